Source: an optimization exercise on an open RTL-to-GDS flow (aim: a short achievable clock period and few clock cycles). Production flows keep margins and buffers that such runs may drop.
In this exercise RTL edits were held to simulation tests only and were not proved equivalent to the original.
The runs stand in the order in which they began. Some may have run side by side, so a run need not build on the results above it, and the first need not be the original design.
Not every run is shown, and edits may drop behaviour that the tests do not exercise.
Power figures rest on the tool's default switching activity, not on a simulated workload.

[design/flow/run.sh]
#!/bin/bash
# synth_recipe.tcl (not shown) runs the flow's synth.tcl, then flattens the netlist and writes it again
# the make line also repeats each setting of config.mk as NAME=value (left out here)
make -C /OpenROAD-flow-scripts/flow DESIGN_CONFIG=/design/flow/config.mk WORK_HOME=/design/flow/orfs CLKGATE_MAP_FILE= SYNTH_SCRIPT=/design/flow/synth_recipe.tcl finish
[design/flow/config.mk]
export PLATFORM = sky130hd
export DESIGN_NAME = Full
export DESIGN_NICKNAME = Full
export VERILOG_FILES = /design/flow/design.v
export SDC_FILE = /design/flow/constraint.sdc
export NUM_CORES = 4
export LEC_CHECK = 0
export CAP_MARGIN = 20
export CORE_MARGIN = 2
export CORE_UTILIZATION = 40
export SLEW_MARGIN = 20
[design/flow/constraint.sdc]
create_clock -name core_clock -period 7.5 [get_ports {clk}]
set_input_delay 1.5000 -clock core_clock [delete_from_list [all_inputs] [get_ports {clk}]]
set_output_delay 1.5000 -clock core_clock [all_outputs]
set_load 0.01 [all_outputs]
[design/flow/design.v]
`timescale 1ns / 1ps
module ff_dce(q, clk, d, reset, en);
	output reg q;
	input clk, reset, en, d;
	always @(posedge clk)
		if(reset) q <= 0;
		else if(en) q <= d;
endmodule
`timescale 1ns / 1ps
module register16(dout, clk, din, reset, load);
	input clk, reset, load;
	input [15:0] din;
	output reg [15:0] dout;
	always @(posedge clk)
		if(reset) dout <= 16'd0;
		else if(load) dout <= din;
endmodule
`timescale 1ns / 1ps
module ALU(aluOut, aluControl, IR, Ra, Rb);
	output [15:0] aluOut;
	input [1:0] aluControl;
	input [5:0] IR;
	input [15:0] Ra, Rb;
	wire [15:0] B;
	assign B = IR[5] ? {{11{IR[4]}},IR[4:0]} : Rb;
	assign aluOut = aluControl[1] ? (aluControl[0] ? ~Ra : (Ra & B))
							: (aluControl[0] ? (Ra + B) : Ra);
endmodule
`timescale 1ns / 1ps
module EAB(input[10:0] IR, input[1:0] selEAB2, input selEAB1, input [15:0] PC, input [15:0] Ra, output[15:0] eabOut);
	wire[15:0] w2, w1, w0;
	wire[15:0] e1, e0;
	assign w2 = IR[10]?{5'b11111, IR[10:0]}:{5'b00000, IR[10:0]};
	assign w1 = IR[8]?{7'b1111111, IR[8:0]}:{7'b0000000, IR[8:0]};
	assign w0 = IR[5]?{10'b1111111111, IR[5:0]}:{10'b0000000000, IR[5:0]};
	assign e1 = selEAB2[1]?(selEAB2[0]?w2:w1):(selEAB2[0]?w0:16'd0);
	assign e0 = selEAB1?Ra:PC;
	assign eabOut = e1 + e0;
endmodule
`timescale 1ns / 1ps
module FF_DC2(q, clk, clr, en, d);
	input clk, clr, en;
	input[15:0] d;
	output reg[15:0] q;
	always @(posedge clk)
	if (clr) q <= 0;
	else if (en)  q <= d;
endmodule
module IR_block(output[15:0] IR, input[15:0] Buss, input clk, input ldIR, input reset);
	FF_DC2 ff(IR, clk, reset, ldIR, Buss);
endmodule
`timescale 1ns / 1ps
module MARMUX(output[15:0] MARMuxOut, input[7:0] IR, input[15:0] eabOut, input selMAR);
	assign MARMuxOut = selMAR?{8'b00000000, IR}:eabOut;
endmodule
`timescale 1ns / 1ps
module NZP(N, Z, P, clk, flagWE, reset, Buss);
	output N, Z, P;
	input clk, flagWE, reset;
	input [15:0] Buss;
	wire Nval, Zval, Pval;
	ff_dce REGN(N, clk, Nval, reset, flagWE);
	ff_dce REGZ(Z, clk, Zval, reset, flagWE);
	ff_dce REGP(P, clk, Pval, reset, flagWE);
	assign Nval = Buss[15];
	assign Zval = &(~Buss);
	assign Pval = ~Zval & ~Buss[15];
endmodule
`timescale 1ns / 1ps
module FF_DC(q, clk, clr, en, d);
	input clk, clr, en;
	input[15:0] d;
	output reg[15:0] q;
	always @(posedge clk)
	if (clr) q <= 0;
	else if (en)  q <= d;
endmodule
module PC(output[15:0] PC, input[15:0] Buss, input[15:0] eabOut, input[1:0] selPC, input clk, input reset, input ldPC);
	 wire[15:0] w;
	 assign w = selPC[1]?Buss:(selPC[0]?eabOut:(PC + 1));
	 FF_DC ff(PC, clk, reset, ldPC, w);
endmodule
`timescale 1ns / 1ps
module RegFile(Ra, Rb, clk, regWE, reset, 
			Buss, DR, SR1, SR2);
	output [15:0] Ra, Rb;
	input [15:0] Buss;
	input clk, regWE, reset;
	input [2:0] DR, SR1, SR2;
	wire [15:0] regs [7:0];
	wire [7:0] write;
	assign write = {8{regWE}} & (8'd1 << DR); 
	register16 REG0(regs[0], clk, Buss, reset, write[0]);
	register16 REG1(regs[1], clk, Buss, reset, write[1]);
	register16 REG2(regs[2], clk, Buss, reset, write[2]);
	register16 REG3(regs[3], clk, Buss, reset, write[3]);
	register16 REG4(regs[4], clk, Buss, reset, write[4]);
	register16 REG5(regs[5], clk, Buss, reset, write[5]);
	register16 REG6(regs[6], clk, Buss, reset, write[6]);
	register16 REG7(regs[7], clk, Buss, reset, write[7]);
	assign Ra = regs[SR1];
	assign Rb = regs[SR2];
endmodule
`timescale 1ns / 1ps
module Memory(output[15:0] mdrOut, input[15:0] Buss, input clk, input reset,
	input ldMAR, input ldMDR, input selMDR, input memWE,
	input[15:0] mem_rdata, output[15:0] mem_addr, output[15:0] mem_wdata);
	wire[15:0] mdrIn;
	assign mdrIn = selMDR ? mem_rdata : Buss;
	register16 MAR(mem_addr, clk, Buss, reset, ldMAR);
	register16 MDR(mdrOut, clk, mdrIn, reset, ldMDR);
	assign mem_wdata = mdrOut;
endmodule
`timescale 1ns / 1ps
module Datapath(
    input selMAR, input[1:0] selPC, input ldPC, input clk, input reset,
	 input enaMARM, input enaPC, input[2:0] DR, input[2:0] SR1, input[2:0] SR2,
	 input regWE, input selEAB1, input[1:0] selEAB2, input ldIR, input[1:0] aluControl,
	 input enaALU, input flagWE, input enaMDR, input ldMAR, input ldMDR, input memWE,
	 input selMDR, output N, output Z, output P, output[15:0] IR,
	 input[15:0] mem_rdata, output[15:0] mem_addr, output[15:0] mem_wdata);
	wire[15:0] MARMuxOut, Buss, PC_out, Ra, Rb, aluOut, mdrOut, eabOut;
	MARMUX marmux_obj(MARMuxOut, IR[7:0], eabOut, selMAR);
	PC pc_obj(PC_out, Buss, eabOut, selPC, clk, reset, ldPC);
	RegFile reg_obj(Ra, Rb, clk, regWE, reset, Buss, DR, SR1, SR2);
	EAB eab_obj(IR[10:0], selEAB2, selEAB1, PC_out, Ra, eabOut);
	IR_block ir_obj(IR, Buss, clk, ldIR, reset);
	NZP nzp_obj(N, Z, P, clk, flagWE, reset, Buss);
	ALU alu_obj(aluOut, aluControl, IR[5:0], Ra, Rb);
	Memory mem_obj(mdrOut, Buss, clk, reset, ldMAR, ldMDR, selMDR, memWE,
		mem_rdata, mem_addr, mem_wdata);
	assign Buss = enaMARM ? MARMuxOut :
	              enaPC   ? PC_out :
	              enaMDR  ? mdrOut :
	              enaALU  ? aluOut : 16'd0;
endmodule
`timescale 1ns / 1ps
module LC3_Control(
	output reg[1:0] aluControl, output reg[2:0] SR1, output[2:0] SR2, output reg[2:0] DR,
	output reg[1:0] selPC, output reg selEAB1, output reg[1:0] selEAB2,
	output enaALU, output regWE, output flagWE, output enaMARM, output selMAR,
	output enaPC, output ldPC, output ldIR, output ldMAR, output ldMDR,
	output selMDR, output memWE, output enaMDR,
	input clk, input reset, input[15:0] IR, input N, input Z, input P,
	input mem_ready, output mem_req, output mem_we);
	parameter IDLE   = 5'd1;
	parameter FETCH0 = 5'd2;
	parameter FETCH1 = 5'd3;
	parameter FETCH2 = 5'd4;
	parameter DECODE = 5'd5;
	parameter AND0   = 5'd6;
	parameter ADD0   = 5'd7;
	parameter NOT0   = 5'd8;
	parameter JSR0   = 5'd9;
	parameter BR0    = 5'd12;
	parameter LD0    = 5'd13;
	parameter ST0    = 5'd14;
	parameter ST1    = 5'd15;
	parameter ST2    = 5'd16;
	parameter RET0   = 5'd17;
	parameter LD1    = 5'd18;
	parameter LD2    = 5'd19;
	reg [4:0] state;
	wire TB;	 
	assign TB = (IR[11] & N) | (IR[10] & Z) | (IR[9] & P);
	always @(posedge clk)
		if(reset) state <= IDLE;
		else case (state)
			IDLE:   state <= FETCH0;
			FETCH0: state <= FETCH1;
			FETCH1: if(mem_ready) state <= FETCH2;
			FETCH2: state <= DECODE;
			DECODE: case (IR[15:12])
				4'b0001: state <= ADD0;
				4'b0101: state <= AND0;
				4'b1001: state <= NOT0;
				4'b0000: state <= BR0;
				4'b0100: state <= JSR0;
				4'b0010: state <= LD0;
				4'b0011: state <= ST0;
				4'b1100: state <= RET0;
				default: state <= FETCH0;
			endcase
			LD0:    state <= LD1;
			LD1:    if(mem_ready) state <= LD2;
			ST0:    state <= ST1;
			ST1:    state <= ST2;
			ST2:    if(mem_ready) state <= FETCH0;
			default: state <= FETCH0;
		endcase
	always @* begin
		aluControl = 2'b00;
		SR1 = IR[8:6];
		DR = IR[11:9];
		selPC = 2'b00;
		selEAB1 = 1'b0;
		selEAB2 = 2'b10;
		case (state)
			AND0: aluControl = 2'b10;
			ADD0: aluControl = 2'b01;
			NOT0: aluControl = 2'b11;
			ST1:  SR1 = IR[11:9];
			JSR0: begin DR = 3'd7; selPC = 2'b01; selEAB2 = 2'b11; end
			BR0:  selPC = 2'b01;
			RET0: begin selPC = 2'b01; selEAB1 = 1'b1; selEAB2 = 2'b00; end
			default: ;
		endcase
	end
	assign SR2 = IR[2:0];
	assign enaALU  = (state == AND0) || (state == ADD0) || (state == NOT0) || (state == ST1);
	assign regWE   = (state == AND0) || (state == ADD0) || (state == NOT0) ||
	                 (state == JSR0) || (state == LD2);
	assign flagWE  = (state == AND0) || (state == ADD0) || (state == NOT0) || (state == LD2);
	assign enaMARM = (state == LD0) || (state == ST0);
	assign selMAR  = 1'b0;
	assign enaPC   = (state == JSR0) || (state == FETCH0);
	assign ldPC    = (state == FETCH0) || (state == JSR0) || (state == RET0) || (state == BR0 && TB);
	assign ldIR    = (state == FETCH2);
	assign ldMAR   = (state == FETCH0) || (state == LD0) || (state == ST0);
	assign ldMDR   = ((state == FETCH1) || (state == LD1)) ? mem_ready : (state == ST1);
	assign selMDR  = (state == FETCH1) || (state == LD1);
	assign memWE   = (state == ST2);
	assign enaMDR  = (state == FETCH2) || (state == LD2);
	assign mem_req = (state == FETCH1) || (state == LD1) || (state == ST2);
	assign mem_we  = memWE;
endmodule
`timescale 1ns / 1ps
module Full(input clk, input reset,
	output mem_req, output mem_we, output[15:0] mem_addr, output[15:0] mem_wdata,
	input[15:0] mem_rdata, input mem_ready);
	wire[1:0] selPC, selEAB2, aluControl;
	wire[2:0] DR, SR1, SR2;
	wire[15:0] IR;
	wire selMAR, ldPC, enaMARM, enaPC, regWE, selEAB1, ldIR, enaALU, flagWE, enaMDR, ldMAR, ldMDR, memWE, selMDR;
	wire N, Z, P;
	Datapath data_obj(
     selMAR, selPC,  ldPC,  clk,  reset,
	  enaMARM,  enaPC,DR,  SR1,  SR2,
	  regWE,  selEAB1, selEAB2,  ldIR, aluControl,
	  enaALU,  flagWE,  enaMDR, ldMAR,  ldMDR,  memWE,
	  selMDR,  N,  Z,  P, IR,
	  mem_rdata, mem_addr, mem_wdata);
	LC3_Control control_obj(
		aluControl, SR1, SR2, DR, selPC, selEAB1, selEAB2,
		enaALU, regWE, flagWE, enaMARM, selMAR, enaPC, ldPC,
		ldIR, ldMAR, ldMDR, selMDR, memWE, enaMDR, clk, reset,
		IR, N, Z, P, mem_ready, mem_req, mem_we
	);
endmodule
==> flow_summary.yaml, run 1 <==
global_routing:
  grt_max_degree: 89
  met1_usage_pct: 50.5
  track_usage_pct: 36.9
  use_met2_pct: 55.4
  grt_pass1_vias: 14300
  grt_first_pass_wirelength_um: 99400
  antenna_found_initial: 0
  gr-usage-met3_pct: 5.92
  overflow: 0
  top_usage_layer: "met2"
cts:
  cts_resized: 0
  cts_tree: "built"
  clock_latency_ns: 0.56
  clockRootBuffer: "clkbuf_16"
  htree_levels: 1
  holdBufCountCts: 0
  clk_path_buf_depth: 3
  clkSinkCount: 205
  numCtsBuffers: 24
  clk_pin_slew_ns: 0.05
  postCtsSetupBuffers: 0
run_status:
  status: "complete, no violations"
setup_path:
  crit_fanout: 30
  cp_data_arrival_time_ns: 7.06
  worstSetupPathType: "register to register"
  start_kind: "register"
  critPathCaptureType: "register"
  worstPathRequired_ns: 7.95
placed_design:
  place.gp.congestion: 1.05
  place_area_um2: 15000
  pre_cts_ws_ns: 1.01
  dp_hpwl_um: 50700
  dp_cells: 2283
  io_buffer_count: 52
die:
  num_rows: 68
  core_um2: 34600
  chipWidth_um: 192
  num_io_pins: 53
  start_util_pct: 40.6
  dieArea_um2: 36700
  die_height_um: 192
layout:
  final_area_um2: 15800
  utilization_pct: 45.8
  fin_nets: 1909
  stdcell_count: 2326
  diodes: 0
  syn_to_final_growth_pct: 12.6
  layout-drive-gt1-share_pct: 9.35
synth:
  synth_area_per_cell_um2: 7.53
  synth-seq-cells: 205
  ys_seq_area_share_pct: 29.2
  ys_types: 99
  yosysWarningCount: 6
  synth-main-ff-cell: "dfxtp_1"
  synthCells: 1869
  netlist_area_um2: 14100
  synth_edf_count: 0
  syn_nets: 1924
  synthArstFlopShare_pct: 0
timing:
  slew_violations: 0
  finalSetupViolations: 0
  timing.final.crit_share_pct: 88.2
  max_freq_ghz: 0.151
  hold_viol: 0
  setup_tns_ns: 0
  tightestPinTransition_ns: 1.18
  slew-limit-headroom_pct: 21.3
  rsz0062_at_grt: "no"
  postLayoutSetupSlackWorst_ns: 0.884
  period_needed_ns: 6.62
  fin_skew_ns: 0.0177
detailed_routing:
  drc: 0
  dr.pass1.iters: 6
  ant_nets: 0
  totalWireLength_um: 68400
  wl_per_cell_um: 29.4
  post_drt_via_cell_ratio: 6.68
  vias: 15500
  drtIter0Drc: 1682
power_and_ir_drop:
  powerDensity_nw_per_um2: 164
  p_leak_uw: 0.00558
  peakVddDrop_mv: 0.156
job:
  maxCapViolations: 0
min_path:
  hp-class: "register to register"
-- state kept, by name (all words and copies together) (netlist names), named ones only --
signal                      count
control_obj.state               5
data_obj.ir_obj.ff.q           16
data_obj.mem_obj.MAR.dout      16
data_obj.mem_obj.MDR.dout      16
data_obj.nzp_obj.REGN.q         1
data_obj.nzp_obj.REGP.q         1
data_obj.nzp_obj.REGZ.q         1
data_obj.pc_obj.ff.q           16
data_obj.reg_obj.REG0.dout     16
data_obj.reg_obj.REG1.dout     16
data_obj.reg_obj.REG2.dout     16
data_obj.reg_obj.REG3.dout     16
data_obj.reg_obj.REG4.dout     16
data_obj.reg_obj.REG5.dout     16
data_obj.reg_obj.REG6.dout     16
data_obj.reg_obj.REG7.dout     16
-- layer usage --
layer	wire [µm]	share of wire, %	vias up
met1	29600	43	7480
met2	29000	42	875
met4	4280	6.3	0
met5	0	0	-
met3	5540	8.1	213
li1	-	-	6959
-- metrics by stage --
stage / hold WS, ns / power (µW)
detailed placement: 0.449 / 1420
global route: 0.498 / 2670
CTS: 0.457 / 2610
floorplan: 0.431 / 1300
global placement: 0.445 / 1420
finish: 0.454 / 2600
-- layout by cell type (no fill, tap or decap), types with 7 or more instances in the layout --
cell,synthesis,routed
nor2b_1,16,16
o211ai_1,11,11
a221oi_1,35,35
clkdlybuf4s50_1,0,51
nand2_1,227,227
nand3b_1,9,9
nor3_1,29,23
a31oi_1,13,12
and2_1,25,25
a311oi_1,8,8
or3_1,9,9
nand3_1,37,37
o21ai_0,130,129
o31ai_1,20,20
a22oi_1,22,22
a21boi_0,9,8
xnor2_1,15,15
a21o_1,17,17
xor2_1,9,9
o22ai_1,23,22
nand2b_1,21,21
o21a_1,21,21
a22o_1,7,7
and3_1,23,23
nor2_1,209,206
o221ai_1,8,8
clkbuf_16,0,24
mux2i_1,26,26
a211oi_1,116,116
mux2_2,25,25
or2_2,7,7
nand4_1,9,9
dfxtp_1,205,204
inv_1,29,29
ha_1,34,34
a21oi_1,157,156
buf_4,0,58
-- logic make-up after synthesis --
group	Yosys count	share of synthesized area [%]
AOI/OAI and AO/OA	692	33.3
adders and majority gates	37	3.38
and+or+nand+nor	672	22.6
muxes	57	4.81
buffers and inverters	182	5.28
DFF	205	29.2
xor gates and xnor gates	24	1.49
-- where the power goes --
part	switching (µW)	leakage, µW	total, µW	internal [µW]
clock	485	0.000390	1190	707
combinational	188	0.00354	281	92.7
sequential	20.1	0.00165	1120	1100
-- path summary, 6_finish.rpt --
check	from	to	slack [ns]	cells past startpoint
worst max-delay path	control_obj.state[0]$_SDFFE_PP1P_	data_obj.nzp_obj.REGP.q$_SDFFE_PP0P_	0.88	17
worst min-delay path	data_obj.nzp_obj.REGN.q$_SDFFE_PP0P_	data_obj.nzp_obj.REGN.q$_SDFFE_PP0P_	0.45	2
worst max register to register	control_obj.state[0]$_SDFFE_PP1P_	data_obj.nzp_obj.REGP.q$_SDFFE_PP0P_	0.88	17
worst min register to register	data_obj.nzp_obj.REGN.q$_SDFFE_PP0P_	data_obj.nzp_obj.REGN.q$_SDFFE_PP0P_	0.45	2
-- final cells by class --
cell class | count | area (µm²)
Clock buffer | 35 | 692
Tap cell | 455 | 569
Fill cell | 3539 | 18800
Sequential cell | 205 | 4110
Timing Repair Buffer | 110 | 957
Clock inverter | 8 | 104
Multi-Input combinational cell | 1482 | 9300
Inverter | 31 | 116
-- critical path: stages, from the launching register on --
cell	delay (ns)
dfxtp_1	0.60
and4b_4	0.69
a211oi_1	0.15
a41o_1	0.40
a2111o_1	0.55
o32ai_1	0.71
o21ai_0	0.33
fa_1	0.53
a21o_1	0.20
a221oi_1	0.31
xnor2_1	0.19
a221oi_1	0.31
o21ai_0	0.18
o31ai_1	0.29
nand2_1	0.19
or4b_1	0.55
nor3_2	0.20
o21ai_1	0.09
-- Yosys cell counts, drive strengths merged, types with 9 or more instances --
cell type    n  area (µm²)
or3          9        56.3
nand3b       9        67.6
dfxtp      205        4100
clkbuf     116         435
and3        23         144
a31oi       13        81.3
a22oi       22         165
nand2      229         878
and2        26         165
xor2         9        78.8
xnor2       15         131
mux2        25         282
a21boi      11        82.6
a221oi      35         307
o22ai       24         156
inv         30         113
nand4        9        56.3
mux2i       26         260
nor3        30         155
o21ai      136         703
buf         35         191
nor2       210         791
a211oi     116         871
a21o        17         128
nor2b       16         100
o211ai      12        95.1
o31ai       20         150
ha          34         425
nand3       38         195
a21oi      158         795
nand2b      21         131
o21a        21         158
Testbench counts, summed over its fixed seeds: cycles 148,711.
==> run 2: changes to the inputs <==
==> design/flow/design.v (replaced) <==
`timescale 1ns / 1ps
module Full(input clk, input reset,
	output mem_req, output mem_we, output[15:0] mem_addr, output[15:0] mem_wdata,
	input[15:0] mem_rdata, input mem_ready);
	reg [15:0] R [0:7];
	reg        N, Z, P;
	reg [15:0] IR;        
	reg [15:0] FA;        
	reg [15:0] TGT;       
	reg        xALU, xJSR, xLD, xST, xRET, xBRn, xBRz, xBRp;
	wire useT = xJSR | xLD | xST | (xBRn & N) | (xBRz & Z) | (xBRp & P);
	assign mem_addr  = useT ? TGT : xRET ? R[7] : FA;
	assign mem_we    = xST;
	assign mem_req   = 1'b1;
	assign mem_wdata = R[IR[11:9]];
	wire fetch = ~(xLD | xST);
	wire [15:0] ra = R[IR[8:6]];
	wire [15:0] rb = IR[5] ? {{11{IR[4]}}, IR[4:0]} : R[IR[2:0]];
	wire [15:0] alu = (IR[15:12] == 4'b0001) ? ra + rb :
	                  (IR[15:12] == 4'b0101) ? (ra & rb) : ~ra;
	wire [15:0] res = xLD ? mem_rdata : alu;
	wire        wr  = xALU | xLD;
	wire [15:0] ins  = mem_rdata;
	wire [3:0]  op   = ins[15:12];
	wire [15:0] nfa  = mem_addr + 16'd1;
	wire [15:0] off  = (op == 4'b0100) ? {{5{ins[10]}}, ins[10:0]} : {{7{ins[8]}}, ins[8:0]};
	wire [15:0] ntgt = nfa + off;
	integer i;
	always @(posedge clk) begin
		if (reset) begin
			for (i = 0; i < 8; i = i + 1) R[i] <= 16'd0;
			N <= 1'b0; Z <= 1'b0; P <= 1'b0;
			IR <= 16'd0; FA <= 16'd0; TGT <= 16'd0;
			xALU <= 1'b0; xJSR <= 1'b0; xLD <= 1'b0; xST <= 1'b0; xRET <= 1'b0;
			xBRn <= 1'b0; xBRz <= 1'b0; xBRp <= 1'b0;
		end else if (mem_ready) begin
			if (wr) begin
				R[IR[11:9]] <= res;
				N <= res[15];
				Z <= (res == 16'd0);
				P <= ~res[15] & (res != 16'd0);
			end
			if (xJSR) R[7] <= FA;
			if (fetch) begin
				IR   <= ins;
				FA   <= nfa;
				TGT  <= ntgt;
				xALU <= (op == 4'b0001) | (op == 4'b0101) | (op == 4'b1001);
				xJSR <= (op == 4'b0100);
				xLD  <= (op == 4'b0010);
				xST  <= (op == 4'b0011);
				xRET <= (op == 4'b1100);
				xBRn <= (op == 4'b0000) & ins[11];
				xBRz <= (op == 4'b0000) & ins[10];
				xBRp <= (op == 4'b0000) & ins[9];
			end else begin
				xALU <= 1'b0; xJSR <= 1'b0; xLD <= 1'b0; xST <= 1'b0; xRET <= 1'b0;
				xBRn <= 1'b0; xBRz <= 1'b0; xBRp <= 1'b0;
			end
		end
	end
endmodule
==> flow_summary.yaml, run 2 <==
min_path:
  hp-class: "register to register"
cts:
  clk_pin_slew_ns: 0.08
  cts_tree: "built"
  cts_resized: 0
  clock_latency_ns: 0.45
  holdBufCountCts: 0
  htree_levels: 4
  clockRootBuffer: "clkbuf_16"
  clk_path_buf_depth: 2
  clkSinkCount: 196
  numCtsBuffers: 17
  postCtsSetupBuffers: 0
layout:
  layout-drive-gt1-share_pct: 16.4
  fin_nets: 1261
  stdcell_count: 1625
  utilization_pct: 44.8
  layout_common_cells: "209 x nor2_1, 128 x edfxtp_1, 112 x nand2_1"
  regMostFlops: "R"
  syn_to_final_growth_pct: 11.4
  largest_reg_flops: 128
  layout_commonest_cell: "nor2_1"
global_routing:
  use_met2_pct: 38.8
  grt_max_degree: 57
  antenna_found_initial: 0
  met1_usage_pct: 32.5
  track_usage_pct: 24.1
  overflow: 0
  gr-usage-met3_pct: 3.11
  grt_pass1_vias: 9889
  grt_first_pass_wirelength_um: 59600
  top_usage_layer: "met2"
synth:
  synth_area_per_cell_um2: 10.4
  ys_types: 76
  synth_area_leaders: "edfxtp_1 30%, mux4_2 17%, dfxtp_1 11%"
  synthCells: 1207
  yosysMostFrequentCell: "nor2_1"
  netlist_area_um2: 12600
  synth-main-ff-cell: "edfxtp_1"
  synth_edf_count: 128
  yosysTopAreaCellShare_pct: 30.5
  synthArstFlopShare_pct: 0
  synth_top_area_cell: "edfxtp_1"
  synth-seq-cells: 196
  syn_nets: 1259
  ys_seq_area_share_pct: 41.3
  yosysWarningCount: 1
  synthTopCellsByCount: "210 x nor2_1, 128 x edfxtp_1, 112 x nand2_1"
timing:
  setup_tns_ns: 0
  timing.final.crit_share_pct: 70.8
  hold_viol: 0
  tightestPinTransition_ns: 1.17
  max_freq_ghz: 0.188
  slew_violations: 0
  finalSetupViolations: 0
  period_needed_ns: 5.31
  rsz0062_at_grt: "no"
  fin_skew_ns: 0.0131
  slew-limit-headroom_pct: 22.3
power_and_ir_drop:
  powerDensity_nw_per_um2: 209
  peakVddDrop_mv: 0.137
  p_leak_uw: 0.00515
setup_path:
  slowest_delay_ns: 0.86
  critPathCaptureType: "register"
  path_delay_family: "compound AO/OA/AOI/OAI gates"
  crit_chain: "buf_4, mux4_2, mux2i_1, o21bai_1, xor2_1, ha_1, or2_2, nor2_1, o21ai_0, o2111a_1, or3_1, a31oi_1, and3_1, o2111a_1, nand4_1, o31ai_1"
  cp_data_arrival_time_ns: 5.67
  worstSetupPathType: "register to register"
  start_kind: "register"
  worstPathRequired_ns: 7.86
  crit_top_cell: "o2111a_1"
  slowest_stage: "a31oi_1"
  crit_fanout: 32
  critical_path_buf_inv_count: 1
placed_design:
  dp_cells: 1592
  io_buffer_count: 51
  place.gp.congestion: 0.931
  dp_hpwl_um: 26900
die:
  num_io_pins: 53
  num_rows: 65
  chipWidth_um: 182
  start_util_pct: 40.3
  core_um2: 31300
  dieArea_um2: 33000
  die_height_um: 182
detailed_routing:
  ant_nets: 0
  wl_per_cell_um: 24.1
  post_drt_via_cell_ratio: 6.12
  drc: 0
  totalWireLength_um: 39200
  drtIter0Drc: 1044
  vias: 9938
  dr.pass1.iters: 5
job:
  maxCapViolations: 0
run_status:
  status: "complete, no violations"
[run 2: changes by cell type in the layout (fill, tap and decap cells not counted), sizes merged, moves of 89 or more]
| cell | delta |
|---|---|
| edfxtp | +128 |
| nand2 | -117 |
| dfxtp | -137 |
| mux4 | +89 |
| a21oi | -95 |
| a211oi | -95 |
[run 2: report_power, final]
part | switching, µW | internal (µW)
logic | 410 | 293
clock network | 460 | 511
registers | 54.4 | 1200
total | 925 | 2000
[run 2: area by class of cell]
class,count,area [µm²]
diodes,1,2.50
flip-flops and latches,196,5210
repair buffers,67,623
inverters,29,109
well taps,402,503
fillers,2928,17300
multi-input cells,898,6980
clock inverters,14,189
clock buffers,18,429
[run 2: path summary, 6_finish.rpt]
check / cells past startpoint / to / slack [ns] / start
max: 16 / Z$_SDFFE_PP0P_ / 2.19 / register
min: 2 / TGT[7]$_SDFFE_PP0P_ / 0.46 / TGT[7]$_SDFFE_PP0P_
min reg2reg: 2 / TGT[7]$_SDFFE_PP0P_ / 0.46 / TGT[7]$_SDFFE_PP0P_
max reg2reg: 16 / Z$_SDFFE_PP0P_ / 2.19 / register
[run 2: stage by stage]
stage / power [µW] / hold slack (ns) / area, µm² / worst slack (ns)
after floorplan: 1740 / 0.429 / 12600 / 3.00
after global placement: 1970 / 0.443 / 13400 / 2.16
after detailed placement: 1970 / 0.447 / 13400 / 2.19
after CTS: 2930 / 0.459 / 14000 / 2.13
after global routing: 3050 / 0.482 / 14000 / 1.84
final: 2930 / 0.456 / 14000 / 2.19
[run 2: metal layers]
metal  part of all wire, %  vias up
li1                      -     4520
met1                    42     4923
met2                    48      423
met3                   6.4       72
met4                   3.9        0
met5                     0        -
[run 2: cell families (layout without fill, tap and decap cells)]
kind of cell	after synthesis	count (layout)	synth area share [%]
muxes	152	152	21.8
xor gates and xnor gates	32	32	2.33
other	1	2	0.0297
adders and majority gates	33	33	3.33
AOI/OAI and AO/OA	218	218	11.1
buffers and inverters	113	128	3.57
and+or+nand+nor	462	462	16.5
DFF	196	196	41.3
[run 2: tightest hold or removal path, delay by kind of cell, from the launching register on]
kind / cells / cell delay (ns)
AND/OR/NAND/NOR: 1 / 0.05
flip-flops: 1 / 0.31
AO/OA/AOI/OAI: 1 / 0.05
Testbench counts for the RTL of run 2, summed over its fixed seeds: cycles 32,881.
==> run 3: changes to the inputs <==
--- a/design/flow/config.mk
+++ b/design/flow/config.mk
@@ -9,3 +9,5 @@
 export CORE_MARGIN = 2
 export CORE_UTILIZATION = 40
+export SETUP_SLACK_MARGIN = 5
 export SLEW_MARGIN = 20
+export TNS_END_PERCENT = 100
==> flow_summary.yaml, run 3 <==
run_status:
  status: "complete, no violations"
setup_path:
  cp.depth: 20
  slowest_delay_ns: 0.51
  worstSetupPathType: "register to register"
  cp_data_arrival_time_ns: 4.46
  critical_path_buf_inv_count: 6
  crit_fanout: 14
  path_delay_family: "simple AND/OR/NAND/NOR gates"
  slowest_stage: "or4_4"
  start_kind: "register"
  reg2reg_slack_ns: 3.39
  regToRegStartpoint: "xST$_SDFFE_PP0P_"
  crit-reg2reg-capture: "TGT[11]$_SDFFE_PP0P_"
  reg2regPathDepth: 20
  critPathCaptureType: "register"
  crit_chain: "nor3_1, buf_6, a21oi_4, or4_4, or3_4, buf_6, buf_6, nor2_4, xnor2_2, ha_4, and2_4, o21ai_4, o311ai_4, buf_4, nand2_2, a21oi_2, buf_4, buf_4, xnor2_1, a211oi_1"
  worstPathRequired_ns: 7.85
synth:
  ys_seq_area_share_pct: 41.3
  synth_area_leaders: "edfxtp_1 30%, mux4_2 17%, dfxtp_1 11%"
  synthCells: 1207
  synthArstFlopShare_pct: 0
  yosysWarningCount: 1
  synth_xor_area_share_pct: 2.33
  synth_top_family_by_area: "multiplexers"
  muxShareOfSynthArea_pct: 21.8
  yosys.area_share.simple_pct: 16.5
  synth_top_area_cell: "edfxtp_1"
  synth_edf_count: 128
  syn_nets: 1259
  synth-main-ff-cell: "edfxtp_1"
  ys_types: 76
  netlist_area_um2: 12600
  synthTopCellsByCount: "210 x nor2_1, 128 x edfxtp_1, 112 x nand2_1"
  synth-seq-cells: 196
  synth_area_per_cell_um2: 10.4
  synth_fa_ha_area_share_pct: 3.33
  yosysTopAreaCellShare_pct: 30.5
  yosysMostFrequentCell: "nor2_1"
  synth-compound-area-share_pct: 11.1
detailed_routing:
  vias: 11600
  ant_nets: 0
  totalWireLength_um: 48000
  post_drt_via_cell_ratio: 6.20
  drc: 0
  dr.pass1.iters: 5
  wl_per_cell_um: 25.6
  drtIter0Drc: 1245
cts:
  clockRootBuffer: "clkbuf_16"
  clk_path_buf_depth: 2
  clkSinkCount: 196
  htree_levels: 4
  clock_latency_ns: 0.44
  numCtsBuffers: 17
  holdBufCountCts: 0
  clk_pin_slew_ns: 0.08
  cts_tree: "built"
die:
  core_um2: 31300
  dieArea_um2: 33000
  start_util_pct: 40.3
  num_rows: 65
  num_io_pins: 53
  die_height_um: 182
  chipWidth_um: 182
min_path:
  hp-class: "register to register"
  min_path_cells: 2
  min_from: "IR[3]$_SDFFE_PP0P_"
  whs_endpoint: "IR[3]$_SDFFE_PP0P_"
layout:
  seqCellArea_um2: 5230
  syn_to_final_growth_pct: 48.3
  regMostFlops: "R"
  layout-drive-gt1-share_pct: 48.6
  layout_common_cells: "172 x nor2_1, 146 x buf_4, 128 x edfxtp_1"
  fin_nets: 1510
  layout_commonest_cell: "nor2_1"
  largest_reg_flops: 128
  nFillCells: 2386
  multi_input_area_um2: 9060
timing:
  rsz0062_at_grt: "yes"
  setup_tns_ns: 0
  timing.final.crit_share_pct: 54.8
  fin_skew_ns: 0.0132
  hold_viol: 0
  slew_violations: 0
  period_needed_ns: 4.11
  slew-limit-headroom_pct: 49.1
  finalSetupViolations: 0
  max_freq_ghz: 0.243
  holdWs_ns: 0.462
  tightestPinTransition_ns: 0.762
global_routing:
  antenna_found_initial: 1
  overflow: 0
  gr-usage-met3_pct: 4.79
  grt_max_degree: 41
  grt_first_pass_wirelength_um: 68500
  top_usage_layer: "met2"
  track_usage_pct: 28.0
  use_met2_pct: 47.4
  met1_usage_pct: 36.0
  grt_pass1_vias: 11200
placed_design:
  dp_hpwl_um: 26400
  io_buffer_count: 51
  place.gp.congestion: 0.935
job:
  maxCapViolations: 0
power_and_ir_drop:
  powerDensity_nw_per_um2: 180
  peakVddDrop_mv: 0.172
  p_leak_uw: 0.00719
run 3: cell counts after synthesis:
No cell type changed its count.
run 3: per-stage QoR:
stage	setup slack, ns	total power, µW	area [µm²]	std cells	utilization, %
6_report	3.39	3380	18700	1874	59.7
5_1_grt	3.28	3490	18700	1873	59.7
4_1_cts	3.40	3210	17300	1785	55.4
3_5_place_dp	2.47	2040	14200	1596	45.3
3_3_place_gp	2.57	2040	14200	1596	45.3
2_1_floorplan	3.67	1840	13700	1207	-
run 3: worst max path at each step:
stage / slack [ns] / from / endpoint
floorplan: 3.67 / register / R[7][15]$_DFFE_PP_
global placement: 2.57 / register / Z$_SDFFE_PP0P_
detailed placement: 2.47 / register / Z$_SDFFE_PP0P_
CTS: 3.40 / register / mem_wdata[13]
global route: 3.28 / register / R[5][15]$_SDFFCE_PN0P_
finish: 3.39 / xST$_SDFFE_PP0P_ / TGT[11]$_SDFFE_PP0P_
run 3: cell type report:
class                      count  area share (%)
antenna                        1          0.0134
clock inverter                13           0.736
tap                          402            2.69
inverter                      29           0.676
timing repair buffer         303            17.2
clock buffer                  19            2.31
multi-input combinational    911            48.4
sequential                   196            28.0
run 3: what timing repair did:
action	4_1_cts	5_1_grt
endpoints found under the setup margin	357	296
cloned	19	2
resized for setup	308	181
setup buffers	138	86
pin swaps	108	79
run 3: tightest hold or removal path, stage by stage (launching register included):
cell and delay [ns]:
dfxtp_1 0.32, nand2_1 0.05, a21oi_1 0.05
run 3: routing by layer:
metal  routed length [µm]  part of all wire, %
met1                18400                   38
met3                 3830                  8.0
met4                 2030                  4.2
met2                23700                   49
met5                    0                    0
run 3: logic make-up after synthesis:
| kind of cell | count (synthesis) |
|---|---|
| and+or+nand+nor | 462 |
| AOI/OAI and AO/OA | 218 |
| DFF | 196 |
| muxes | 152 |
| buffers and inverters | 113 |
| adders and majority gates | 33 |
| xor gates and xnor gates | 32 |
| other | 1 |
run 3: power breakdown:
part | internal [µW] | switching (µW) | total (µW)
logic | 593 | 608 | 1200
clock network | 471 | 455 | 926
registers | 1200 | 50.7 | 1250
==> run 4: changes to the inputs <==
==> design/flow/design.v (replaced) <==
`timescale 1ns / 1ps
module Full(input clk, input reset,
	output mem_req, output mem_we, output[15:0] mem_addr, output[15:0] mem_wdata,
	input[15:0] mem_rdata, input mem_ready);
	function [15:0] add16(input [15:0] a, input [15:0] b);
		reg [15:0] g, p, g1, p1, g2, p2, g3, p3, g4;
		integer k;
		begin
			g = a & b; p = a ^ b;
			for (k = 0; k < 16; k = k + 1) begin
				g1[k] = (k >= 1) ? g[k] | (p[k] & g[k-1]) : g[k];
				p1[k] = (k >= 1) ? p[k] & p[k-1] : p[k];
			end
			for (k = 0; k < 16; k = k + 1) begin
				g2[k] = (k >= 2) ? g1[k] | (p1[k] & g1[k-2]) : g1[k];
				p2[k] = (k >= 2) ? p1[k] & p1[k-2] : p1[k];
			end
			for (k = 0; k < 16; k = k + 1) begin
				g3[k] = (k >= 4) ? g2[k] | (p2[k] & g2[k-4]) : g2[k];
				p3[k] = (k >= 4) ? p2[k] & p2[k-4] : p2[k];
			end
			for (k = 0; k < 16; k = k + 1)
				g4[k] = (k >= 8) ? g3[k] | (p3[k] & g3[k-8]) : g3[k];
			add16 = p ^ {g4[14:0], 1'b0};
		end
	endfunction
	reg [15:0] R [0:7];
	reg        N, Z, P;
	reg [15:0] M;         
	reg [15:0] FA;        
	reg [15:0] A, B, S;   
	reg [2:0]  D;         
	reg        xADD, xAND, xNOT, xJSR, xLD, xST;
	reg        we;
	assign mem_addr  = M;
	assign mem_we    = we;
	assign mem_req   = 1'b1;
	assign mem_wdata = S;
	wire [15:0] sum  = add16(A, B);
	wire [15:0] band = A & B;
	wire [15:0] zv   = ~((A ^ B) ^ {A[14:0] | B[14:0], 1'b0});
	wire        xALU = xADD | xAND | xNOT;
	wire [15:0] res  = xLD ? mem_rdata : xADD ? sum : xAND ? band : ~A;
	wire        resZ = xLD ? (mem_rdata == 16'd0) : xADD ? (&zv) : xAND ? (band == 16'd0) : (&A);
	wire        wr   = xALU | xLD;
	wire        nN   = wr ? res[15] : N;
	wire        nZ   = wr ? resZ : Z;
	wire        nP   = wr ? ~res[15] & ~resZ : P;
	wire [15:0] R7n  = xJSR ? FA : R[7];
	function [15:0] rd(input [2:0] s);
		rd = (wr && D == s) ? res : (xJSR && s == 3'd7) ? FA : R[s];
	endfunction
	wire        fetch = ~(xLD | xST);
	wire [15:0] ins  = mem_rdata;
	wire [3:0]  op   = ins[15:12];
	wire [15:0] inc  = M + 16'd1;
	wire [15:0] off  = ins[14] ? {{5{ins[10]}}, ins[10:0]} : {{7{ins[8]}}, ins[8:0]};
	wire [15:0] tgt  = add16(inc, off);
	wire        iBR  = (op == 4'b0000);
	wire        iJSR = (op == 4'b0100);
	wire        iLD  = (op == 4'b0010);
	wire        iST  = (op == 4'b0011);
	wire        iRET = (op == 4'b1100);
	wire        take = iJSR | iLD | iST |
	                   (iBR & ((ins[11] & nN) | (ins[10] & nZ) | (ins[9] & nP)));
	wire [15:0] nM   = take ? tgt : iRET ? R7n : inc;
	integer i;
	always @(posedge clk) begin
		if (reset) begin
			for (i = 0; i < 8; i = i + 1) R[i] <= 16'd0;
			N <= 1'b0; Z <= 1'b0; P <= 1'b0;
			M <= 16'd0; FA <= 16'd0; A <= 16'd0; B <= 16'd0; S <= 16'd0; D <= 3'd0;
			xADD <= 1'b0; xAND <= 1'b0; xNOT <= 1'b0; xJSR <= 1'b0; xLD <= 1'b0; xST <= 1'b0;
			we <= 1'b0;
		end else if (mem_ready) begin
			if (wr) R[D] <= res;
			if (xJSR) R[7] <= FA;
			N <= nN; Z <= nZ; P <= nP;
			if (fetch) begin
				M    <= nM;
				FA   <= inc;
				A    <= rd(ins[8:6]);
				B    <= ins[5] ? {{11{ins[4]}}, ins[4:0]} : rd(ins[2:0]);
				S    <= rd(ins[11:9]);
				D    <= ins[11:9];
				xADD <= (op == 4'b0001);
				xAND <= (op == 4'b0101);
				xNOT <= (op == 4'b1001);
				xJSR <= iJSR;
				xLD  <= iLD;
				xST  <= iST;
				we   <= iST;
			end else begin
				M    <= FA;
				xADD <= 1'b0; xAND <= 1'b0; xNOT <= 1'b0; xJSR <= 1'b0; xLD <= 1'b0; xST <= 1'b0;
				we   <= 1'b0;
			end
		end
	end
endmodule
==> flow_summary.yaml, run 4 <==
global_routing:
  gr-usage-met3_pct: 5.60
  met1_usage_pct: 40.3
  top_usage_layer: "met2"
  grt_max_degree: 51
  track_usage_pct: 30.0
  use_met2_pct: 47.0
  grt_pass1_vias: 13600
  grt_first_pass_wirelength_um: 88200
  overflow: 0
  antenna_found_initial: 0
detailed_routing:
  drc: 0
  drtIter0Drc: 1861
  wl_per_cell_um: 26.9
  post_drt_via_cell_ratio: 6.30
  vias: 14600
  ant_nets: 0
  totalWireLength_um: 62000
  dr.pass1.iters: 6
die:
  dieArea_um2: 39600
  num_io_pins: 53
  die_height_um: 199
  chipWidth_um: 199
  start_util_pct: 40.5
  num_rows: 71
  core_um2: 37600
setup_path:
  regToRegStartpoint: "A[14]$_SDFFE_PP0P_"
  crit-reg2reg-capture: "M[2]$_SDFFE_PP0P_"
  reg2reg_slack_ns: 4.22
  crit_fanout: 6
  worstPathRequired_ns: 7.94
  worstSetupStartpoint: "mem_rdata[0]"
  reg2regPathDepth: 13
  critical_path_buf_inv_count: 6
  path_delay_family: "buffers and inverters"
  slowest_stage: "or3_1"
  crit_top_cell: "buf_4"
  critPathCaptureType: "register"
  cp_data_arrival_time_ns: 3.84
  start_kind: "input pin"
  worstSetupPathType: "input pin to register"
  crit_chain: "buf_12, buf_16, buf_4, buf_8, nor4_4, nand3_1, or3_1, o221ai_2, buf_4, nor2_1, mux2i_4, buf_4, a21o_4, nand3_1, a22o_1"
  slowest_delay_ns: 0.37
placed_design:
  dp_hpwl_um: 35500
  pre_cts_ws_ns: 2.74
  place_area_um2: 16600
  place.gp.congestion: 0.963
  io_buffer_count: 51
timing:
  hold_viol: 0
  slew-limit-headroom_pct: 40.6
  tightestPinTransition_ns: 0.888
  finalSetupViolations: 0
  slew_violations: 0
  holdWs_ns: 0.476
  rsz0062_at_grt: "yes"
  fin_skew_ns: 0.0129
  timing.final.crit_share_pct: 45.3
  postLayoutSetupSlackWorst_ns: 4.10
  setup_tns_ns: 0
  max_freq_ghz: 0.294
  period_needed_ns: 3.40
synth:
  yosysWarningCount: 1
  synth-main-ff-cell: "edfxtp_1"
  synth_edf_count: 128
  syn_nets: 1651
  synth-seq-cells: 220
  ys_seq_area_share_pct: 37.3
  synthArstFlopShare_pct: 0
  yosysTopAreaCellShare_pct: 25.2
  netlist_area_um2: 15200
  synthTopCellsByCount: "246 x nor2_1, 144 x nand2_1, 128 x edfxtp_1"
  synth_area_per_cell_um2: 9.62
  synthCells: 1583
  yosysMostFrequentCell: "nor2_1"
  synth_top_area_cell: "edfxtp_1"
  synth_area_leaders: "edfxtp_1 25%, mux4_2 14%, dfxtp_1 12%"
  ys_types: 79
layout:
  syn_to_final_growth_pct: 44.6
  largest_reg_flops: 128
  layout_common_cells: "168 x nor2_1, 128 x edfxtp_1, 125 x nand2_1"
  utilization_pct: 58.6
  fin_nets: 1846
  diodes: 0
  final_area_um2: 22000
  regMostFlops: "R"
  layout_commonest_cell: "nor2_1"
  layout-drive-gt1-share_pct: 44.8
min_path:
  min_from: "B[4]$_SDFFE_PP0P_"
  hp-class: "register to register"
  whs_endpoint: "B[4]$_SDFFE_PP0P_"
  min_path_cells: 2
cts:
  htree_levels: 1
  clock_latency_ns: 0.56
  clk_pin_slew_ns: 0.07
  clockRootBuffer: "clkbuf_16"
  clk_path_buf_depth: 3
  clkSinkCount: 220
  cts_tree: "built"
  numCtsBuffers: 26
job:
  maxCapViolations: 0
power_and_ir_drop:
  p_leak_uw: 0.00843
  powerDensity_nw_per_um2: 174
  peakVddDrop_mv: 0.201
run_status:
  status: "complete, no violations"
## run 4: worst min-delay path: stages (launching register included)
cell and delay, ns:
dfxtp_2 0.35, nand2_1 0.06, nand2_1 0.04
## run 4: area by class of cell
cell class,instances,area (µm²)
well taps,511,639
fillers,2944,15600
repair inverters,1,8.76
clock inverters,18,244
clock buffers,30,676
multi-input cells,1185,10900
flip-flops and latches,220,5800
repair buffers,288,3550
inverters,56,244
## run 4: where the power goes
part / switching (µW) / internal, µW
Combinational: 545 / 483
Sequential: 76.4 / 1340
Clock: 542 / 848
## run 4: worst max path at each step
stage                                    end  slack, ns  cells after the start
after detailed placement  R[7][12]$_DFFE_PP_       2.74                      6
after CTS                 M[14]$_SDFFE_PP0P_       4.14                     13
final                      M[2]$_SDFFE_PP0P_       4.10                     15
after global placement    R[7][12]$_DFFE_PP_       2.86                      6
after global routing      M[11]$_SDFFE_PP0P_       3.99                     15
after floorplan           M[14]$_SDFFE_PP0P_       3.82                     11
## run 4: timing repair
item,in CTS,in global routing
pin swaps,124,109
cloned,28,2
endpoints found under the hold margin,0,0
setup buffers,101,81
endpoints found under the setup margin,381,329
hold buffers,0,0
resized for setup,547,271
## run 4: metal layers
metal	share of wire, %	vias to the layer above	routed length (µm)
li1	-	6240	-
met1	38	7091	23400
met2	45	983	28100
met3	11	240	6720
met4	6.1	0	3810
met5	0	-	0
## run 4: kinds of logic (layout without fill, tap and decap cells)
group,count (synthesis),after routing,synth area share [%]
AOI/OAI and AO/OA,355,356,14.9
buffers and inverters,184,393,4.91
xor gates and xnor gates,59,59,3.39
DFF,220,220,37.3
muxes,181,181,19.9
other,1,1,0.0246
adders and majority gates,49,49,4.13
and+or+nand+nor,534,539,15.4
## run 4: stage by stage
step | total power, µW | cells
2_1_floorplan | 1910 | 1583
3_3_place_gp | 2110 | 2049
3_5_place_dp | 2110 | 2049
4_1_cts | 3690 | 2226
5_1_grt | 3940 | 2309
6_report | 3830 | 2309
Testbench counts for the RTL of run 4, summed over its fixed seeds: cycles 32,881.
==> run 5: changes to the inputs <==
--- a/design/flow/design.v
+++ b/design/flow/design.v
@@ -33,4 +33,9 @@
 	reg        xADD, xAND, xNOT, xJSR, xLD, xST;
 	reg        we;
+	reg [15:0] cIR  [0:15];
+	reg [15:0] cTGT [0:15];
+	reg [11:0] cTag [0:15];
+	reg [15:0] cV;
+	reg        fill;      
 	assign mem_addr  = M;
 	assign mem_we    = we;
@@ -65,4 +70,18 @@
 	                   (iBR & ((ins[11] & nN) | (ins[10] & nZ) | (ins[9] & nP)));
 	wire [15:0] nM   = take ? tgt : iRET ? R7n : inc;
+	wire [3:0]  ci   = FA[3:0];
+	wire        hit  = cV[ci] & (cTag[ci] == FA[15:4]) & ~(xST & (M == FA));
+	wire [15:0] cins = cIR[ci];
+	wire [3:0]  cop  = cins[15:12];
+	wire [15:0] cinc = FA + 16'd1;
+	wire        cBR  = (cop == 4'b0000);
+	wire        cJSR = (cop == 4'b0100);
+	wire        cLD  = (cop == 4'b0010);
+	wire        cST  = (cop == 4'b0011);
+	wire        cRET = (cop == 4'b1100);
+	wire        ctake = cJSR | cLD | cST |
+	                    (cBR & ((cins[11] & nN) | (cins[10] & nZ) | (cins[9] & nP)));
+	wire [15:0] cnM  = ctake ? cTGT[ci] : cRET ? R7n : cinc;
+	wire [3:0]  si   = M[3:0];    
 	integer i;
 	always @(posedge clk) begin
@@ -73,4 +92,5 @@
 			xADD <= 1'b0; xAND <= 1'b0; xNOT <= 1'b0; xJSR <= 1'b0; xLD <= 1'b0; xST <= 1'b0;
 			we <= 1'b0;
+			cV <= 16'd0; fill <= 1'b0;
 		end else if (mem_ready) begin
 			if (wr) R[D] <= res;
@@ -91,9 +111,33 @@
 				xST  <= iST;
 				we   <= iST;
+				fill <= 1'b0;
+				if (fill) begin
+					cIR[M[3:0]]  <= ins;
+					cTGT[M[3:0]] <= tgt;
+					cTag[M[3:0]] <= M[15:4];
+					cV[M[3:0]]   <= 1'b1;
+				end
+			end else if (hit) begin
+				M    <= cnM;
+				FA   <= cinc;
+				A    <= rd(cins[8:6]);
+				B    <= cins[5] ? {{11{cins[4]}}, cins[4:0]} : rd(cins[2:0]);
+				S    <= rd(cins[11:9]);
+				D    <= cins[11:9];
+				xADD <= (cop == 4'b0001);
+				xAND <= (cop == 4'b0101);
+				xNOT <= (cop == 4'b1001);
+				xJSR <= cJSR;
+				xLD  <= cLD;
+				xST  <= cST;
+				we   <= cST;
+				fill <= 1'b0;
 			end else begin
 				M    <= FA;
 				xADD <= 1'b0; xAND <= 1'b0; xNOT <= 1'b0; xJSR <= 1'b0; xLD <= 1'b0; xST <= 1'b0;
 				we   <= 1'b0;
+				fill <= 1'b1;
 			end
+			if (xST && cTag[si] == M[15:4]) cV[si] <= 1'b0;
 		end
 	end
==> flow_summary.yaml, run 5 <==
setup_path:
  critPathCaptureType: "register"
  start_kind: "register"
  worstPathRequired_ns: 8.14
  slowest_stage: "mux4_2"
  crit_fanout: 6
  crit_chain: "buf_8, buf_12, buf_8, buf_16, mux4_2, a22o_1, a221oi_4, buf_12, buf_8, buf_4, nand4_4, o21ai_1, mux2i_1, o22a_1, a311oi_2"
  worstSetupPathType: "register to register"
  crit_top_cell: "buf_8"
  cp_data_arrival_time_ns: 4.41
  slowest_delay_ns: 0.49
timing:
  rsz0062_at_grt: "yes"
  tightestPinTransition_ns: 1.41
  setup_tns_ns: 0
  max_freq_ghz: 0.265
  slew-limit-headroom_pct: 6.18
  holdWs_ns: 0.491
  timing.final.crit_share_pct: 50.2
  period_needed_ns: 3.77
  finalSetupViolations: 0
  hold_viol: 0
  slew_violations: 0
  fin_skew_ns: 0.0561
layout:
  syn_to_final_growth_pct: 39.8
  fin_nets: 4362
  layout-drive-gt1-share_pct: 44.8
  layout_common_cells: "832 x edfxtp_1, 387 x mux4_2, 321 x buf_4"
  layout_commonest_cell: "edfxtp_1"
  nFillCells: 9129
  stdcell_count: 6015
die:
  num_io_pins: 53
  die_height_um: 358
  core_um2: 124000
  num_rows: 129
  chipWidth_um: 358
  start_util_pct: 40.4
  dieArea_um2: 128000
placed_design:
  io_buffer_count: 51
  place.gp.congestion: 1.00
  dp_hpwl_um: 109000
  dp_cells: 5163
global_routing:
  antenna_found_initial: 10
  overflow: 0
  grt_first_pass_wirelength_um: 295000
  track_usage_pct: 32.7
  grt_pass1_vias: 38200
  grt_max_degree: 64
detailed_routing:
  drc: 0
  ant_nets: 0
  dr.pass1.iters: 12
  vias: 41200
  post_drt_via_cell_ratio: 6.84
  totalWireLength_um: 226000
  drtIter0Drc: 7509
  wl_per_cell_um: 37.6
synth:
  synthTopCellsByCount: "832 x edfxtp_1, 387 x mux4_2, 320 x nor2_1"
  ys_seq_area_share_pct: 54.4
  synth_area_per_cell_um2: 13.8
  synthCells: 3642
  ys_types: 94
  yosysTopAreaCellShare_pct: 49.8
  synthArstFlopShare_pct: 0
  synth-seq-cells: 949
  synth-main-ff-cell: "edfxtp_1"
  synth_edf_count: 832
  yosysMostFrequentCell: "edfxtp_1"
  netlist_area_um2: 50200
  synth_top_area_cell: "edfxtp_1"
  yosysWarningCount: 1
  synth_area_leaders: "edfxtp_1 50%, mux4_2 17%, dfxtp_1 4.7%"
  syn_nets: 3716
power_and_ir_drop:
  p_leak_uw: 0.0244
  peakVddDrop_mv: 0.207
  powerDensity_nw_per_um2: 217
cts:
  numCtsBuffers: 99
  clkSinkCount: 949
  htree_levels: 3
  clk_path_buf_depth: 3
  holdBufCountCts: 0
  clock_latency_ns: 0.77
  clk_pin_slew_ns: 0.07
  cts_tree: "built"
  clockRootBuffer: "clkbuf_16"
min_path:
  hp-class: "register to register"
job:
  maxCapViolations: 0
run_status:
  status: "complete, no violations"
[run 5: changes by cell type in the layout (fill, tap and decap cells not counted), moves of 74 or more]
cell       previous run  this run
edfxtp_1            128       832
mux4_2               95       387
buf_4               123       321
buf_12               38       175
nand2_1             125       247
mux2i_1              54       167
clkbuf_16            27       131
nor2_1              168       250
buf_6                81       155
[run 5: repair_timing]
item	in CTS	in global routing
setup endpoints to repair	1334	1222
resized for setup	1014	311
buffers inserted	405	124
gates cloned	97	34
pin swaps	149	142
[run 5: kinds of logic (layout without fill, tap and decap cells)]
family / Yosys count / count (layout) / synth area share [%]
other: 1 / 10 / 0.00747
adder cells (fa/ha/maj): 55 / 55 / 1.40
AND/OR/NAND/NOR: 873 / 884 / 7.82
AO/OA/AOI/OAI: 634 / 635 / 8.43
multiplexers: 632 / 632 / 22.4
flip-flops: 949 / 949 / 54.4
XOR/XNOR: 126 / 126 / 2.23
buffers and inverters: 372 / 1087 / 3.32
[run 5: routing by layer]
metal / track usage [%] / wire (µm) / vias to the layer above
met1: 40.5 / 74100 / 20500
met5: 0.667 / 158 / -
met4: 23.5 / 23700 / 6
li1: - / - / 15800
met2: 47.9 / 93400 / 3666
met3: 11.2 / 34800 / 1264
[run 5: power by group]
| group | switching [µW] | total (µW) | internal, µW |
|---|---|---|---|
| combinational | 2180 | 3990 | 1810 |
| sequential | 155 | 6100 | 5940 |
| clock | 2250 | 5120 | 2870 |
| total | 4590 | 15200 | 10600 |
[run 5: area by class of cell]
cell class	instances	area [µm²]	share of cell area, %
flip-flops and latches	949	27500	39.2
well taps	1637	2050	2.92
repair buffers	845	12200	17.4
multi-input cells	2333	24800	35.4
inverters	60	278	0.396
clock inverters	59	661	0.941
clock buffers	123	2650	3.77
diodes	9	22.5	0.0321
[run 5: per-stage QoR]
stage                     setup slack, ns  power [µW]  instance area [µm²]  util, %
after global placement               2.03        8740                53800     43.3
after floorplan                      3.65        7990                52200        -
after CTS                            3.95       14700                67000     54.0
final                                3.73       15200                70200     56.5
after global routing                 3.69       15500                70200     56.5
after detailed placement             1.87        8750                53900     43.4
[run 5: worst paths after layout]
| kind | startpoint | slack [ns] | cells past startpoint | end |
|---|---|---|---|---|
| min reg2reg | S[4]$_SDFFE_PP0P_ | 0.49 | 1 | S[4]$_SDFFE_PP0P_ |
| max | register | 3.73 | 15 | M[1]$_SDFFE_PP0P_ |
| max reg2reg | register | 3.73 | 15 | M[1]$_SDFFE_PP0P_ |
| min | S[4]$_SDFFE_PP0P_ | 0.49 | 1 | S[4]$_SDFFE_PP0P_ |
[run 5: critical path: cells and delay by family (launching register included)]
kind | cells | cell delay [ns]
DFF | 1 | 0.45
AOI/OAI and AO/OA | 5 | 1.41
and+or+nand+nor | 1 | 0.18
buffers and inverters | 7 | 0.91
muxes | 2 | 0.67
Testbench counts for the RTL of run 5, summed over its fixed seeds: cycles 29,404.
==> run 6: changes to the inputs <==
==> design/flow/design.v (replaced) <==
`timescale 1ns / 1ps
module Full(input clk, input reset,
	output mem_req, output mem_we, output[15:0] mem_addr, output[15:0] mem_wdata,
	input[15:0] mem_rdata, input mem_ready);
	function [15:0] pfx16(input [15:0] g, input [15:0] p);
		reg [15:0] g1, p1, g2, p2, g3, p3, g4;
		integer k;
		begin
			for (k = 0; k < 16; k = k + 1) begin
				g1[k] = (k >= 1) ? g[k] | (p[k] & g[k-1]) : g[k];
				p1[k] = (k >= 1) ? p[k] & p[k-1] : p[k];
			end
			for (k = 0; k < 16; k = k + 1) begin
				g2[k] = (k >= 2) ? g1[k] | (p1[k] & g1[k-2]) : g1[k];
				p2[k] = (k >= 2) ? p1[k] & p1[k-2] : p1[k];
			end
			for (k = 0; k < 16; k = k + 1) begin
				g3[k] = (k >= 4) ? g2[k] | (p2[k] & g2[k-4]) : g2[k];
				p3[k] = (k >= 4) ? p2[k] & p2[k-4] : p2[k];
			end
			for (k = 0; k < 16; k = k + 1)
				g4[k] = (k >= 8) ? g3[k] | (p3[k] & g3[k-8]) : g3[k];
			pfx16 = p ^ {g4[14:0], 1'b0};
		end
	endfunction
	function [15:0] inc16(input [15:0] x);
		integer k;
		begin
			inc16[0] = ~x[0];
			for (k = 1; k < 16; k = k + 1)
				inc16[k] = x[k] ^ (&(x | ~((16'd1 << k) - 16'd1)));
		end
	endfunction
	reg [15:0] R [0:7];
	reg        N, Z, P;
	reg [15:0] M;         
	reg [15:0] FA;        
	reg [15:0] A, B, Bn, S;   
	reg [2:0]  D;         
	reg        xADD, xAND, xNOT, xJSR, xLD, xST;
	reg        we;
	assign mem_addr  = M;
	assign mem_we    = we;
	assign mem_req   = 1'b1;
	assign mem_wdata = S;
	wire [15:0] band = A & ~Bn;
	wire [15:0] sum  = pfx16(band, A ^ B);
	wire [15:0] zv   = ~((A ^ B) ^ {A[14:0] | ~Bn[14:0], 1'b0});
	wire        xALU = xADD | xAND | xNOT;
	wire [15:0] res  = xLD ? mem_rdata : xADD ? sum : xAND ? band : ~A;
	wire        resZ = xLD ? (mem_rdata == 16'd0) : xADD ? (&zv) : xAND ? (band == 16'd0) : (&A);
	wire        wr   = xALU | xLD;
	wire        nN   = wr ? res[15] : N;
	wire        nZ   = wr ? resZ : Z;
	wire        nP   = wr ? ~res[15] & ~resZ : P;
	wire [15:0] R7n  = xJSR ? FA : R[7];
	function [15:0] rd(input [2:0] s);
		rd = (wr && D == s) ? res : (xJSR && s == 3'd7) ? FA : R[s];
	endfunction
	wire        fetch = ~(xLD | xST);
	wire [15:0] ins  = mem_rdata;
	wire [3:0]  op   = ins[15:12];
	wire [15:0] inc  = inc16(M);
	wire [15:0] off  = ins[14] ? {{5{ins[10]}}, ins[10:0]} : {{7{ins[8]}}, ins[8:0]};
	wire [15:0] tgt  = pfx16(inc & off, inc ^ off);
	wire        iBR  = (op == 4'b0000);
	wire        iJSR = (op == 4'b0100);
	wire        iLD  = (op == 4'b0010);
	wire        iST  = (op == 4'b0011);
	wire        iRET = (op == 4'b1100);
	wire        take = iJSR | iLD | iST |
	                   (iBR & ((ins[11] & nN) | (ins[10] & nZ) | (ins[9] & nP)));
	wire [15:0] nM   = take ? tgt : iRET ? R7n : inc;
	integer i;
	always @(posedge clk) begin
		if (reset) begin
			for (i = 0; i < 8; i = i + 1) R[i] <= 16'd0;
			N <= 1'b0; Z <= 1'b0; P <= 1'b0;
			M <= 16'd0; FA <= 16'd0; A <= 16'd0; B <= 16'd0; Bn <= 16'hffff; S <= 16'd0; D <= 3'd0;
			xADD <= 1'b0; xAND <= 1'b0; xNOT <= 1'b0; xJSR <= 1'b0; xLD <= 1'b0; xST <= 1'b0;
			we <= 1'b0;
		end else if (mem_ready) begin
			if (wr) R[D] <= res;
			if (xJSR) R[7] <= FA;
			N <= nN; Z <= nZ; P <= nP;
			if (fetch) begin
				M    <= nM;
				FA   <= inc;
				A    <= rd(ins[8:6]);
				B    <= ins[5] ? {{11{ins[4]}}, ins[4:0]} : rd(ins[2:0]);
				Bn   <= ~(ins[5] ? {{11{ins[4]}}, ins[4:0]} : rd(ins[2:0]));
				S    <= rd(ins[11:9]);
				D    <= ins[11:9];
				xADD <= (op == 4'b0001);
				xAND <= (op == 4'b0101);
				xNOT <= (op == 4'b1001);
				xJSR <= iJSR;
				xLD  <= iLD;
				xST  <= iST;
				we   <= iST;
			end else begin
				M    <= FA;
				xADD <= 1'b0; xAND <= 1'b0; xNOT <= 1'b0; xJSR <= 1'b0; xLD <= 1'b0; xST <= 1'b0;
				we   <= 1'b0;
			end
		end
	end
endmodule
==> flow_summary.yaml, run 6 <==
run_status:
  status: "complete, no violations"
cts:
  clk_pin_slew_ns: 0.07
  clk_path_buf_depth: 3
  cts_tree: "built"
  clockRootBuffer: "clkbuf_16"
  clock_latency_ns: 0.59
  htree_levels: 1
  numCtsBuffers: 28
  clkSinkCount: 236
detailed_routing:
  ant_nets: 0
  wl_per_cell_um: 28.8
  drtIter0Drc: 2186
  totalWireLength_um: 69100
  vias: 15900
  post_drt_via_cell_ratio: 6.61
  dr.pass1.iters: 8
  drc: 0
synth:
  synth_edf_count: 128
  synthArstFlopShare_pct: 0
  synth-seq-cells: 236
  ys_types: 79
  syn_nets: 1673
  ys_seq_area_share_pct: 38.1
  synth_area_leaders: "edfxtp_1 24%, dfxtp_1 14%, mux4_2 14%"
  yosysWarningCount: 1
  netlist_area_um2: 15800
  synth_top_area_cell: "edfxtp_1"
  synth_area_per_cell_um2: 9.65
  yosysTopAreaCellShare_pct: 24.4
  synthCells: 1633
  synthTopCellsByCount: "245 x nor2_1, 132 x nand2_1, 128 x edfxtp_1"
  synth-main-ff-cell: "edfxtp_1"
  yosysMostFrequentCell: "nor2_1"
setup_path:
  regToRegStartpoint: "xADD$_SDFFE_PP0P_"
  worstSetupStartpoint: "mem_rdata[1]"
  crit_chain: "buf_12, buf_12, fa_2, a21o_1, a21o_1, a21oi_2, buf_4, buf_6, buf_6, buf_6, buf_6, o21bai_1, xor2_1, mux2i_1, a211oi_1"
  path_delay_family: "compound AO/OA/AOI/OAI gates"
  worstSetupPathType: "input pin to register"
  worstPathRequired_ns: 7.99
  start_kind: "input pin"
  cp_data_arrival_time_ns: 3.72
  critical_path_buf_inv_count: 7
  slowest_delay_ns: 0.40
  critPathCaptureType: "register"
  slowest_stage: "fa_2"
  crit_fanout: 4
  crit_top_cell: "buf_6"
die:
  core_um2: 38700
  start_util_pct: 40.7
  chipWidth_um: 202
  dieArea_um2: 41000
  num_rows: 72
  die_height_um: 202
  num_io_pins: 53
timing:
  setup_tns_ns: 0
  period_needed_ns: 3.24
  timing.final.crit_share_pct: 43.2
  fin_skew_ns: 0.0180
  rsz0062_at_grt: "yes"
  tightestPinTransition_ns: 0.888
  max_freq_ghz: 0.309
  finalSetupViolations: 0
  hold_viol: 0
  slew-limit-headroom_pct: 40.4
  holdWs_ns: 0.487
  slew_violations: 0
job:
  maxCapViolations: 0
power_and_ir_drop:
  p_leak_uw: 0.00900
  powerDensity_nw_per_um2: 171
  peakVddDrop_mv: 0.157
  total_power_uw: 4070
global_routing:
  grt_first_pass_wirelength_um: 97400
  antenna_found_initial: 0
  grt_max_degree: 58
  grt_pass1_vias: 15000
  overflow: 0
  track_usage_pct: 31.6
placed_design:
  io_buffer_count: 51
  dp_hpwl_um: 36400
  place.gp.congestion: 0.938
layout:
  layout-drive-gt1-share_pct: 45.8
  layout_common_cells: "190 x nor2_1, 128 x edfxtp_1, 121 x buf_4"
  largest_reg_flops: 128
  syn_to_final_growth_pct: 50.7
  diodes: 0
  fin_nets: 1902
  layout_commonest_cell: "nor2_1"
  nFillCells: 2919
  regMostFlops: "R"
min_path:
  min_from: "Bn[15]$_SDFFE_PP1P_"
  hp-class: "register to register"
## run 6: cell count changes in the layout (fill, tap and decap cells not counted), sizes merged, moves of 110 or more
cell	before	now
mux2i	205	95
mux4	387	96
clkbuf	157	37
buf	787	302
nand2	280	139
edfxtp	832	128
## run 6: through the flow
step                      util, %  setup WS (ns)  std cells  cell area, µm²
final                        61.3           4.26       2402           23700
after global routing         61.3           4.15       2402           23700
after CTS                    57.0           4.28       2337           22100
after detailed placement     44.2           2.83       2093           17100
after global placement       44.2           2.92       2093           17100
after floorplan                 -           3.99       1633           16900
## run 6: final cells by class
type / instances / area [µm²] / area share, %
clock buffers: 32 / 737 / 3.10
clock inverters: 20 / 173 / 0.727
inverters: 20 / 90.1 / 0.379
multi-input cells: 1250 / 11700 / 49.3
flip-flops and latches: 236 / 6150 / 25.9
well taps: 518 / 648 / 2.73
repair buffers: 325 / 4230 / 17.8
repair inverters: 1 / 5.00 / 0.0211
## run 6: power by group
group	switching, µW	internal, µW
registers	114	1430
clock network	600	802
logic	580	542
total	1290	2770
## run 6: cell families after synthesis
kind of cell | Yosys count | share of synthesized area (%)
other | 1 | 0.0238
XOR/XNOR | 73 | 4.15
AO/OA/AOI/OAI | 380 | 15.2
flip-flops | 236 | 38.1
buffers and inverters | 157 | 3.92
multiplexers | 206 | 20.8
adder cells (fa/ha/maj) | 21 | 1.72
AND/OR/NAND/NOR | 559 | 16.0
## run 6: path summary, 6_finish.rpt
path                              end  slack, ns  cells past startpoint
setup reg to reg    M[3]$_SDFFE_PP0P_       4.39                     13
hold reg to reg   Bn[15]$_SDFFE_PP1P_       0.49                      1
setup / recovery    M[6]$_SDFFE_PP0P_       4.26                     15
hold / removal    Bn[15]$_SDFFE_PP1P_       0.49                      1
## run 6: metal layers
| metal | share of wire (%) | up-vias | track usage, % | wire length (µm) |
|---|---|---|---|---|
| met2 | 45 | 1198 | 49.8 | 31100 |
| li1 | - | 6574 | - | - |
| met4 | 7.9 | 0 | 18.4 | 5440 |
| met3 | 11 | 358 | 6.16 | 7910 |
| met1 | 36 | 7758 | 40.7 | 24700 |
| met5 | 0 | - | 0 | 0 |
## run 6: timing repair
action	4_1_cts	5_1_grt
pin swaps	108	115
hold buffers	0	0
gates resized for setup	645	268
buffers inserted	155	63
setup endpoints to repair	397	366
cloned	37	2
Testbench counts for the RTL of run 6, summed over its fixed seeds: cycles 32,881.
==> run 7: changes to the inputs <==
--- a/design/flow/design.v
+++ b/design/flow/design.v
@@ -3,4 +3,8 @@
 	output mem_req, output mem_we, output[15:0] mem_addr, output[15:0] mem_wdata,
 	input[15:0] mem_rdata, input mem_ready);
+	localparam CW = 2;             
+	localparam CN = 1 << CW;
+	localparam BW = 3;             
+	localparam BN = 1 << BW;
 	function [15:0] pfx16(input [15:0] g, input [15:0] p);
 		reg [15:0] g1, p1, g2, p2, g3, p3, g4;
@@ -40,4 +44,18 @@
 	reg        xADD, xAND, xNOT, xJSR, xLD, xST;
 	reg        we;
+	reg [15:0]      cIR  [0:CN-1];
+	reg [15:0]      cTGT [0:CN-1];
+	reg [15-CW:0]   cTag [0:CN-1];
+	reg [CN-1:0]    cV;
+	reg             fill;      
+	reg [15:0]      bT   [0:BN-1];
+	reg [15-BW:0]   bTag [0:BN-1];
+	reg [2:0]       bNZP [0:BN-1];
+	reg [BN-1:0]    bPr;       
+	reg [BN-1:0]    bV;
+	reg             fB, fPr;
+	reg [2:0]       fNZP;
+	reg [BW-1:0]    fIdx;
+	reg [15:0]      fAlt;      
 	assign mem_addr  = M;
 	assign mem_we    = we;
@@ -69,7 +87,29 @@
 	wire        iST  = (op == 4'b0011);
 	wire        iRET = (op == 4'b1100);
+	wire        iALU = (op == 4'b0001) | (op == 4'b0101) | (op == 4'b1001);
 	wire        take = iJSR | iLD | iST |
 	                   (iBR & ((ins[11] & nN) | (ins[10] & nZ) | (ins[9] & nP)));
-	wire [15:0] nM   = take ? tgt : iRET ? R7n : inc;
+	wire        fCond = (fNZP[2] & nN) | (fNZP[1] & nZ) | (fNZP[0] & nP);
+	wire        mis  = fB & (fCond != fPr);
+	wire [15:0] i15  = inc16({1'b0, M[15:1]});
+	wire [15:0] inc2 = {i15[14:0], M[0]};
+	wire [BW-1:0] bi = inc[BW-1:0];
+	wire        bhit = bV[bi] & (bTag[bi] == inc[15:BW]);
+	wire        fold = iALU & bhit;
+	wire [15:0] fM   = bPr[bi] ? bT[bi] : inc2;
+	wire [15:0] nM   = take ? tgt : iRET ? R7n : fold ? fM : inc;
+	wire [CW-1:0] ci = FA[CW-1:0];
+	wire        hit  = cV[ci] & (cTag[ci] == FA[15:CW]) & ~(xST & (M == FA));
+	wire [15:0] cins = cIR[ci];
+	wire [3:0]  cop  = cins[15:12];
+	wire [15:0] cinc = inc16(FA);
+	wire        cBR  = (cop == 4'b0000);
+	wire        cJSR = (cop == 4'b0100);
+	wire        cLD  = (cop == 4'b0010);
+	wire        cST  = (cop == 4'b0011);
+	wire        cRET = (cop == 4'b1100);
+	wire        ctake = cJSR | cLD | cST |
+	                    (cBR & ((cins[11] & nN) | (cins[10] & nZ) | (cins[9] & nP)));
+	wire [15:0] cnM  = ctake ? cTGT[ci] : cRET ? R7n : cinc;
 	integer i;
 	always @(posedge clk) begin
@@ -80,9 +120,30 @@
 			xADD <= 1'b0; xAND <= 1'b0; xNOT <= 1'b0; xJSR <= 1'b0; xLD <= 1'b0; xST <= 1'b0;
 			we <= 1'b0;
+			cV <= {CN{1'b0}}; fill <= 1'b0;
+			bV <= {BN{1'b0}}; fB <= 1'b0; fPr <= 1'b0; fNZP <= 3'd0; fIdx <= {BW{1'b0}}; fAlt <= 16'd0;
 		end else if (mem_ready) begin
 			if (wr) R[D] <= res;
 			if (xJSR) R[7] <= FA;
 			N <= nN; Z <= nZ; P <= nP;
-			if (fetch) begin
+			if (fB) bPr[fIdx] <= fCond;
+			fB <= 1'b0;
+			if (mis) begin
+				M    <= fAlt;
+				xADD <= 1'b0; xAND <= 1'b0; xNOT <= 1'b0; xJSR <= 1'b0; xLD <= 1'b0; xST <= 1'b0;
+				we   <= 1'b0;
+				fill <= 1'b0;
+			end else if (fetch) begin
+				fB   <= fold;
+				fPr  <= bPr[bi];
+				fNZP <= bNZP[bi];
+				fIdx <= bi;
+				fAlt <= bPr[bi] ? inc2 : bT[bi];
+				if (iBR) begin
+					bT[M[BW-1:0]]   <= tgt;
+					bTag[M[BW-1:0]] <= M[15:BW];
+					bNZP[M[BW-1:0]] <= ins[11:9];
+					bPr[M[BW-1:0]]  <= take;
+					bV[M[BW-1:0]]   <= 1'b1;
+				end
 				M    <= nM;
 				FA   <= inc;
@@ -99,9 +160,35 @@
 				xST  <= iST;
 				we   <= iST;
+				fill <= 1'b0;
+				if (fill) begin
+					cIR[M[CW-1:0]]  <= ins;
+					cTGT[M[CW-1:0]] <= tgt;
+					cTag[M[CW-1:0]] <= M[15:CW];
+					cV[M[CW-1:0]]   <= 1'b1;
+				end
+			end else if (hit) begin
+				M    <= cnM;
+				FA   <= cinc;
+				A    <= rd(cins[8:6]);
+				B    <= cins[5] ? {{11{cins[4]}}, cins[4:0]} : rd(cins[2:0]);
+				Bn   <= ~(cins[5] ? {{11{cins[4]}}, cins[4:0]} : rd(cins[2:0]));
+				S    <= rd(cins[11:9]);
+				D    <= cins[11:9];
+				xADD <= (cop == 4'b0001);
+				xAND <= (cop == 4'b0101);
+				xNOT <= (cop == 4'b1001);
+				xJSR <= cJSR;
+				xLD  <= cLD;
+				xST  <= cST;
+				we   <= cST;
+				fill <= 1'b0;
 			end else begin
 				M    <= FA;
 				xADD <= 1'b0; xAND <= 1'b0; xNOT <= 1'b0; xJSR <= 1'b0; xLD <= 1'b0; xST <= 1'b0;
 				we   <= 1'b0;
+				fill <= 1'b1;
 			end
+			if (xST && cTag[M[CW-1:0]] == M[15:CW]) cV[M[CW-1:0]] <= 1'b0;
+			if (xST && bTag[M[BW-1:0]] == M[15:BW]) bV[M[BW-1:0]] <= 1'b0;
 		end
 	end
==> flow_summary.yaml, run 7 <==
detailed_routing:
  wl_per_cell_um: 34.3
  vias: 36900
  dr.pass1.iters: 8
  drtIter0Drc: 5900
  drc: 0
  totalWireLength_um: 186000
  post_drt_via_cell_ratio: 6.82
  ant_nets: 0
die:
  start_util_pct: 40.2
  core_um2: 107000
  num_io_pins: 53
  dieArea_um2: 110000
  die_height_um: 332
  num_rows: 120
  chipWidth_um: 332
synth:
  synth-main-ff-cell: "edfxtp_1"
  synth_edf_count: 576
  synth-seq-cells: 723
  yosysMostFrequentCell: "edfxtp_1"
  ys_seq_area_share_pct: 47.2
  synthCells: 3558
  ys_types: 96
  synthArstFlopShare_pct: 0
  netlist_area_um2: 42900
  synth_area_per_cell_um2: 12.1
  synth_top_area_cell: "edfxtp_1"
  synthTopCellsByCount: "576 x edfxtp_1, 338 x nor2_1, 326 x mux4_2"
  yosysWarningCount: 1
  yosysTopAreaCellShare_pct: 40.3
  synth_area_leaders: "edfxtp_1 40%, mux4_2 17%, dfxtp_1 6.9%"
  syn_nets: 3617
setup_path:
  slowest_delay_ns: 0.42
  reg2regPathDepth: 18
  worstPathRequired_ns: 7.88
  crit_fanout: 6
  start_kind: "input pin"
  crit_chain: "buf_6, buf_6, buf_6, or4_4, nor3_2, a41oi_1, o21ai_1, nor2_2, a21oi_2, a2111o_1, o21ai_4, buf_12, nor3_4, buf_6, and4b_4, buf_12"
  crit_path_end: "cTGT[3][5]$_DFFE_PP_"
  cp_data_arrival_time_ns: 4.64
  crit_top_cell: "buf_6"
  critPathCaptureType: "register"
  reg2reg_slack_ns: 3.31
  slowest_stage: "or4_4"
  regToRegStartpoint: "M[0]$_SDFFE_PP0P_"
  worstSetupStartpoint: "mem_rdata[12]"
  worstSetupPathType: "input pin to register"
  crit-reg2reg-capture: "M[0]$_SDFFE_PP0P_"
global_routing:
  overflow: 0
  use_met2_pct: 46.8
  top_usage_layer: "met2"
  grt_pass1_vias: 34700
  gr-usage-met3_pct: 10.3
  track_usage_pct: 31.9
  met1_usage_pct: 39.1
  antenna_found_initial: 5
  grt_max_degree: 60
  grt_first_pass_wirelength_um: 254000
power_and_ir_drop:
  intPower_uw: 7990
  peakVddDrop_mv: 0.221
  swShare_pct: 30.7
  pwr-share-seq_pct: 40.1
  powerDensity_nw_per_um2: 202
  p_leak_uw: 0.0204
  power_frac_clock_pct: 34.7
  power.switching_uw: 3540
  combinationalPowerShare_pct: 25.2
timing:
  slew_violations: 0
  holdWs_ns: 0.460
  hold_viol: 0
  rsz0062_at_grt: "yes"
  slew-limit-headroom_pct: 19.3
  setup_tns_ns: 0
  timing.final.crit_share_pct: 56.7
  fin_skew_ns: 0.0679
  max_freq_ghz: 0.235
  finalSetupViolations: 0
  tightestPinTransition_ns: 1.21
  period_needed_ns: 4.25
placed_design:
  place_area_um2: 45200
  dp_cells: 4802
  place.gp.congestion: 0.926
  io_buffer_count: 51
  dp_hpwl_um: 95900
cts:
  clk_path_buf_depth: 3
  clk_pin_slew_ns: 0.06
  holdBufCountCts: 0
  htree_levels: 3
  clockRootBuffer: "clkbuf_16"
  clock_latency_ns: 0.70
  cts_tree: "built"
  numCtsBuffers: 78
  clkSinkCount: 723
layout:
  syn_to_final_growth_pct: 33.0
  layout-drive-gt1-share_pct: 38.3
  fin_nets: 3997
  stdcell_count: 5410
  utilization_pct: 53.4
  layout_commonest_cell: "edfxtp_1"
  final_area_um2: 57100
  layout_common_cells: "576 x edfxtp_1, 324 x mux4_2, 295 x nor2_1"
min_path:
  min_path_cells: 2
  hp-class: "register to register"
job:
  maxCapViolations: 0
run_status:
  status: "complete, no violations"
-- run 7: cell count changes after synthesis, moves of 37 or more --
cell / previous run / this run
a21oi_1: 97 / 189
buf_2: 8 / 58
clkbuf_1: 106 / 218
dfxtp_1: 108 / 147
edfxtp_1: 128 / 576
mux2i_1: 95 / 217
mux4_2: 96 / 326
nand2_1: 132 / 282
nand4_1: 12 / 49
nor2_1: 245 / 338
o211ai_1: 13 / 88
o21ai_0: 119 / 188
xnor2_1: 35 / 103
-- run 7: layer usage --
| layer | up-vias | wire [µm] |
|---|---|---|
| met4 | 6 | 17900 |
| met2 | 3110 | 78800 |
| met5 | - | 40 |
| met1 | 18200 | 63100 |
| li1 | 14600 | - |
| met3 | 984 | 25700 |
-- run 7: worst min path at each step --
stage	slack, ns	end	startpoint
CTS	0.46	S[8]$_SDFFE_PP0P_	S[8]$_SDFFE_PP0P_
global route	0.47	S[8]$_SDFFE_PP0P_	S[8]$_SDFFE_PP0P_
finish	0.46	S[8]$_SDFFE_PP0P_	S[8]$_SDFFE_PP0P_
global placement	0.43	Bn[15]$_SDFFE_PP1P_	Bn[15]$_SDFFE_PP1P_
detailed placement	0.45	fAlt[12]$_SDFFE_PP0P_	fAlt[12]$_SDFFE_PP0P_
floorplan	0.43	Bn[15]$_SDFFE_PP1P_	Bn[15]$_SDFFE_PP1P_
-- run 7: critical path: cells and delay by family --
| family | cells | cell delay [ns] |
|---|---|---|
| compound gates | 5 | 1.00 |
| buf+inv | 6 | 0.83 |
| simple gates | 5 | 1.28 |
-- run 7: cells by family after synthesis --
group | count (synthesis) | synth area share (%)
simple gates | 955 | 10.4
compound gates | 729 | 11.0
flops | 723 | 47.2
mux | 578 | 23.1
buf+inv | 360 | 3.60
xor+xnor | 172 | 3.61
fa+ha+maj | 40 | 1.18
other cells | 1 | 0.00874
-- run 7: area by class of cell --
cell class	instances	area, µm²
fillers	8547	49700
multi-input cells	2491	23800
flip-flops and latches	723	20400
repair buffers	618	8350
clock buffers	109	2130
well taps	1403	1760
clock inverters	37	474
inverters	26	114
diodes	3	7.51
-- run 7: power by group through the flow --
stage | clock, µW | sequential (µW) | combinational (µW)
after detailed placement | 0 | 4710 | 2020
after CTS | 4000 | 4610 | 2530
final | 4010 | 4620 | 2900
after floorplan | 0 | 4630 | 1450
after global routing | 4170 | 4630 | 2980
after global placement | 0 | 4700 | 2000
-- run 7: per-stage QoR --
step                      worst slack, ns  power (µW)
after detailed placement             1.20        6720
after global placement               1.34        6710
final                                3.25       11500
after CTS                            3.32       11100
after floorplan                      2.32        6080
after global routing                 3.20       11800
-- run 7: timing repair --
item / 4_1_cts / 5_1_grt
setup endpoints to repair: 1064 / 992
pin swaps: 118 / 118
hold endpoints to repair: 0 / 0
setup buffers: 265 / 111
cloned: 68 / 15
resized for setup: 728 / 301
Testbench counts for the RTL of run 7, summed over its fixed seeds: cycles 28,005.
==> run 8: changes to the inputs <==
==> design/flow/design.v: back to that of run 6 <==
--- a/design/flow/config.mk
+++ b/design/flow/config.mk
@@ -9,5 +9,5 @@
 export CORE_MARGIN = 2
 export CORE_UTILIZATION = 40
-export SETUP_SLACK_MARGIN = 5
+export SETUP_SLACK_MARGIN = 4.6
 export SLEW_MARGIN = 20
 export TNS_END_PERCENT = 100
==> flow_summary.yaml, run 8 <==
layout:
  layout-drive-gt1-share_pct: 29.9
  diodes: 0
  utilization_pct: 52.4
  largest_reg_flops: 128
  regMostFlops: "R"
  layout_commonest_cell: "nor2_1"
  syn_to_final_growth_pct: 28.8
  fin_nets: 1753
  layout_common_cells: "238 x nor2_1, 128 x edfxtp_1, 115 x nand2_1"
setup_path:
  path_delay_family: "simple AND/OR/NAND/NOR gates"
  critical_path_buf_inv_count: 3
  crit_chain: "buf_4, nor4_4, nand4_1, o32ai_2, a21oi_1, o31ai_2, or3b_1, mux2i_2, a21oi_4, buf_12, buf_16, and3_4, o31ai_1"
  reg2regPathDepth: 13
  slowest_delay_ns: 0.40
  regToRegStartpoint: "B[2]$_SDFFE_PP0P_"
  crit-reg2reg-capture: "M[9]$_SDFFE_PP0P_"
  critPathCaptureType: "register"
  reg2reg_slack_ns: 4.30
  worstSetupPathType: "input pin to register"
  cp_data_arrival_time_ns: 3.72
  worstPathRequired_ns: 7.98
  cp.depth: 13
  start_kind: "input pin"
  crit_fanout: 10
  slowest_stage: "or3b_1"
power_and_ir_drop:
  powerDensity_nw_per_um2: 191
  peakVddDrop_mv: 0.166
  intPower_uw: 2690
  power_frac_clock_pct: 37.6
  power.switching_uw: 1190
  pwr-share-seq_pct: 39.7
  swShare_pct: 30.6
  combinationalPowerShare_pct: 22.7
  p_leak_uw: 0.00794
synth:
  synth-seq-cells: 236
  yosysWarningCount: 1
  ys_seq_area_share_pct: 38.1
  synth_area_per_cell_um2: 9.65
  ys_types: 79
  syn_nets: 1673
  synthCells: 1633
  netlist_area_um2: 15800
  synthArstFlopShare_pct: 0
  yosysMostFrequentCell: "nor2_1"
  synth_area_leaders: "edfxtp_1 24%, dfxtp_1 14%, mux4_2 14%"
  yosysTopAreaCellShare_pct: 24.4
  synth-main-ff-cell: "edfxtp_1"
  synth_edf_count: 128
  synth_top_area_cell: "edfxtp_1"
  synthTopCellsByCount: "245 x nor2_1, 132 x nand2_1, 128 x edfxtp_1"
detailed_routing:
  dr.pass1.iters: 6
  ant_nets: 0
  wl_per_cell_um: 26.1
  totalWireLength_um: 58800
  post_drt_via_cell_ratio: 6.28
  drc: 0
  drtIter0Drc: 1812
  vias: 14200
min_path:
  whs_endpoint: "Bn[6]$_SDFFE_PP1P_"
  hp-class: "register to register"
  min_path_cells: 2
  min_from: "Bn[6]$_SDFFE_PP1P_"
run_status:
  status: "complete, no violations"
timing:
  slew_violations: 0
  timing.final.crit_share_pct: 43.2
  period_needed_ns: 3.24
  slew-limit-headroom_pct: 25.3
  rsz0062_at_grt: "yes"
  max_freq_ghz: 0.309
  setup_tns_ns: 0
  fin_skew_ns: 0.0325
  tightestPinTransition_ns: 1.12
  holdWs_ns: 0.480
  hold_viol: 0
  finalSetupViolations: 0
die:
  chipWidth_um: 202
  num_io_pins: 53
  num_rows: 72
  dieArea_um2: 41000
  core_um2: 38700
  start_util_pct: 40.7
  die_height_um: 202
global_routing:
  grt_max_degree: 63
  overflow: 0
  track_usage_pct: 27.7
  grt_pass1_vias: 13200
  grt_first_pass_wirelength_um: 85900
  antenna_found_initial: 2
cts:
  clk_pin_slew_ns: 0.06
  htree_levels: 1
  clkSinkCount: 236
  clk_path_buf_depth: 3
  clock_latency_ns: 0.60
  numCtsBuffers: 28
  clockRootBuffer: "clkbuf_16"
  cts_tree: "built"
job:
  maxCapViolations: 0
placed_design:
  place.gp.congestion: 0.936
  io_buffer_count: 51
  dp_hpwl_um: 37200
[run 8: cell count changes after synthesis, sizes merged, moves of 70 or more]
cell and delta:
mux2i -122, o211ai -75, o21ai -70, clkbuf -114, nand2 -152, a21oi -91
edfxtp -448, nor2 -94, mux4 -230, buf -83, xnor2 -70
[run 8: timing repair]
action,in CTS,in global routing
setup endpoints to repair,395,197
pin swaps,42,46
setup buffers,52,31
hold buffers,0,0
hold endpoints to repair,0,0
gates resized for setup,268,129
cloned,16,4
[run 8: cells by family (layout without fill, tap and decap cells)]
family | after synthesis | in the layout | share of synthesized area, %
and+or+nand+nor | 559 | 559 | 16.0
AOI/OAI and AO/OA | 380 | 381 | 15.2
DFF | 236 | 236 | 38.1
muxes | 206 | 206 | 20.8
buffers and inverters | 157 | 257 | 3.92
xor gates and xnor gates | 73 | 73 | 4.15
adders and majority gates | 21 | 21 | 1.72
other | 1 | 1 | 0.0238
[run 8: through the flow]
stage	total power, µW	instances	area [µm²]	setup slack, ns
floorplan	2010	1633	16400	3.99
global placement	2220	2096	16900	2.91
detailed placement	2230	2098	16900	2.81
CTS	3790	2217	19400	4.32
global route	3990	2252	20300	4.18
finish	3870	2252	20300	4.26
[run 8: layout make-up]
class	instances	area [µm²]
Tap cell	518	648
Sequential cell	236	6070
Clock buffer	30	708
Fill cell	3429	18400
Multi-Input combinational cell	1241	10300
Clock inverter	21	258
Inverter	20	82.6
Timing Repair inverter	1	5.00
Timing Repair Buffer	185	2230
[run 8: power groups by stage]
| stage | combinational [µW] | clock, µW | sequential (µW) |
|---|---|---|---|
| floorplan | 505 | 0 | 1500 |
| global placement | 673 | 0 | 1550 |
| detailed placement | 679 | 0 | 1550 |
| CTS | 791 | 1470 | 1530 |
| global route | 927 | 1520 | 1540 |
| finish | 880 | 1460 | 1540 |
[run 8: worst reg2reg max path, cell delays in order (launching register included)]
cell	delay, ns
dfxtp_1	0.44
xor2_1	0.29
xnor2_1	0.17
a2111oi_2	0.47
nand4_1	0.27
o31ai_2	0.29
or3b_1	0.18
mux2i_2	0.09
a21oi_4	0.22
buf_6	0.15
buf_16	0.13
buf_4	0.13
nor3_4	0.03
o31ai_1	0.25
[run 8: how the worst max path moves through the flow]
| stage | from | end | slack (ns) |
|---|---|---|---|
| final | mem_rdata[9] | M[9]$_SDFFE_PP0P_ | 4.26 |
| after global routing | mem_rdata[0] | M[14]$_SDFFE_PP0P_ | 4.18 |
| after CTS | M[0]$_SDFFE_PP0P_ | M[14]$_SDFFE_PP0P_ | 4.32 |
| after detailed placement | mem_ready | R[7][14]$_DFFE_PP_ | 2.81 |
| after global placement | mem_ready | R[3][2]$_SDFFCE_PN0P_ | 2.91 |
| after floorplan | mem_rdata[0] | M[14]$_SDFFE_PP0P_ | 3.99 |
[run 8: per-layer routing]
layer,vias up,part of all wire [%],routed length (µm),track usage [%]
met3,148,9.2,5400,4.45
met4,2,4.8,2810,10.3
met2,757,44,26100,42.8
li1,6224,-,-,-
met1,7022,42,24400,39.3
met5,-,0.020,12,0
Testbench counts for the RTL of run 8, summed over its fixed seeds: cycles 32,881.
==> run 9: changes to the inputs <==
--- a/design/flow/design.v
+++ b/design/flow/design.v
@@ -72,4 +72,5 @@
 	                   (iBR & ((ins[11] & nN) | (ins[10] & nZ) | (ins[9] & nP)));
 	wire [15:0] nM   = take ? tgt : iRET ? R7n : inc;
+	wire        rhaz = iRET & wr & (D == 3'd7);    
 	integer i;
 	always @(posedge clk) begin
@@ -84,5 +85,8 @@
 			if (xJSR) R[7] <= FA;
 			N <= nN; Z <= nZ; P <= nP;
-			if (fetch) begin
+			if (fetch & rhaz) begin
+				xADD <= 1'b0; xAND <= 1'b0; xNOT <= 1'b0; xJSR <= 1'b0; xLD <= 1'b0; xST <= 1'b0;
+				we   <= 1'b0;
+			end else if (fetch) begin
 				M    <= nM;
 				FA   <= inc;
--- a/design/flow/config.mk
+++ b/design/flow/config.mk
@@ -9,5 +9,5 @@
 export CORE_MARGIN = 2
 export CORE_UTILIZATION = 40
-export SETUP_SLACK_MARGIN = 4.6
+export SETUP_SLACK_MARGIN = 5
 export SLEW_MARGIN = 20
 export TNS_END_PERCENT = 100
==> flow_summary.yaml, run 9 <==
setup_path:
  reg2reg_slack_ns: 4.40
  critPathCaptureType: "register"
  worstPathRequired_ns: 7.96
  start_kind: "input pin"
  reg2regPathDepth: 11
  crit_chain: "buf_12, buf_16, nor4_4, nand4_1, a2bb2oi_2, o41ai_4, a21oi_2, nand2_1, a21oi_2, o22ai_4, o21a_4, mux2i_1, o21ai_1"
  worstSetupPathType: "input pin to register"
  slowest_stage: "o22ai_4"
  path_delay_family: "compound AO/OA/AOI/OAI gates"
  regToRegStartpoint: "A[9]$_SDFFE_PP0P_"
  cp_data_arrival_time_ns: 3.75
  critical_path_buf_inv_count: 2
  slowest_delay_ns: 0.34
  crit_fanout: 8
  crit-reg2reg-capture: "M[9]$_SDFFE_PP0P_"
  crit_top_cell: "a21oi_2"
placed_design:
  io_buffer_count: 51
  dp_hpwl_um: 35700
  dp_cells: 2074
  place.gp.congestion: 0.915
cts:
  clock_latency_ns: 0.61
  clk_path_buf_depth: 3
  cts_tree: "built"
  clkSinkCount: 236
  holdBufCountCts: 0
  clockRootBuffer: "clkbuf_16"
  htree_levels: 1
  numCtsBuffers: 29
  clk_pin_slew_ns: 0.07
synth:
  synth_xor_area_share_pct: 4.68
  yosysTopAreaCellShare_pct: 24.5
  yosysWarningCount: 1
  yosys.area_share.simple_pct: 16.6
  netlist_area_um2: 15700
  synth_area_leaders: "edfxtp_1 25%, dfxtp_1 14%, mux4_2 14%"
  synth_top_area_cell: "edfxtp_1"
  synth_edf_count: 128
  synth_top_family_by_area: "multiplexers"
  synth_area_per_cell_um2: 9.73
  yosysMostFrequentCell: "nor2_1"
  ys_types: 82
  synth-main-ff-cell: "edfxtp_1"
  synth-compound-area-share_pct: 14.1
  synthCells: 1611
  muxShareOfSynthArea_pct: 20.5
  synthArstFlopShare_pct: 0
  synthTopCellsByCount: "256 x nor2_1, 134 x nand2_1, 128 x edfxtp_1"
  ys_seq_area_share_pct: 38.3
  syn_nets: 1651
  synth-seq-cells: 236
  synth_fa_ha_area_share_pct: 1.72
run_status:
  status: "complete, no violations"
layout:
  layout-drive-gt1-share_pct: 44.3
  fin_nets: 1884
  stdcell_count: 2386
  layout_common_cells: "221 x nor2_1, 136 x buf_4, 128 x edfxtp_1"
  syn_to_final_growth_pct: 46.0
  regMostFlops: "R"
  layout_commonest_cell: "nor2_1"
  largest_reg_flops: 128
  nFillCells: 3000
global_routing:
  grt_max_degree: 39
  track_usage_pct: 30.4
  antenna_found_initial: 3
  grt_pass1_vias: 14300
  top_usage_layer: "met2"
  met1_usage_pct: 39.6
  gr-usage-met3_pct: 7.14
  use_met2_pct: 46.8
  grt_first_pass_wirelength_um: 92800
  overflow: 0
min_path:
  min_from: "Bn[13]$_SDFFE_PP1P_"
  whs_endpoint: "Bn[13]$_SDFFE_PP1P_"
  hp-class: "register to register"
  min_path_cells: 2
timing:
  hold_viol: 0
  slew_violations: 0
  fin_skew_ns: 0.0327
  slew-limit-headroom_pct: 48.8
  setup_tns_ns: 0
  rsz0062_at_grt: "yes"
  holdWs_ns: 0.482
  finalSetupViolations: 0
  period_needed_ns: 3.28
  tightestPinTransition_ns: 0.768
  max_freq_ghz: 0.305
  timing.final.crit_share_pct: 43.7
die:
  core_um2: 38600
  num_io_pins: 53
  die_height_um: 202
  num_rows: 72
  dieArea_um2: 40800
  start_util_pct: 40.6
  chipWidth_um: 202
power_and_ir_drop:
  power.switching_uw: 1310
  pwr-share-seq_pct: 36.9
  peakVddDrop_mv: 0.136
  p_leak_uw: 0.00890
  intPower_uw: 2860
  swShare_pct: 31.4
  combinationalPowerShare_pct: 26.4
  powerDensity_nw_per_um2: 182
  power_frac_clock_pct: 36.6
detailed_routing:
  drc: 0
  totalWireLength_um: 68500
  dr.pass1.iters: 6
  ant_nets: 0
  vias: 15300
  post_drt_via_cell_ratio: 6.42
  wl_per_cell_um: 28.7
  drtIter0Drc: 2297
job:
  maxCapViolations: 0
[run 9: how the worst max path moves through the flow]
stage / from / end / slack (ns) / depth (start not counted)
2_1_floorplan: mem_rdata[11] / M[7]$_SDFFE_PP0P_ / 4.08 / 13
6_report: mem_rdata[9] / M[11]$_SDFFE_PP0P_ / 4.22 / 13
3_3_place_gp: mem_rdata[13] / Bn[12]$_SDFFE_PP1P_ / 2.20 / 10
3_5_place_dp: mem_rdata[13] / Bn[12]$_SDFFE_PP1P_ / 2.13 / 10
5_1_grt: mem_rdata[9] / M[7]$_SDFFE_PP0P_ / 4.23 / 13
4_1_cts: mem_rdata[2] / M[9]$_SDFFE_PP0P_ / 4.35 / 13
[run 9: timing repair]
item	4_1_cts	5_1_grt
gates resized for setup	552	225
buffers inserted	122	91
setup endpoints to repair	397	305
pin swaps	83	85
cloned	28	16
[run 9: through the flow]
step | cell area [µm²] | worst slack, ns | power [µW] | utilization (%)
CTS | 21000 | 4.35 | 3980 | 54.4
finish | 22900 | 4.22 | 4160 | 59.2
global route | 22900 | 4.23 | 4260 | 59.2
detailed placement | 17000 | 2.13 | 2270 | 44.1
floorplan | 16800 | 4.08 | 2070 | -
global placement | 17000 | 2.20 | 2260 | 44.1
[run 9: kinds of logic after synthesis]
| family | after synthesis |
|---|---|
| AOI/OAI and AO/OA | 347 |
| xor gates and xnor gates | 77 |
| adders and majority gates | 21 |
| buffers and inverters | 160 |
| DFF | 236 |
| muxes | 198 |
| other | 1 |
| and+or+nand+nor | 571 |
[run 9: power groups by stage]
stage	Combinational [µW]	Sequential, µW	Clock [µW]
finish	1100	1540	1530
global placement	711	1550	0
CTS	936	1530	1520
detailed placement	720	1550	0
floorplan	565	1510	0
global route	1150	1550	1570
[run 9: final cells by class]
| cell class | count | area, µm² | area share, % |
|---|---|---|---|
| Multi-Input combinational cell | 1228 | 11000 | 47.9 |
| Sequential cell | 236 | 6110 | 26.7 |
| Timing Repair Buffer | 325 | 4050 | 17.7 |
| Clock buffer | 38 | 810 | 3.54 |
| Tap cell | 518 | 648 | 2.83 |
| Clock inverter | 15 | 203 | 0.885 |
| Inverter | 24 | 96.3 | 0.421 |
| Antenna cell | 2 | 5.00 | 0.0219 |
[run 9: tightest hold or removal path, cell delays in order (launching register included)]
cell and delay [ns]:
dfxtp_1 0.33, nand2_1 0.06, nand2_1 0.05
[run 9: metal layers]
metal	part of all wire [%]	vias to the layer above
li1	-	6409
met1	36	7462
met2	44	1130
met3	13	310
met4	7.8	0
met5	0	-
Testbench counts for the RTL of run 9, summed over its fixed seeds: cycles 32,881.
==> run 10: changes to the inputs <==
--- a/design/flow/design.v
+++ b/design/flow/design.v
@@ -48,6 +48,6 @@
 	wire [15:0] zv   = ~((A ^ B) ^ {A[14:0] | ~Bn[14:0], 1'b0});
 	wire        xALU = xADD | xAND | xNOT;
-	wire [15:0] res  = xLD ? mem_rdata : xADD ? sum : xAND ? band : ~A;
-	wire        resZ = xLD ? (mem_rdata == 16'd0) : xADD ? (&zv) : xAND ? (band == 16'd0) : (&A);
+	wire [15:0] res  = xADD ? sum : xLD ? mem_rdata : xAND ? band : ~A;
+	wire        resZ = xADD ? (&zv) : xLD ? (mem_rdata == 16'd0) : xAND ? (band == 16'd0) : (&A);
 	wire        wr   = xALU | xLD;
 	wire        nN   = wr ? res[15] : N;
@@ -55,6 +55,22 @@
 	wire        nP   = wr ? ~res[15] & ~resZ : P;
 	wire [15:0] R7n  = xJSR ? FA : R[7];
+	wire [7:0]  fwd = {8{wr}} & (8'd1 << D);
+	wire [127:0] Rm;
+	genvar gj;
+	generate for (gj = 0; gj < 8; gj = gj + 1) begin : g_rm
+		if (gj == 7)
+			assign Rm[16*gj +: 16] = fwd[gj] ? 16'd0 : xJSR ? FA : R[gj];
+		else
+			assign Rm[16*gj +: 16] = fwd[gj] ? 16'd0 : R[gj];
+	end endgenerate
 	function [15:0] rd(input [2:0] s);
-		rd = (wr && D == s) ? res : (xJSR && s == 3'd7) ? FA : R[s];
+		reg [7:0] h;
+		integer j;
+		begin
+			h = 8'd1 << s;
+			rd = {16{|(h & fwd)}} & res;
+			for (j = 0; j < 8; j = j + 1)
+				rd = rd | ({16{h[j]}} & Rm[16*j +: 16]);
+		end
 	endfunction
 	wire        fetch = ~(xLD | xST);
@@ -63,5 +79,9 @@
 	wire [15:0] inc  = inc16(M);
 	wire [15:0] off  = ins[14] ? {{5{ins[10]}}, ins[10:0]} : {{7{ins[8]}}, ins[8:0]};
-	wire [15:0] tgt  = pfx16(inc & off, inc ^ off);
+	wire [15:0] tlo  = pfx16({5'd0, inc[10:0] & off[10:0]}, {5'd0, inc[10:0] ^ off[10:0]});
+	wire [15:0] hp1  = inc16({11'd0, inc[15:11]});
+	wire [15:0] hm1  = ~inc16({11'd0, ~inc[15:11]});
+	wire [4:0]  thi  = (tlo[11] == off[15]) ? inc[15:11] : tlo[11] ? hp1[4:0] : hm1[4:0];
+	wire [15:0] tgt  = {thi, tlo[10:0]};
 	wire        iBR  = (op == 4'b0000);
 	wire        iJSR = (op == 4'b0100);
==> flow_summary.yaml, run 10 <==
timing:
  finalSetupViolations: 0
  slew_violations: 0
  postLayoutSetupSlackWorst_ns: 3.84
  rsz0062_at_grt: "yes"
  tightestPinTransition_ns: 1.09
  period_needed_ns: 3.66
  max_freq_ghz: 0.273
  setup_tns_ns: 0
  hold_viol: 0
  holdWs_ns: 0.462
  timing.final.crit_share_pct: 48.8
  fin_skew_ns: 0.0289
  slew-limit-headroom_pct: 27.3
die:
  num_io_pins: 53
  num_rows: 70
  start_util_pct: 40.4
  die_height_um: 196
  core_um2: 36400
  chipWidth_um: 196
  dieArea_um2: 38300
cts:
  clkSinkCount: 236
  holdBufCountCts: 0
  htree_levels: 1
  cts_tree: "built"
  numCtsBuffers: 28
  clk_path_buf_depth: 3
  clockRootBuffer: "clkbuf_16"
  clock_latency_ns: 0.60
  clk_pin_slew_ns: 0.06
synth:
  synthArstFlopShare_pct: 0
  synth_area_per_cell_um2: 8.61
  yosysTopAreaCellShare_pct: 26.1
  synthCells: 1707
  ys_types: 82
  synth_edf_count: 128
  synth-main-ff-cell: "edfxtp_1"
  synth-seq-cells: 236
  synth_area_leaders: "edfxtp_1 26%, dfxtp_1 15%, nor2_1 6.9%"
  synthTopCellsByCount: "269 x nor2_1, 145 x nand2_1, 128 x edfxtp_1"
  ys_seq_area_share_pct: 40.9
  yosysMostFrequentCell: "nor2_1"
  syn_nets: 1747
  netlist_area_um2: 14700
  synth_top_area_cell: "edfxtp_1"
  yosysWarningCount: 1
global_routing:
  grt_first_pass_wirelength_um: 104000
  use_met2_pct: 55.0
  antenna_found_initial: 0
  track_usage_pct: 36.8
  gr-usage-met3_pct: 9.59
  top_usage_layer: "met2"
  grt_pass1_vias: 15700
  grt_max_degree: 74
  overflow: 0
  met1_usage_pct: 47.6
placed_design:
  io_buffer_count: 51
  place.gp.congestion: 0.950
  place_area_um2: 16400
  dp_hpwl_um: 41000
  pre_cts_ws_ns: 2.35
setup_path:
  critPathCaptureType: "register"
  worstPathRequired_ns: 7.98
  critical_path_buf_inv_count: 2
  slowest_delay_ns: 0.43
  crit_fanout: 5
  start_kind: "register"
  worstSetupPathType: "register to register"
  crit_chain: "ha_2, ha_1, xor2_2, ha_4, o21a_1, a2111oi_4, o2111ai_2, a21oi_2, buf_6, nand2_4, inv_4, a22oi_2, xnor2_1, or3_1, a311oi_2"
  cp.depth: 15
  path_delay_family: "compound AO/OA/AOI/OAI gates"
  reg2regPathDepth: 15
  slowest_stage: "a2111oi_4"
  cp_data_arrival_time_ns: 4.15
layout:
  syn_to_final_growth_pct: 51.3
  layout_commonest_cell: "nor2_1"
  final_area_um2: 22200
  utilization_pct: 61.1
  layout_common_cells: "226 x nor2_1, 160 x buf_4, 128 x edfxtp_1, 128 x nand2_1, 115 x buf_6"
  largest_reg_flops: 128
  regMostFlops: "R"
  layout-drive-gt1-share_pct: 41.5
  fin_nets: 1999
min_path:
  hp-class: "register to register"
  min_path_cells: 2
power_and_ir_drop:
  pwr-share-seq_pct: 37.8
  powerDensity_nw_per_um2: 182
  power.switching_uw: 1310
  swShare_pct: 32.3
  combinationalPowerShare_pct: 27.0
  intPower_uw: 2730
  p_leak_uw: 0.00854
  power_frac_clock_pct: 35.2
  peakVddDrop_mv: 0.171
detailed_routing:
  ant_nets: 0
  drc: 0
  totalWireLength_um: 74700
  post_drt_via_cell_ratio: 6.85
  drtIter0Drc: 2778
  dr.pass1.iters: 11
  vias: 16800
  wl_per_cell_um: 30.5
run_status:
  status: "complete, no violations"
job:
  maxCapViolations: 0
[run 10: per-stage QoR]
stage	cells	total power, µW
after floorplan	1707	2010
after global placement	2115	2230
after detailed placement	2115	2240
after CTS	2377	3860
after global routing	2448	4120
final	2449	4040
[run 10: worst min-delay path: cells and delay by family (launching register included)]
family           cells  cell delay (ns)
AO/OA/AOI/OAI        1             0.05
AND/OR/NAND/NOR      1             0.05
flip-flops           1             0.32
[run 10: repair_timing]
item / in CTS / in global routing
setup buffers: 198 / 64
hold endpoints to repair: 0 / 0
cloned: 13 / 7
gates resized for setup: 579 / 215
pin swaps: 114 / 134
endpoints found under the setup margin: 396 / 303
[run 10: area by class of cell]
type / count / area, µm²
flip-flops and latches: 236 / 6150
well taps: 468 / 586
clock buffers: 35 / 757
clock inverters: 16 / 184
diodes: 1 / 2.50
multi-input cells: 1307 / 10300
inverters: 26 / 129
repair buffers: 360 / 4120
fillers: 2913 / 14200
[run 10: final timing paths]
path                              to              start  slack (ns)
hold / removal     S[1]$_SDFFE_PP0P_  S[1]$_SDFFE_PP0P_        0.46
setup / recovery  M[14]$_SDFFE_PP0P_  M[1]$_SDFFE_PP0P_        3.84
hold reg to reg    S[1]$_SDFFE_PP0P_  S[1]$_SDFFE_PP0P_        0.46
setup reg to reg  M[14]$_SDFFE_PP0P_  M[1]$_SDFFE_PP0P_        3.84
[run 10: power groups by stage]
stage | clock [µW] | sequential [µW] | combinational [µW]
floorplan | 0 | 1510 | 502
detailed placement | 0 | 1540 | 692
global placement | 0 | 1540 | 690
finish | 1420 | 1530 | 1090
global route | 1470 | 1530 | 1120
CTS | 1420 | 1520 | 915
[run 10: routing by layer]
layer | part of all wire, % | up-vias
met1 | 37 | 8044
met3 | 13 | 451
li1 | - | 6897
met2 | 42 | 1379
met4 | 8.2 | 2
met5 | 0.14 | -
[run 10: cell families (layout without fill, tap and decap cells)]
family	after synthesis	count (layout)	synth area share (%)
AOI/OAI and AO/OA	489	489	23.9
xor gates and xnor gates	70	70	4.32
adders and majority gates	21	21	1.84
buffers and inverters	170	437	4.64
DFF	236	236	40.9
muxes	40	40	2.80
other	1	2	0.0255
and+or+nand+nor	680	686	21.6
Testbench counts for the RTL of run 10, summed over its fixed seeds: cycles 32,881.
==> run 11: changes to the inputs <==
--- a/design/flow/design.v
+++ b/design/flow/design.v
@@ -3,4 +3,8 @@
 	output mem_req, output mem_we, output[15:0] mem_addr, output[15:0] mem_wdata,
 	input[15:0] mem_rdata, input mem_ready);
+	localparam CW = 2;             
+	localparam CN = 1 << CW;
+	localparam BW = 3;             
+	localparam BN = 1 << BW;
 	function [15:0] pfx16(input [15:0] g, input [15:0] p);
 		reg [15:0] g1, p1, g2, p2, g3, p3, g4;
@@ -40,4 +44,25 @@
 	reg        xADD, xAND, xNOT, xJSR, xLD, xST;
 	reg        we;
+	reg [15:0]      cIR  [0:CN-1];
+	reg [15:0]      cTGT [0:CN-1];
+	reg [15-CW:0]   cTag [0:CN-1];
+	reg [CN-1:0]    cV;
+	reg             fill;      
+	reg [15:0]      bT   [0:BN-1];
+	reg [15-BW:0]   bTag [0:BN-1];
+	reg [2:0]       bNZP [0:BN-1];
+	reg [BN-1:0]    bPr;       
+	reg [BN-1:0]    bV;
+	reg             fB, fPr;
+	reg [2:0]       fNZP;
+	reg [BW-1:0]    fIdx;
+	reg [15:0]      fAlt;      
+	reg             seqA;      
+	reg [15:0]      kA;        
+	reg             wB, wPr;
+	reg [BW-1:0]    wIdx;
+	reg [15-BW:0]   wTag;
+	reg [15:0]      wT;
+	reg [2:0]       wNZP;
 	assign mem_addr  = M;
 	assign mem_we    = we;
@@ -48,6 +73,6 @@
 	wire [15:0] zv   = ~((A ^ B) ^ {A[14:0] | ~Bn[14:0], 1'b0});
 	wire        xALU = xADD | xAND | xNOT;
-	wire [15:0] res  = xADD ? sum : xLD ? mem_rdata : xAND ? band : ~A;
-	wire        resZ = xADD ? (&zv) : xLD ? (mem_rdata == 16'd0) : xAND ? (band == 16'd0) : (&A);
+	wire [15:0] res  = xLD ? mem_rdata : xADD ? sum : xAND ? band : ~A;
+	wire        resZ = xLD ? (mem_rdata == 16'd0) : xADD ? (&zv) : xAND ? (band == 16'd0) : (&A);
 	wire        wr   = xALU | xLD;
 	wire        nN   = wr ? res[15] : N;
@@ -55,22 +80,6 @@
 	wire        nP   = wr ? ~res[15] & ~resZ : P;
 	wire [15:0] R7n  = xJSR ? FA : R[7];
-	wire [7:0]  fwd = {8{wr}} & (8'd1 << D);
-	wire [127:0] Rm;
-	genvar gj;
-	generate for (gj = 0; gj < 8; gj = gj + 1) begin : g_rm
-		if (gj == 7)
-			assign Rm[16*gj +: 16] = fwd[gj] ? 16'd0 : xJSR ? FA : R[gj];
-		else
-			assign Rm[16*gj +: 16] = fwd[gj] ? 16'd0 : R[gj];
-	end endgenerate
 	function [15:0] rd(input [2:0] s);
-		reg [7:0] h;
-		integer j;
-		begin
-			h = 8'd1 << s;
-			rd = {16{|(h & fwd)}} & res;
-			for (j = 0; j < 8; j = j + 1)
-				rd = rd | ({16{h[j]}} & Rm[16*j +: 16]);
-		end
+		rd = (wr && D == s) ? res : (xJSR && s == 3'd7) ? FA : R[s];
 	endfunction
 	wire        fetch = ~(xLD | xST);
@@ -79,9 +88,5 @@
 	wire [15:0] inc  = inc16(M);
 	wire [15:0] off  = ins[14] ? {{5{ins[10]}}, ins[10:0]} : {{7{ins[8]}}, ins[8:0]};
-	wire [15:0] tlo  = pfx16({5'd0, inc[10:0] & off[10:0]}, {5'd0, inc[10:0] ^ off[10:0]});
-	wire [15:0] hp1  = inc16({11'd0, inc[15:11]});
-	wire [15:0] hm1  = ~inc16({11'd0, ~inc[15:11]});
-	wire [4:0]  thi  = (tlo[11] == off[15]) ? inc[15:11] : tlo[11] ? hp1[4:0] : hm1[4:0];
-	wire [15:0] tgt  = {thi, tlo[10:0]};
+	wire [15:0] tgt  = pfx16(inc & off, inc ^ off);
 	wire        iBR  = (op == 4'b0000);
 	wire        iJSR = (op == 4'b0100);
@@ -89,8 +94,32 @@
 	wire        iST  = (op == 4'b0011);
 	wire        iRET = (op == 4'b1100);
+	wire        iALU = (op == 4'b0001) | (op == 4'b0101) | (op == 4'b1001);
 	wire        take = iJSR | iLD | iST |
 	                   (iBR & ((ins[11] & nN) | (ins[10] & nZ) | (ins[9] & nP)));
-	wire [15:0] nM   = take ? tgt : iRET ? R7n : inc;
-	wire        rhaz = iRET & wr & (D == 3'd7);    
+	wire        fCond = (fNZP[2] & nN) | (fNZP[1] & nZ) | (fNZP[0] & nP);
+	wire        mis  = fB & (fCond != fPr);
+	wire [15:0] i15  = inc16({1'b0, M[15:1]});
+	wire [15:0] inc2 = {i15[14:0], M[0]};
+	wire [BW-1:0] bi = M[BW-1:0];
+	wire        bhit = bV[bi] & (bTag[bi] == M[15:BW]);
+	wire        fold = iALU & bhit;
+	wire [15:0] fM   = bPr[bi] ? bT[bi] : inc2;
+	wire [15:0] nM   = take ? tgt : iRET ? R7n : fold ? fM : inc;
+	wire        r7w  = wr & (D == 3'd7);        
+	wire        rhaz = iRET & r7w;
+	wire [CW-1:0] ci = FA[CW-1:0];
+	wire        hit  = cV[ci] & (cTag[ci] == FA[15:CW]) & ~(xST & (M == FA)) &
+	                   ~((cIR[ci][15:12] == 4'b1100) & r7w);
+	wire [15:0] cins = cIR[ci];
+	wire [3:0]  cop  = cins[15:12];
+	wire [15:0] cinc = inc16(FA);
+	wire        cBR  = (cop == 4'b0000);
+	wire        cJSR = (cop == 4'b0100);
+	wire        cLD  = (cop == 4'b0010);
+	wire        cST  = (cop == 4'b0011);
+	wire        cRET = (cop == 4'b1100);
+	wire        ctake = cJSR | cLD | cST |
+	                    (cBR & ((cins[11] & nN) | (cins[10] & nZ) | (cins[9] & nP)));
+	wire [15:0] cnM  = ctake ? cTGT[ci] : cRET ? R7n : cinc;
 	integer i;
 	always @(posedge clk) begin
@@ -101,12 +130,46 @@
 			xADD <= 1'b0; xAND <= 1'b0; xNOT <= 1'b0; xJSR <= 1'b0; xLD <= 1'b0; xST <= 1'b0;
 			we <= 1'b0;
+			cV <= {CN{1'b0}}; fill <= 1'b0;
+			bV <= {BN{1'b0}}; fB <= 1'b0; fPr <= 1'b0; fNZP <= 3'd0; fIdx <= {BW{1'b0}}; fAlt <= 16'd0;
+			seqA <= 1'b0; kA <= 16'd0; wB <= 1'b0; wPr <= 1'b0; wIdx <= {BW{1'b0}}; wTag <= {(16-BW){1'b0}};
+			wT <= 16'd0; wNZP <= 3'd0;
 		end else if (mem_ready) begin
 			if (wr) R[D] <= res;
 			if (xJSR) R[7] <= FA;
 			N <= nN; Z <= nZ; P <= nP;
-			if (fetch & rhaz) begin
+			if (fB) bPr[fIdx] <= fCond;
+			fB <= 1'b0;
+			if (wB) begin
+				bT[wIdx]   <= wT;
+				bTag[wIdx] <= wTag;
+				bNZP[wIdx] <= wNZP;
+				bPr[wIdx]  <= wPr;
+				bV[wIdx]   <= 1'b1;
+			end
+			wB   <= fetch & seqA & iBR;
+			wIdx <= kA[BW-1:0];
+			wTag <= kA[15:BW];
+			wT   <= tgt;
+			wNZP <= ins[11:9];
+			wPr  <= take;
+			seqA <= fetch & ~mis & iALU & ~fold;
+			kA   <= M;
+			if (fetch & fill) begin
+				cIR[M[CW-1:0]]  <= ins;
+				cTGT[M[CW-1:0]] <= tgt;
+				cTag[M[CW-1:0]] <= M[15:CW];
+				cV[M[CW-1:0]]   <= 1'b1;
+			end
+			if (mis | (fetch & rhaz)) begin
+				M    <= mis ? fAlt : M;
 				xADD <= 1'b0; xAND <= 1'b0; xNOT <= 1'b0; xJSR <= 1'b0; xLD <= 1'b0; xST <= 1'b0;
 				we   <= 1'b0;
+				fill <= 1'b0;
 			end else if (fetch) begin
+				fB   <= fold;
+				fPr  <= bPr[bi];
+				fNZP <= bNZP[bi];
+				fIdx <= bi;
+				fAlt <= bPr[bi] ? inc2 : bT[bi];
 				M    <= nM;
 				FA   <= inc;
@@ -123,9 +186,28 @@
 				xST  <= iST;
 				we   <= iST;
+				fill <= 1'b0;
+			end else if (hit) begin
+				M    <= cnM;
+				FA   <= cinc;
+				A    <= rd(cins[8:6]);
+				B    <= cins[5] ? {{11{cins[4]}}, cins[4:0]} : rd(cins[2:0]);
+				Bn   <= ~(cins[5] ? {{11{cins[4]}}, cins[4:0]} : rd(cins[2:0]));
+				S    <= rd(cins[11:9]);
+				D    <= cins[11:9];
+				xADD <= (cop == 4'b0001);
+				xAND <= (cop == 4'b0101);
+				xNOT <= (cop == 4'b1001);
+				xJSR <= cJSR;
+				xLD  <= cLD;
+				xST  <= cST;
+				we   <= cST;
+				fill <= 1'b0;
 			end else begin
 				M    <= FA;
 				xADD <= 1'b0; xAND <= 1'b0; xNOT <= 1'b0; xJSR <= 1'b0; xLD <= 1'b0; xST <= 1'b0;
 				we   <= 1'b0;
-			end
+				fill <= 1'b1;
+			end
+			if (xST && cTag[M[CW-1:0]] == M[15:CW]) cV[M[CW-1:0]] <= 1'b0;
 		end
 	end
==> flow_summary.yaml, run 11 <==
cts:
  clk_path_buf_depth: 3
  htree_levels: 3
  clk_pin_slew_ns: 0.06
  clock_latency_ns: 0.71
  cts_tree: "built"
  clockRootBuffer: "clkbuf_16"
  numCtsBuffers: 84
  clkSinkCount: 777
synth:
  ys_types: 89
  ys_seq_area_share_pct: 49.6
  synth-main-ff-cell: "edfxtp_1"
  synthArstFlopShare_pct: 0
  synth-seq-cells: 777
  yosysMostFrequentCell: "edfxtp_1"
  syn_nets: 3659
  yosysWarningCount: 1
  synth_top_area_cell: "edfxtp_1"
  synthCells: 3602
  synth_area_leaders: "edfxtp_1 40%, mux4_2 16%, dfxtp_1 9.4%"
  yosysTopAreaCellShare_pct: 40.3
  synth_edf_count: 576
  synthTopCellsByCount: "576 x edfxtp_1, 377 x nor2_1, 336 x nand2_1"
  netlist_area_um2: 43000
  synth_area_per_cell_um2: 11.9
power_and_ir_drop:
  p_leak_uw: 0.0194
  total_power_uw: 11700
  powerDensity_nw_per_um2: 213
  peakVddDrop_mv: 0.150
detailed_routing:
  ant_nets: 0
  vias: 35000
  dr.pass1.iters: 8
  post_drt_via_cell_ratio: 6.58
  wl_per_cell_um: 32.1
  drc: 0
  totalWireLength_um: 171000
  drtIter0Drc: 5297
run_status:
  status: "complete, no violations"
layout:
  final_area_um2: 54900
  layout-drive-gt1-share_pct: 34.2
  layout_common_cells: "576 x edfxtp_1, 342 x nor2_1, 320 x nand2_1"
  fin_nets: 3912
  syn_to_final_growth_pct: 27.7
  layout_commonest_cell: "edfxtp_1"
min_path:
  min_path_cells: 2
  hp-class: "register to register"
setup_path:
  cp.depth: 16
  crit_top_cell: "or3_4"
  slowest_stage: "or3_4"
  start_kind: "register"
  worstSetupPathType: "register to register"
  crit_fanout: 9
  critical_path_buf_inv_count: 5
  reg2regPathDepth: 16
  crit_chain: "xnor2_4, o21ai_2, or3_4, or3_4, o211ai_1, buf_4, o211ai_4, mux2i_4, a41o_4, buf_6, nor4_4, buf_12, buf_16, buf_8, nand3_1, a21oi_1"
  critPathCaptureType: "register"
  worstPathRequired_ns: 8.11
  cp_data_arrival_time_ns: 4.44
  slowest_delay_ns: 0.39
  path_delay_family: "simple AND/OR/NAND/NOR gates"
global_routing:
  track_usage_pct: 29.9
  overflow: 0
  antenna_found_initial: 6
  grt_pass1_vias: 32500
  grt_first_pass_wirelength_um: 239000
  grt_max_degree: 73
timing:
  setup_tns_ns: 0
  max_freq_ghz: 0.261
  fin_skew_ns: 0.0519
  postLayoutSetupSlackWorst_ns: 3.67
  timing.final.crit_share_pct: 51.1
  hold_viol: 0
  rsz0062_at_grt: "yes"
  period_needed_ns: 3.83
  slew-limit-headroom_pct: 15.6
  finalSetupViolations: 0
  slew_violations: 0
  tightestPinTransition_ns: 1.23
die:
  start_util_pct: 40.2
  dieArea_um2: 110000
  core_um2: 107000
  num_io_pins: 53
  num_rows: 120
  chipWidth_um: 332
  die_height_um: 332
placed_design:
  place.gp.congestion: 0.965
  dp_hpwl_um: 93300
  place_area_um2: 45500
  pre_cts_ws_ns: 1.79
  io_buffer_count: 51
job:
  maxCapViolations: 0
-- run 11: cell count changes after synthesis, moves of 62 or more --
cell / delta
edfxtp_1: +448
mux4_2: +299
mux2i_1: +193
nand2_1: +191
clkbuf_1: +118
nor2_1: +108
o21ai_0: +94
dfxtp_1: +93
a21oi_1: +80
xnor2_1: +62
-- run 11: cell families after synthesis --
| family | count (synthesis) | share of synthesized area [%] |
|---|---|---|
| xor+xnor | 161 | 3.38 |
| simple gates | 1038 | 10.8 |
| other cells | 1 | 0.00873 |
| buf+inv | 366 | 3.33 |
| fa+ha+maj | 38 | 1.12 |
| compound gates | 668 | 10.0 |
| flops | 777 | 49.6 |
| mux | 553 | 21.7 |
-- run 11: metrics by stage --
step | hold WS, ns | instances | utilization, %
after floorplan | 0.427 | 3602 | -
after global placement | 0.445 | 4838 | 42.6
after detailed placement | 0.445 | 4838 | 42.6
after CTS | 0.458 | 5243 | 50.0
after global routing | 0.480 | 5329 | 51.4
final | 0.456 | 5330 | 51.4
-- run 11: worst reg2reg max path: stages (launching register included) --
cell and delay (ns):
dfxtp_4 0.38, xnor2_4 0.21, o21ai_2 0.10, or3_4 0.39
or3_4 0.34, o211ai_1 0.17, buf_4 0.17, o211ai_4 0.10
mux2i_4 0.23, a41o_4 0.33, buf_6 0.13, nor4_4 0.32
buf_12 0.22, buf_16 0.17, buf_8 0.19, nand3_1 0.16
a21oi_1 0.17
-- run 11: area by class of cell --
class                           instances  area (µm²)
Sequential cell                       777       21500
Inverter                               45         226
Clock inverter                         37         477
Tap cell                             1403        1760
Multi-Input combinational cell       2474       22800
Antenna cell                            2        5.00
Timing Repair inverter                  1        16.3
Fill cell                            8904       51900
Clock buffer                          119        2340
Timing Repair Buffer                  472        5820
-- run 11: report_power, final --
group	switching [µW]	total (µW)	internal, µW
sequential	175	4910	4740
clock	1850	4270	2420
combinational	1380	2480	1100
-- run 11: repair_timing --
| action | CTS | global route |
|---|---|---|
| cloned | 39 | 9 |
| hold buffers | 0 | 0 |
| setup endpoints to repair | 969 | 533 |
| pin swaps | 105 | 96 |
| buffers inserted | 210 | 76 |
| resized for setup | 706 | 172 |
-- run 11: final timing paths --
| path | start | to | slack [ns] |
|---|---|---|---|
| min reg2reg | S[12]$_SDFFE_PP0P_ | S[12]$_SDFFE_PP0P_ | 0.46 |
| max reg2reg | A[8]$_SDFFE_PP0P_ | S[0]$_SDFFE_PP0P_ | 3.67 |
| min | S[12]$_SDFFE_PP0P_ | S[12]$_SDFFE_PP0P_ | 0.46 |
| max | A[8]$_SDFFE_PP0P_ | S[0]$_SDFFE_PP0P_ | 3.67 |
-- run 11: per-layer routing --
metal  wire length [µm]  GRT usage, %  up-vias  part of all wire [%]
met4              11000          16.2       10                   6.4
li1                   -             -    14300                     -
met3              24400          9.34      614                    14
met2              71400          42.7     2678                    42
met1              64300          40.6    17500                    38
met5                140             0        -                 0.082
Testbench counts for the RTL of run 11, summed over its fixed seeds: cycles 27,797.

[re-timing with driven ports]
No port has a modelled driver above. Below, the same layouts with a new extraction and two added sets of constraints.
Step 1 (the two cells are an assumption about what drives the block):
set clk [get_ports {clk}]
set_driving_cell -lib_cell sky130_fd_sc_hd__clkbuf_16 $clk
set_driving_cell -lib_cell sky130_fd_sc_hd__buf_2 [delete_from_list [all_inputs] $clk]
Step 2, shift: input delay + t, output delay - t, t = (earliest + latest rising clock arrival at the registers) / 2. This alone moves slack from input paths to output paths.
Slacks: no drivers / after step 1 / after step 2; pairs: no drivers / after step 1.
| run | t, ns | setup WS [ns] | hold slack, ns | clock arrival spread, ns | worst data-port slew with drivers (ns) |
|---|---|---|---|---|---|
| run 1 | 0.611 | 0.884 / 0.884 / 0.884 | 0.454 / 0.454 / 0.454 | 0.017 / 0.017 | 0.08 |
| run 2 | 0.497 | 2.189 / 2.189 / 2.189 | 0.456 / 0.456 / 0.456 | 0.013 / 0.013 | 0.04 |
| run 3 | 0.486 | 3.388 / 3.373 / 3.097 | 0.462 / 0.462 / 0.462 | 0.013 / 0.014 | 0.05 |
| run 4 | 0.603 | 4.100 / 4.106 / 3.502 | 0.476 / 0.476 / 0.476 | 0.012 / 0.013 | 0.18 |
| run 5 | 0.821 | 3.731 / 3.731 / 3.054 | 0.491 / 0.491 / 0.491 | 0.056 / 0.056 | 0.34 |
| run 6 | 0.632 | 4.263 / 4.266 / 3.634 | 0.487 / 0.487 / 0.487 | 0.018 / 0.018 | 0.08 |
| run 7 | 0.738 | 3.248 / 3.235 / 2.498 | 0.460 / 0.460 / 0.460 | 0.068 / 0.067 | 0.28 |
| run 8 | 0.639 | 4.260 / 4.272 / 3.632 | 0.480 / 0.480 / 0.480 | 0.032 / 0.033 | 0.06 |
| run 9 | 0.645 | 4.219 / 4.226 / 3.580 | 0.482 / 0.482 / 0.482 | 0.033 / 0.033 | 0.08 |
| run 10 | 0.639 | 3.838 / 3.838 / 3.222 | 0.462 / 0.462 / 0.462 | 0.029 / 0.029 | 0.09 |
| run 11 | 0.760 | 3.669 / 3.627 / 2.867 | 0.456 / 0.456 / 0.456 | 0.052 / 0.052 | 0.38 |
After both steps setup and hold are still met in every run listed. The setup slack of run 11, which loses most, moves by -0.042 ns with the drivers and by -0.802 ns with both steps.
